Source: an optimization exercise on an open RTL-to-GDS flow (aim: small area). Production flows keep margins and buffers that such runs may drop.
Where RTL was checked, it was by simulation tests only, not by an equivalence proof against the original.
Runs are listed by start time; runs that overlapped did not see each other's results, and the first one shown may already differ from the original design.
Some runs may be left out. An edit can pass the tests and still lose a function that they never use.
For runs 4, 7 and 8, only the layout was checked, not whether the RTL still works.
No driver is modelled on the clock port, so clock power and skew are understated where the tree is cut down; a real chip needs a root buffer or a tree.
Power and IR drop assume default switching activity.

[flow/design.v]
`timescale 1ns / 1ps
module hello(clk, rst, LED_F12, LCD_E, LCD_RS, LCD_RW, DB, SF_CE0,
                  BTN_NORTH, BTN_SOUTH, BTN_WEST, BTN_EAST
    );
input clk, rst, BTN_NORTH, BTN_SOUTH, BTN_WEST, BTN_EAST;
output reg LED_F12, LCD_RS, LCD_E, LCD_RW, SF_CE0;
output reg [3:0] DB;
localparam [0:(128*8)-1] first_line = "Hello World. This is a verilog module displaying on the LCD.                                                                   ";
localparam [0:(128*8)-1] second_line = "Second line of text. This is a string stored as a bit array.                                                                   ";
reg [31:0] lcd_init_wait_cur;
reg [31:0] cmd_wait_cur;
reg [8:0] display_init_command_cur;
reg [1:0] disp_state;
reg [1:0] disp_state_nxt;
reg [31:0] init_counter;
reg [31:0] cmd_counter;
reg [31:0] wait_after_clear;
reg [7:0] current_command;
reg [8:0] send_data_commands [17*2-1:0] ;
reg [3:0] current_init_step;
reg [2:0] current_cmd_step;
reg clear_display;
reg display_change;
reg btn_north_detected, btn_east_detected, btn_west_detected;
reg btn_east, btn_west, btn_north;
reg [5:0] cur_ptr;
integer loop;
reg cmd_ready;
reg cmd_or_data; reg [7:0] cmd; reg cmd_valid;
reg [1:0] cmd_state;
reg [1:0] cmd_state_nxt;
always @(*)
begin
    case (current_init_step)
        4'd0: lcd_init_wait_cur = 750000 ;
        4'd1: lcd_init_wait_cur = 750000 + 12 ;
        4'd2: lcd_init_wait_cur = 750000 + 12 + 205000 ;
        4'd3: lcd_init_wait_cur = 750000 + 12 + 205000 + 12 ;
        4'd4: lcd_init_wait_cur = 750000 + 12 + 205000 + 12 + 5000;
        4'd5: lcd_init_wait_cur = 750000 + 12 + 205000 + 12 + 5000 + 12 ;
        4'd6: lcd_init_wait_cur = 750000 + 12 + 205000 + 12 + 5000 + 12 + 2000 ;
        4'd7: lcd_init_wait_cur = 750000 + 12 + 205000 + 12 + 5000 + 12 + 2000 + 12 ;
        4'd8: lcd_init_wait_cur = 750000 + 12 + 205000 + 12 + 5000 + 12 + 2000 + 12 + 2000 ;
        default: lcd_init_wait_cur = 0;
    endcase
end
always @(*)
begin
    case (current_cmd_step)
        3'd0: cmd_wait_cur = 1;
        3'd1: cmd_wait_cur = 1 + 15;
        3'd2: cmd_wait_cur = 1 + 15 + 50;
        3'd3: cmd_wait_cur = 1 + 15 + 50 + 15;
        3'd4: cmd_wait_cur = 1 + 15 + 50 + 15 + 4000;
        default: cmd_wait_cur = 0;
    endcase
end
always @(*)
begin
    case (current_command[1:0])
        2'd0: display_init_command_cur = {1'b0, 8'h28};
        2'd1: display_init_command_cur = {1'b0, 8'b110};
        2'd2: display_init_command_cur = {1'b0, 8'h0c};
        default: display_init_command_cur = {1'b0, 8'b1};
    endcase
end
always @(posedge clk)
begin
    if (rst)
    begin
        clear_display <= 0;
        display_change <= 0;
        cur_ptr = 0;
        LED_F12 <= 0;
        btn_east <= 0;
        btn_west <= 0;
        btn_north <= 0;
        btn_east_detected <= 0;
        btn_west_detected <= 0;
        btn_north_detected <= 0;
    end
    else
    begin
    if (btn_north != BTN_NORTH)
    begin
        btn_north_detected <= 1;
        btn_north <= BTN_NORTH;
    end
    else btn_north_detected <= 0;
    if (btn_east != BTN_EAST)
    begin
        btn_east_detected <= 1;
        btn_east <= BTN_EAST;
    end
    else btn_east_detected <= 0;
    if (btn_west != BTN_WEST)
    begin
        btn_west_detected <= 1;
        btn_west <= BTN_WEST;
    end
    else btn_west_detected <= 0;
    if (disp_state == 3)
    begin
        if (btn_east_detected == 1 && btn_east == 1)
        begin
            display_change <= 1;
            cur_ptr = cur_ptr + 6'b1;
        end
        if (btn_west_detected == 1 && btn_west == 1)
        begin
            display_change <= 1;
            if (cur_ptr != 0) cur_ptr = cur_ptr - 6'b1;
        end
        if (btn_north_detected == 1 && btn_north == 1)
        begin
            clear_display <= 1;
        end
    end
    if (display_change == 1)
    begin
        LED_F12 <= ~LED_F12;
        display_change <= 0;
    end
    if (clear_display == 1)
        clear_display <= 0;
    end
end
task write_command_nibble;
    input [3:0] cmd;
    begin
        LCD_RW <= 0;
        DB <= cmd;
        LCD_E <=1;
     end
endtask
task write_pause;
    LCD_E <= 0;
endtask
task write_cmd_or_data(input [31:0] index, input cmd_or_data_, input [7:0] cmd_);
    begin
    if ((cmd_ready != 0) && (cmd_valid == 0))
    begin
        if (cmd_ready == 1)
        begin
            cmd_or_data <= cmd_or_data_;
            cmd <= cmd_;
            cmd_valid <= 1;
        end
    end
    if ((cmd_ready == 0) && (cmd_valid == 1))
    begin
        cmd_valid <= 0;
        current_command <= current_command + 1;
    end
    end
endtask
always @(posedge clk)
begin
    if (rst)
    begin
        cmd_state <= 0;
        cmd_state_nxt <= 0;
        cmd_ready <= 1;
        cmd_counter <= 0;
        current_cmd_step <= 0;
        LCD_E <= 0;
        DB <= 3'h3;
        LCD_RS <= 0;
        LCD_RW <= 0;
    end
    else
    begin
    case (cmd_state)
        0:
        begin
            if (cmd_valid == 1)
            begin
                cmd_state_nxt <= 1;
                cmd_ready <= 0;
            end
            cmd_counter <= 0;
            current_cmd_step <= 0;
        end
        1:
        begin
            LCD_RS <= cmd_or_data;
            if (cmd_counter == cmd_wait_cur )
            begin
                case (current_cmd_step)
                    0: write_command_nibble( cmd [7:4] );
                    1: LCD_E <= 0;
                    2: write_command_nibble( cmd [3:0] );
                    3: LCD_E <= 0;
                    4:
                        begin
                            cmd_state_nxt <= 0;
                            cmd_ready <= 1;
                        end
                endcase
                current_cmd_step <= (current_cmd_step + 3'h1);
            end
            cmd_counter <= cmd_counter + 1;
        end
    endcase
    cmd_state <= cmd_state_nxt;
    end
end
always @(posedge clk)
begin
    if (rst)
    begin
        disp_state <= 0;
        disp_state_nxt <= 0;
        init_counter <= 0;
        current_init_step <= 0;
        current_command <= 0;
        wait_after_clear <= 0;
        cmd_valid <= 0;
        cmd_or_data <= 0;
        cmd <= 0;
        SF_CE0 <= 0;
    end
    else
    begin
    case (disp_state)
        0:
        begin
            SF_CE0 <= 1;
            if (init_counter == lcd_init_wait_cur)
            begin
                if (current_init_step != 9-1)
                    current_init_step <= (current_init_step + 4'h1);
            end
            if (current_init_step == 9-1)
            begin
                disp_state_nxt <= 1;
                current_init_step <= 0;
                init_counter <= 0;
            end
            else
            begin
                init_counter <= init_counter + 1;
            end
            end
        1:
        begin
            if (current_command < 4)
                write_cmd_or_data( current_command, display_init_command_cur[8], display_init_command_cur[7:0]  );
            if ((current_command==4) && (cmd_ready != 0) && wait_after_clear <= 82000 ) wait_after_clear <= wait_after_clear + 1;
            if (wait_after_clear > 82000) begin
                wait_after_clear <=0;
                current_command <= 0;
                disp_state_nxt <= 2;
            end
        end
        2:
        begin
            send_data_commands[0] <= {1'b0, 8'h80};
            for (loop = 1; loop < 17; loop = loop + 1)
            begin
                send_data_commands[loop] <= {1'b1, first_line[(loop+cur_ptr)*8+:8] };
            end
            send_data_commands[17] <= {1'b0, 8'h80 | 8'h40};
            for (loop = 18; loop < 34; loop = loop + 1)
            begin
                send_data_commands[loop] <= {1'b1, second_line[(loop-17+cur_ptr)*8+:8] };
            end
            if (current_command < 34) write_cmd_or_data(current_command, send_data_commands[current_command][8], send_data_commands[current_command][7:0]);
            if ( (current_command==34) && (cmd_ready != 0) && (cmd_valid == 0) )
            begin
                current_command <= 0;
                disp_state_nxt <= 3;
            end
        end
        3:
        begin
            if (clear_display) disp_state_nxt <= 1;
            if (display_change) disp_state_nxt <= 2;
        end
        default:
        begin
        end
    endcase
    disp_state <= disp_state_nxt;
    end
end
endmodule
[flow/run.sh]
#!/bin/bash
# synth_recipe.tcl (not shown) runs the flow's synth.tcl, then flattens the netlist and writes it again
# the make line also repeats each setting of config.mk as NAME=value (left out here)
make -C /OpenROAD-flow-scripts/flow DESIGN_CONFIG=/design/flow/config.mk WORK_HOME=/design/flow/orfs CLKGATE_MAP_FILE= SYNTH_SCRIPT=/design/flow/synth_recipe.tcl finish
[flow/config.mk]
export PLATFORM = sky130hd
export DESIGN_NAME = hello
export DESIGN_NICKNAME = hello
export VERILOG_FILES = /design/flow/design.v
export SDC_FILE = /design/flow/constraint.sdc
export NUM_CORES = 4
export LEC_CHECK = 0
export CAP_MARGIN = 20
export CORE_MARGIN = 2
export CORE_UTILIZATION = 40
export PLACE_DENSITY = 0.6
export SLEW_MARGIN = 20
[flow/constraint.sdc]
create_clock -name core_clock -period 10.0 [get_ports {clk}]
set_input_delay 2.0000 -clock core_clock [delete_from_list [all_inputs] [get_ports {clk}]]
set_output_delay 2.0000 -clock core_clock [all_outputs]
set_load 0.01 [all_outputs]
==> results_dict.tcl, run 1 <==
set metrics [dict create \
    first_iter_violations 6758 \
    final_layout_size_suffix_gt1_frac 0.0804 \
    yosys_top_cell_by_area "sky130_fd_sc_hd__edfxtp_1" \
    leading_post_synthesis_cells_by_instance_count "sky130_fd_sc_hd__nand2_1 (580), sky130_fd_sc_hd__nor2_1 (574), sky130_fd_sc_hd__a21oi_1 (440)" \
    ctsLongestPathBuffers 3 \
    timing.critical_path.mode_cell "sky130_fd_sc_hd__buf_4" \
    std_cell_rows 107 \
    port_buffers 12 \
    netlist_area_sq_um 34300 \
    tritoncts_clock_tree "built" \
    cts_htree_levels 2 \
    setup_viol 0 \
    wl_per_cell_um 29.7 \
    grt_antenna_before_repair 10 \
    cap_violations 0 \
    slew_headroom 0.155 \
    start_kind "register" \
    outcome "finished clean" \
    area_delta_synth_final_pct 8.20 \
    worst_clock_skew_ns 0.0418 \
    routabilityCongestion 1.09 \
    filler_cell_count 8742 \
    cp_max_fo 69 \
    grt_pass1_vias 34100 \
    hold_viol 0 \
    drt_first_pass_iters 8 \
    detailedPlacementHpwl_mm 112 \
    ant_nets 0 \
    ys_ff_latch 389 \
    maximum_number_of_pins_on_one_net_before_global_route_repair 142 \
    grt_remaining_overflow 0 \
    yosys.cell_types.count 93 \
    clock_tree.root_cell "sky130_fd_sc_hd__clkbuf_16" \
    design.die.area_sq_um 88100 \
    drc 0 \
    end_kind "register" \
    tns_ns 0 \
    synthesis.yosys.warnings 2 \
    synth.area.top_cells "sky130_fd_sc_hd__edfxtp_1 (20%), sky130_fd_sc_hd__dfxtp_1 (9.6%), sky130_fd_sc_hd__a21oi_1 (6.4%), sky130_fd_sc_hd__nand2_1 (6.3%), sky130_fd_sc_hd__nor2_1 (6.3%)" \
    finalCriticalPeriod_ns 5.15 \
    syn_inst 4652 \
    clock_insertion_delay_worst_skew_ns 0.63 \
    mean_instance_size_in_the_synthesized_netlist_sq_um 7.38 \
    clkSinkCount 389 \
    path_class "reg2reg" \
    critical-path-max-stage-delay_ns 1.00 \
    fraction_of_synthesis_flops_using_an_asynchronous_set_or_reset_pin 0 \
    dpl.cell_count 5489 \
    yosysTopAreaCellShare 0.196 \
    start_util 0.403 \
    arrival_ns 5.42 \
    slew_violations 0 \
    finalNonFillerCells 5573 \
    synth-edff-count 224 \
    drt-total-wl_mm 165 \
    tritoncts.num_buffers 45 \
    worst_pin_slew_ns 1.26 \
    layout_worst_path_cycle_share 0.515 \
    cell_by_cell_trace_of_the_critical_path "buf_4 > buf_4 > ha_1 > nand2_1 > nor2_1 > nor3_1" \
    nets 4470 \
    postCtsResizedCells 0 \
    fin_util 0.436 \
    critical_path.slowest_cell "sky130_fd_sc_hd__nor2_1" \
    route.vias.total 38800 \
    synth_most_common_cell "sky130_fd_sc_hd__nand2_1" \
    die-height_um 297 \
    synthFlopType "sky130_fd_sc_hd__edfxtp_1" \
    rsz0062_at_grt "no" \
    floorplan.die.width_um 297 \
    synth.yosys.seq_area_share 0.292 \
    num_io_pins 15 \
    hold_path.class "reg2reg" \
    data_required_time_of_the_worst_path_ns 10.27 \
    cts.hold.buffers_added 0 \
    wire_length_of_the_first_global_routing_pass_mm 238 \
    synth_nets 4730 \
    core-area_sq_um 85100 \
    path_clk_slew_ns 0.06 \
    cts_setup_buffers 0 \
    routed_via_density 6.97 \
    grt_util_all_layers 0.356 \
    fmaxAchievable_mhz 194 \
]
==> path summary, 6_finish.rpt <==
| path | slack (ns) | to | start | cells past startpoint |
|---|---|---|---|---|
| max reg2reg | 4.85 | send_data_commands[18][3]$_SDFFCE_PP0P_ | cur_ptr[2]$_SDFFE_PP0P_ | 6 |
| min reg2reg | 0.43 | clear_display$_SDFF_PP0_ | clear_display$_SDFF_PP0_ | 1 |
| max | 4.85 | send_data_commands[18][3]$_SDFFCE_PP0P_ | cur_ptr[2]$_SDFFE_PP0P_ | 6 |
| min | 0.43 | clear_display$_SDFF_PP0_ | clear_display$_SDFF_PP0_ | 1 |
==> final cells by class <==
cell class,count,area (sq um),area share
Antenna cell,3,7.51,0.000202
Clock buffer,61,1240,0.0335
Clock inverter,20,278,0.00748
Inverter,69,259,0.00698
Multi-Input combinational cell,3729,22600,0.610
Sequential cell,389,10000,0.271
Tap cell,1144,1430,0.0386
Timing Repair Buffer,158,1220,0.0330
==> kinds of logic after synthesis <==
logic type                 share of synthesized area
and+or+nand+nor                                0.228
adders and majority gates                     0.0271
xor gates and xnor gates                      0.0424
AOI/OAI and AO/OA                              0.320
muxes                                         0.0308
DFF                                            0.292
other                                       0.000109
buffers and inverters                         0.0595
==> cell usage in the layout, fill, tap and decap left out, types with 92 or more instances in the layout <==
| cell | Yosys | routed |
|---|---|---|
| sky130_fd_sc_hd__nor2_1 | 574 | 568 |
| sky130_fd_sc_hd__o211ai_1 | 92 | 92 |
| sky130_fd_sc_hd__a22oi_1 | 112 | 112 |
| sky130_fd_sc_hd__dfxtp_1 | 165 | 160 |
| sky130_fd_sc_hd__buf_4 | 1 | 145 |
| sky130_fd_sc_hd__a21oi_1 | 440 | 440 |
| sky130_fd_sc_hd__nor3_1 | 136 | 136 |
| sky130_fd_sc_hd__o21ai_0 | 339 | 339 |
| sky130_fd_sc_hd__nand3_1 | 123 | 123 |
| sky130_fd_sc_hd__nand2_1 | 580 | 580 |
| sky130_fd_sc_hd__edfxtp_1 | 224 | 224 |
| sky130_fd_sc_hd__a211oi_1 | 148 | 148 |
==> worst max-delay path: cells and delay by family, from the launching register on <==
family	cells	cell delay (ns)
adders and majority gates	1	0.98
buffers and inverters	2	1.15
DFF	1	0.68
and+or+nand+nor	3	1.98
==> stage by stage <==
step | hold WS, ns | area (sq um) | setup slack, ns
2_1_floorplan | 0.398 | 34300 | 1.09
6_report | 0.432 | 37100 | 4.85
4_1_cts | 0.432 | 37100 | 5.05
3_5_place_dp | 0.422 | 35600 | 5.07
5_1_grt | 0.437 | 37100 | 4.88
3_3_place_gp | 0.420 | 35600 | 5.05
==> layer usage <==
layer,part of all wire,global-route usage,up-vias
li1,-,-,16900
met1,0.38,0.482,18300
met2,0.40,0.499,3030
met3,0.14,0.0979,674
met4,0.075,0.216,10
met5,0.00042,0,-
==> registers in the layout, indices dropped and copies added (netlist names), 2 cells and up <==
name,cells
send_data_commands,224
cmd_counter,32
init_counter,32
wait_after_clear,32
lcd_init_wait_cur,15
cmd,8
current_command,8
cur_ptr,6
DB,4
current_init_step,4
current_cmd_step,3
disp_state,2
disp_state_nxt,2
Power of run 1 is not shown: the default activity estimate is doubtful for this run.
==> run 2: changes to the inputs <==
==> flow/design.v (replaced) <==
`timescale 1ns / 1ps
module hello(clk, rst, LED_F12, LCD_E, LCD_RS, LCD_RW, DB, SF_CE0,
             BTN_NORTH, BTN_SOUTH, BTN_WEST, BTN_EAST);
input clk, rst, BTN_NORTH, BTN_SOUTH, BTN_WEST, BTN_EAST;
output reg LED_F12, LCD_RS, SF_CE0;
output LCD_E, LCD_RW;
output reg [3:0] DB;
function [6:0] text_rom(input [7:0] x);
begin
    text_rom = 7'bx;
    case (x)
    8'd2: text_rom = 7'h48;
    8'd3: text_rom = 7'h65;
    8'd4: text_rom = 7'h6c;
    8'd5: text_rom = 7'h6c;
    8'd6: text_rom = 7'h6f;
    8'd7: text_rom = 7'h20;
    8'd8: text_rom = 7'h57;
    8'd9: text_rom = 7'h6f;
    8'd10: text_rom = 7'h72;
    8'd11: text_rom = 7'h6c;
    8'd12: text_rom = 7'h64;
    8'd13: text_rom = 7'h2e;
    8'd14: text_rom = 7'h20;
    8'd15: text_rom = 7'h54;
    8'd16: text_rom = 7'h68;
    8'd17: text_rom = 7'h69;
    8'd18: text_rom = 7'h73;
    8'd19: text_rom = 7'h20;
    8'd20: text_rom = 7'h69;
    8'd21: text_rom = 7'h73;
    8'd22: text_rom = 7'h20;
    8'd23: text_rom = 7'h61;
    8'd24: text_rom = 7'h20;
    8'd25: text_rom = 7'h76;
    8'd26: text_rom = 7'h65;
    8'd27: text_rom = 7'h72;
    8'd28: text_rom = 7'h69;
    8'd29: text_rom = 7'h6c;
    8'd30: text_rom = 7'h6f;
    8'd31: text_rom = 7'h67;
    8'd32: text_rom = 7'h20;
    8'd33: text_rom = 7'h6d;
    8'd34: text_rom = 7'h6f;
    8'd35: text_rom = 7'h64;
    8'd36: text_rom = 7'h75;
    8'd37: text_rom = 7'h6c;
    8'd38: text_rom = 7'h65;
    8'd39: text_rom = 7'h20;
    8'd40: text_rom = 7'h64;
    8'd41: text_rom = 7'h69;
    8'd42: text_rom = 7'h73;
    8'd43: text_rom = 7'h70;
    8'd44: text_rom = 7'h6c;
    8'd45: text_rom = 7'h61;
    8'd46: text_rom = 7'h79;
    8'd47: text_rom = 7'h69;
    8'd48: text_rom = 7'h6e;
    8'd49: text_rom = 7'h67;
    8'd50: text_rom = 7'h20;
    8'd51: text_rom = 7'h6f;
    8'd52: text_rom = 7'h6e;
    8'd53: text_rom = 7'h20;
    8'd54: text_rom = 7'h74;
    8'd55: text_rom = 7'h68;
    8'd56: text_rom = 7'h65;
    8'd57: text_rom = 7'h20;
    8'd58: text_rom = 7'h4c;
    8'd59: text_rom = 7'h43;
    8'd60: text_rom = 7'h44;
    8'd61: text_rom = 7'h2e;
    8'd62: text_rom = 7'h20;
    8'd63: text_rom = 7'h20;
    8'd64: text_rom = 7'h20;
    8'd65: text_rom = 7'h20;
    8'd66: text_rom = 7'h20;
    8'd67: text_rom = 7'h20;
    8'd68: text_rom = 7'h20;
    8'd69: text_rom = 7'h20;
    8'd70: text_rom = 7'h20;
    8'd71: text_rom = 7'h20;
    8'd72: text_rom = 7'h20;
    8'd73: text_rom = 7'h20;
    8'd74: text_rom = 7'h20;
    8'd75: text_rom = 7'h20;
    8'd76: text_rom = 7'h20;
    8'd77: text_rom = 7'h20;
    8'd78: text_rom = 7'h20;
    8'd79: text_rom = 7'h20;
    8'd80: text_rom = 7'h20;
    8'd147: text_rom = 7'h53;
    8'd148: text_rom = 7'h65;
    8'd149: text_rom = 7'h63;
    8'd150: text_rom = 7'h6f;
    8'd151: text_rom = 7'h6e;
    8'd152: text_rom = 7'h64;
    8'd153: text_rom = 7'h20;
    8'd154: text_rom = 7'h6c;
    8'd155: text_rom = 7'h69;
    8'd156: text_rom = 7'h6e;
    8'd157: text_rom = 7'h65;
    8'd158: text_rom = 7'h20;
    8'd159: text_rom = 7'h6f;
    8'd160: text_rom = 7'h66;
    8'd161: text_rom = 7'h20;
    8'd162: text_rom = 7'h74;
    8'd163: text_rom = 7'h65;
    8'd164: text_rom = 7'h78;
    8'd165: text_rom = 7'h74;
    8'd166: text_rom = 7'h2e;
    8'd167: text_rom = 7'h20;
    8'd168: text_rom = 7'h54;
    8'd169: text_rom = 7'h68;
    8'd170: text_rom = 7'h69;
    8'd171: text_rom = 7'h73;
    8'd172: text_rom = 7'h20;
    8'd173: text_rom = 7'h69;
    8'd174: text_rom = 7'h73;
    8'd175: text_rom = 7'h20;
    8'd176: text_rom = 7'h61;
    8'd177: text_rom = 7'h20;
    8'd178: text_rom = 7'h73;
    8'd179: text_rom = 7'h74;
    8'd180: text_rom = 7'h72;
    8'd181: text_rom = 7'h69;
    8'd182: text_rom = 7'h6e;
    8'd183: text_rom = 7'h67;
    8'd184: text_rom = 7'h20;
    8'd185: text_rom = 7'h73;
    8'd186: text_rom = 7'h74;
    8'd187: text_rom = 7'h6f;
    8'd188: text_rom = 7'h72;
    8'd189: text_rom = 7'h65;
    8'd190: text_rom = 7'h64;
    8'd191: text_rom = 7'h20;
    8'd192: text_rom = 7'h61;
    8'd193: text_rom = 7'h73;
    8'd194: text_rom = 7'h20;
    8'd195: text_rom = 7'h61;
    8'd196: text_rom = 7'h20;
    8'd197: text_rom = 7'h62;
    8'd198: text_rom = 7'h69;
    8'd199: text_rom = 7'h74;
    8'd200: text_rom = 7'h20;
    8'd201: text_rom = 7'h61;
    8'd202: text_rom = 7'h72;
    8'd203: text_rom = 7'h72;
    8'd204: text_rom = 7'h61;
    8'd205: text_rom = 7'h79;
    8'd206: text_rom = 7'h2e;
    8'd207: text_rom = 7'h20;
    8'd208: text_rom = 7'h20;
    8'd209: text_rom = 7'h20;
    8'd210: text_rom = 7'h20;
    8'd211: text_rom = 7'h20;
    8'd212: text_rom = 7'h20;
    8'd213: text_rom = 7'h20;
    8'd214: text_rom = 7'h20;
    8'd215: text_rom = 7'h20;
    8'd216: text_rom = 7'h20;
    8'd217: text_rom = 7'h20;
    8'd218: text_rom = 7'h20;
    8'd219: text_rom = 7'h20;
    8'd220: text_rom = 7'h20;
    8'd221: text_rom = 7'h20;
    8'd222: text_rom = 7'h20;
    8'd223: text_rom = 7'h20;
    8'd224: text_rom = 7'h20;
    8'd225: text_rom = 7'h20;
    endcase
end
endfunction
localparam K_RS  = 2;
localparam K_HI  = 1 + 2;
localparam K_E0  = 1 + 15 + 2;
localparam K_LO  = 1 + 15 + 50 + 2;
localparam K_E1  = K_LO + 15;
localparam K_END = K_E1 + 4000 + 1;
localparam W_END = K_END + 82000 + 1;
localparam I_END = 750000 + 4*12 + 205000 + 5000 + 2000 + 2;
reg [19:0] T;
reg B, V, P;
reg [1:0] ds, dn;
reg [5:0] cc;
reg [5:0] cur_ptr;
reg be, bw, bn, pe, pw, pn;
reg dchg, clr;
wire [12:0] K = T[12:0];
wire kend = B && (K == K_END);
wire R = !B || kend;
wire W = (ds == 1) && (cc == 4);
assign LCD_RW = 1'b0;
assign LCD_E = B && ((K >= K_HI+1 && K <= K_E0) || (K >= K_LO+1 && K <= K_E1));
wire [6:0] a = cc + cur_ptr;
wire [6:0] ch = text_rom({cc >= 19, a});
reg [8:0] sel;
always @(*) begin
    sel = {1'b0, 8'h80};
    if (ds == 1 || ds == 2) begin
        if (cc == 1 && !P) sel = {1'b0, 8'h28};
        if (ds == 1) begin
            if (cc == 2) sel = {1'b0, 8'b110};
            if (cc == 3) sel = {1'b0, 8'h0c};
            if (cc == 4) sel = {1'b0, 8'b1};
        end else begin
            if (cc >= 2 && cc <= 17) sel = {1'b1, 1'b0, ch};
            if (cc == 18) sel = {1'b0, 8'h80 | 8'h40};
            if (cc >= 19) sel = {1'b1, 1'b0, ch};
        end
    end
end
always @(posedge clk) begin
    if (rst) begin
        T <= 0;
        B <= 0;
    end else if (ds == 0) begin
        T <= (T == I_END) ? 20'd0 : T + 20'd1;
    end else if (B) begin
        if (kend) begin
            B <= 0;
            T <= W ? T + 20'd1 : 20'd0;
        end else
            T <= T + 20'd1;
    end else if (V) begin
        B <= 1;
        T <= T + 20'd1;
    end else if (W) begin
        T <= (T == W_END) ? 20'd0 : T + 20'd1;
    end
end
always @(posedge clk) begin
    if (rst) begin
        LCD_RS <= 0;
        DB <= 4'h3;
    end else if (B) begin
        if (K == K_RS) LCD_RS <= sel[8];
        if (K == K_HI) DB <= sel[7:4];
        if (K == K_LO) DB <= sel[3:0];
    end
end
always @(posedge clk) SF_CE0 <= !rst;
always @(posedge clk) begin
    if (rst) begin
        ds <= 0;
        dn <= 0;
        cc <= 0;
        V <= 0;
        P <= 0;
    end else begin
        ds <= dn;
        case (ds)
        0:
            if (T == I_END) begin
                ds <= 1;
                dn <= 1;
            end
        1: begin
            if (cc < 4) begin
                if (R && !V) V <= 1;
                if (!R && V) begin V <= 0; cc <= cc + 1; end
            end
            if (cc >= 2) P <= 0;
            if (W && !B && T == W_END) begin
                cc <= 0;
                dn <= 2;
            end
        end
        2: begin
            if (cc < 34) begin
                if (R && !V) V <= 1;
                if (!R && V) begin V <= 0; cc <= cc + 1; end
            end
            if (cc == 34 && R && !V) begin
                cc <= 0;
                dn <= 3;
            end
        end
        3: begin
            P <= 1;
            if (clr) dn <= 1;
            if (dchg) dn <= 2;
        end
        endcase
    end
end
always @(posedge clk) begin
    be <= BTN_EAST;
    bw <= BTN_WEST;
    bn <= BTN_NORTH;
    pe <= BTN_EAST & ~be;
    pw <= BTN_WEST & ~bw;
    pn <= BTN_NORTH & ~bn;
end
always @(posedge clk) begin
    if (rst) begin
        dchg <= 0;
        clr <= 0;
        LED_F12 <= 0;
        cur_ptr <= 0;
    end else begin
        dchg <= !dchg && ds == 3 && (pe || pw);
        clr <= !clr && ds == 3 && pn;
        if (dchg) LED_F12 <= !LED_F12;
        if (ds == 3) begin
            if (pe && !pw)
                cur_ptr <= cur_ptr + 6'd1;
            else if (pw && !pe) begin
                if (cur_ptr != 0) cur_ptr <= cur_ptr - 6'd1;
            end else if (pe && pw && cur_ptr == 6'd63)
                cur_ptr <= 0;
        end
    end
end
endmodule
==> run 2 against run 1 <==
Still clean on timing, DRC and antenna. Core utilization up 0.21 points. Synthesized area fell by 86%. Sequential cell count is 335 lower. Final cell count down 86%. Routed wire length down 92%.
==> results_dict.tcl, run 2 <==
set metrics [dict create \
    outcome "finished clean" \
    hold_viol 0 \
    rsz0062_at_grt "no" \
    registers.top_by_ff_count "T" \
    area_used_by_multi_input_combinational_logic_sq_um 3520 \
    floorplan.die.width_um 114 \
    min_path_cells 1 \
    combinationalPowerShare 0.039 \
    routed_via_density 6.18 \
    cts.hold.buffers_added 0 \
    yosysTopAreaCellShare 0.222 \
    yosys_top_cell_by_area "sky130_fd_sc_hd__dfxtp_1" \
    clkSinkCount 54 \
    register_area_sq_um 1080 \
    data_required_time_of_the_worst_path_ns 8.00 \
    layout_common_cells "sky130_fd_sc_hd__nor2_1 (79), sky130_fd_sc_hd__nand2_1 (75), sky130_fd_sc_hd__dfxtp_1 (54)" \
    synth_most_common_cell "sky130_fd_sc_hd__nor2_1" \
    cellLeakagePower_nw 1.92 \
    final_layout_size_suffix_gt1_frac 0.0711 \
    synthFlopType "sky130_fd_sc_hd__dfxtp_1" \
    cp_max_fo 6 \
    synth-edff-count 0 \
    end_kind "primary output" \
    placed_cell_area_sq_um 5050 \
    vdd.ir_drop.worst_uv 109 \
    top_flop_regs "T: 20 flops, cc: 6 flops, cur_ptr: 6 flops" \
    die-height_um 114 \
    powerDensity_nw_per_um2 88.4 \
    area_delta_synth_final_pct 7.41 \
    drc 0 \
    design.die.area_sq_um 13100 \
    grt_antenna_before_repair 0 \
    largest_register_ffs 20 \
    fraction_of_power_consumed_by_the_clock_network 0.486 \
    finalCriticalPeriod_ns 4.45 \
    worstReg2RegStart "cc[2]$_SDFFE_PP0P_" \
    start_util 0.408 \
    crit-reg2reg-capture "DB[1]$_SDFFE_PP1P_" \
    power.switching_fraction 0.204 \
    routabilityCongestion 0.966 \
    drt_first_pass_iters 5 \
    worst_clock_skew_ns 0.00778 \
    filler_cell_count 1232 \
    min_delay_worst_endpoint "pe$_DFF_P_" \
    port_buffers 12 \
    min_from "be$_DFF_P_" \
    fmaxAchievable_mhz 225 \
    layout_worst_path_cycle_share 0.445 \
    proportion_of_power_drawn_by_flip_flops_and_latches 0.476 \
    layout.cells.most_common "sky130_fd_sc_hd__nor2_1" \
    ctsLongestPathBuffers 2 \
    post-route-cell-area_sq_um 5240 \
    cts_setup_buffers 0 \
    syn_inst 644 \
    grt_util_all_layers 0.214 \
    tritoncts.num_buffers 5 \
    slew_headroom 0.379 \
    postCtsResizedCells 0 \
    wire_length_of_the_first_global_routing_pass_mm 22.7 \
    ys_ff_latch 54 \
    setup_viol 0 \
    drt-total-wl_mm 14.0 \
    ant_nets 0 \
    arrival_ns 2.45 \
    tns_ns 0 \
    num_io_pins 15 \
    netlist_area_sq_um 4880 \
    synth_nets 685 \
    mean_instance_size_in_the_synthesized_netlist_sq_um 7.58 \
    std_cell_rows 40 \
    route.vias.total 4823 \
    tritoncts_clock_tree "built" \
    slew_violations 0 \
    yosys.cell_types.count 85 \
    fraction_of_synthesis_flops_using_an_asynchronous_set_or_reset_pin 0 \
    synth.area.top_cells "sky130_fd_sc_hd__dfxtp_1 (22%), sky130_fd_sc_hd__ha_1 (8.7%), sky130_fd_sc_hd__nor2_1 (6.1%), sky130_fd_sc_hd__nand2_1 (5.8%), sky130_fd_sc_hd__a21oi_1 (3.1%)" \
    first_iter_violations 457 \
    wl_per_cell_um 17.9 \
    leading_post_synthesis_cells_by_instance_count "sky130_fd_sc_hd__nor2_1 (79), sky130_fd_sc_hd__nand2_1 (75), sky130_fd_sc_hd__dfxtp_1 (54)" \
    synthesis.yosys.warnings 1 \
    power.internal_mw 0.369 \
    maximum_number_of_pins_on_one_net_before_global_route_repair 30 \
    hold_path.class "reg2reg" \
    diodes 0 \
    clock_insertion_delay_worst_skew_ns 0.30 \
    nets 673 \
    synth.yosys.seq_area_share 0.222 \
    cap_violations 0 \
    path_class "reg2out" \
    grt_pass1_vias 4605 \
    grt_remaining_overflow 0 \
    start_kind "register" \
    core-area_sq_um 12000 \
    reg2reg_setup_slack_ns 6.25 \
    detailedPlacementHpwl_mm 10.2 \
    reg2regPathDepth 9 \
    worst_pin_slew_ns 0.931 \
    clock_tree.root_cell "sky130_fd_sc_hd__clkbuf_16" \
    cts_htree_levels 2 \
    switching_power_mw 0.0946 \
    path_clk_slew_ns 0.07 \
]
run 2: power by group through the flow:
stage	clock (mW)	combinational, mW	sequential (mW)
after global routing	0.238	0.0202	0.221
after detailed placement	0	0.0178	0.225
after CTS	0.231	0.0179	0.220
final	0.225	0.0178	0.220
after floorplan	0	0.0128	0.224
after global placement	0	0.0176	0.225
run 2: logic make-up after synthesis:
logic type,count (synthesis),share of synthesized area
compound gates,177,0.270
xor+xnor,29,0.0551
fa+ha+maj,35,0.0913
buf+inv,61,0.0579
flops,54,0.222
mux,4,0.00846
other cells,1,0.000768
simple gates,283,0.295
run 2: cell type report:
type,instances,share of cell area
clock buffer,5,0.0239
clock inverter,3,0.0131
sequential,54,0.206
tap,147,0.0351
inverter,23,0.0165
timing repair buffer,19,0.0329
multi-input combinational,529,0.672
run 2: how the worst max path moves through the flow:
stage,start,slack [ns],cells past startpoint,endpoint
finish,T[8]$_SDFFE_PP0P_,5.55,4,LCD_E
global route,T[8]$_SDFFE_PP0P_,5.47,4,LCD_E
CTS,T[8]$_SDFFE_PP0P_,5.53,4,LCD_E
detailed placement,T[8]$_SDFFE_PP0P_,5.86,4,LCD_E
global placement,T[8]$_SDFFE_PP0P_,5.87,4,LCD_E
floorplan,T[8]$_SDFFE_PP0P_,6.46,3,LCD_E
run 2: per-layer routing:
layer	part of all wire	vias up	routed length (um)	GRT usage
met5	0	-	0	0
met4	0.035	0	485	0.101
met3	0.057	44	802	0.0291
met2	0.46	182	6470	0.355
met1	0.44	2249	6200	0.274
li1	-	2348	-	-
run 2: through the flow:
step	power, mW	util	instances	hold WS [ns]	setup slack [ns]
after global placement	0.243	0.422	772	0.372	5.87
after detailed placement	0.243	0.422	772	0.375	5.86
after global routing	0.479	0.438	780	0.390	5.47
after floorplan	0.237	-	644	0.367	6.46
final	0.463	0.438	780	0.383	5.55
after CTS	0.469	0.438	780	0.385	5.53
run 2: critical path: stages (launching register included):
cell	delay [ns]
sky130_fd_sc_hd__dfxtp_1	0.37
sky130_fd_sc_hd__or4_1	0.61
sky130_fd_sc_hd__or3_4	0.38
sky130_fd_sc_hd__and4b_1	0.26
sky130_fd_sc_hd__clkdlybuf4s50_1	0.54
==> run 3: changes to the inputs <==
==> flow/flow/run.sh (new file) <==
#!/bin/bash
# Standard synthesis, then an area-oriented re-mapping of the combinational
# logic (flip-flops kept as they are, same names and cells), then the
# standard layout steps from the floorplan on.
set -euo pipefail
HERE=$(pwd)
RES=$HERE/orfs/results/$FLOW_PLATFORM/hello/base
LIB=$FLOW_HOME/platforms/$FLOW_PLATFORM/lib/sky130_fd_sc_hd__tt_025C_1v80.lib

bash standard.sh synth > standard_synth.log 2>&1

cp $RES/1_2_yosys.v $HERE/1_2_yosys_standard.v
DU=$(sed -n '/DONT_USE_CELLS += /,/^$/p' $FLOW_HOME/platforms/$FLOW_PLATFORM/config.mk \
     | grep -o "sky130_fd_sc_hd__[a-z0-9_]*" | sed 's/^/-dont_use /' | tr '\n' ' ')
yosys -p "
read_liberty -ignore_miss_func $LIB
read_verilog -overwrite $HERE/flow/ff_stubs.v
read_verilog $HERE/1_2_yosys_standard.v
hierarchy -top $FLOW_TOP
flatten
opt_clean -purge
read_liberty -lib -overwrite $LIB
abc -liberty $LIB $DU -script $HERE/flow/abc_area.scr
opt_clean -purge
setundef -zero
hilomap -singleton -hicell sky130_fd_sc_hd__conb_1 HI -locell sky130_fd_sc_hd__conb_1 LO
splitnets
opt_clean -purge
stat -liberty $LIB
check -assert
write_verilog -noattr -noexpr -nohex -nodec $HERE/1_2_yosys_area.v
" > reopt.log 2>&1

cp $HERE/1_2_yosys_area.v $RES/1_2_yosys.v
rm -f $RES/1_synth.odb
bash standard.sh finish > standard_finish.log 2>&1
==> flow/flow/abc_area.scr (new file) <==
strash
&get -n
&deepsyn -T 60 -S 1
&dch -f
&nf -R 1000
&put
==> flow/flow/ff_stubs.v (new file) <==
// Flip-flop cells kept as they are while the combinational logic is re-mapped.
(* blackbox *) module sky130_fd_sc_hd__dfxtp_1(input CLK, input D, output Q); endmodule
==> flow/standard.sh (new file) <==
#!/bin/bash
# synth_recipe.tcl (not shown) runs the flow's synth.tcl, then flattens the netlist and writes it again
# the make line also repeats each setting of config.mk as NAME=value (left out here)
make -C /OpenROAD-flow-scripts/flow DESIGN_CONFIG=/design/flow/config.mk WORK_HOME=/design/flow/orfs CLKGATE_MAP_FILE= SYNTH_SCRIPT=/design/flow/synth_recipe.tcl "${@:-finish}"
removed: flow/run.sh
==> run 3 against run 2 <==
Still clean on timing, DRC and antenna. Global-route usage is 0.90 points higher. Sequential share of layout area is 8.1 points higher. Synthesized area is 31% lower. Clock-buffer cell count unchanged. Largest cell class unchanged. Largest power group is now sequential cells. Highest routed layer unchanged.
==> results_dict.tcl, run 3 <==
set metrics [dict create \
    slew_headroom 0.432 \
    grt_remaining_overflow 0 \
    synth_nets 474 \
    min_path_cells 1 \
    synthesis.yosys.warnings 1 \
    worst_pin_slew_ns 0.849 \
    wire_length_of_the_first_global_routing_pass_mm 15.9 \
    area_delta_synth_final_pct 11.2 \
    grtUsageMet3 0.0298 \
    slew_violations 0 \
    timing.critical_path.mode_cell "sky130_fd_sc_hd__a21oi_1" \
    maximum_number_of_pins_on_one_net_before_global_route_repair 21 \
    data_required_time_of_the_worst_path_ns 10.18 \
    tritoncts.num_buffers 5 \
    grt_pass1_vias 3184 \
    ctsLongestPathBuffers 2 \
    routabilityCongestion 0.979 \
    top_flop_regs "T: 20 flops, cc: 6 flops, cur_ptr: 6 flops" \
    clock_tree.root_cell "sky130_fd_sc_hd__clkbuf_8" \
    timing.critical_path.depth 18 \
    clkSinkCount 54 \
    cts.hold.buffers_added 0 \
    detailedPlacementHpwl_mm 7.63 \
    tritoncts_clock_tree "built" \
    ant_nets 0 \
    busiest_grt_layer "met2" \
    cts_htree_levels 2 \
    reg2reg_setup_slack_ns 4.88 \
    cap_violations 0 \
    end_kind "register" \
    num_io_pins 15 \
    registers.top_by_ff_count "T" \
    grt.met2_usage 0.329 \
    floorplan.die.width_um 96 \
    crit_family "compound AO/OA/AOI/OAI gates" \
    start_kind "register" \
    critical_path.slowest_cell "sky130_fd_sc_hd__o41ai_1" \
    syn_inst 468 \
    drt-total-wl_mm 10.2 \
    postLayoutSetupSlackWorst_ns 4.88 \
    dp_worst_setup_slack_ns 4.99 \
    reg2regPathDepth 18 \
    route.vias.total 3709 \
    die-height_um 96 \
    layout.cells.most_common "sky130_fd_sc_hd__nor2_1" \
    cp_max_fo 9 \
    start_util 0.412 \
    outcome "finished clean" \
    routed_via_density 6.20 \
    tns_ns 0 \
    netlist_area_sq_um 3390 \
    powerDensity_nw_per_um2 95.4 \
    mean_instance_size_in_the_synthesized_netlist_sq_um 7.23 \
    setup_viol 0 \
    worst-path-buf-inv 0 \
    path_class "reg2reg" \
    design.die.area_sq_um 9220 \
    drt_first_pass_iters 5 \
    finalCriticalPeriod_ns 5.12 \
    vdd.ir_drop.worst_uv 63.2 \
    layout_worst_path_cycle_share 0.512 \
    path_clk_slew_ns 0.10 \
    grt_antenna_before_repair 0 \
    port_buffers 12 \
    wl_per_cell_um 17.0 \
    postCtsResizedCells 0 \
    clock_insertion_delay_worst_skew_ns 0.31 \
    fmaxAchievable_mhz 195 \
    first_iter_violations 286 \
    core-area_sq_um 8220 \
    std_cell_rows 33 \
    critical-path-max-stage-delay_ns 0.64 \
    layout_common_cells "sky130_fd_sc_hd__nor2_1 (68), sky130_fd_sc_hd__dfxtp_1 (54), sky130_fd_sc_hd__nand2_1 (52)" \
    hold_viol 0 \
    final_layout_size_suffix_gt1_frac 0.0264 \
    drc 0 \
    cellLeakagePower_nw 1.31 \
    hold_path.class "reg2reg" \
    worst_clock_skew_ns 0.00562 \
    largest_register_ffs 20 \
    nets 499 \
    arrival_ns 5.30 \
    diodes 0 \
    cts_setup_buffers 0 \
    grtUsageMet1 0.317 \
    cell_by_cell_trace_of_the_critical_path "xnor2_1 > a21oi_1 > nor2_1 > maj3_1 > xor2_1 > nor2_1 > o41ai_1 > a21oi_1 > nand3b_1 > a21oi_1 > a21oi_1 > nor2_1 > a21oi_1 > nor2_1 > a2111oi_0 > nor4_1 > a211oi_1 > nor3_1" \
    rsz0062_at_grt "no" \
    grt_util_all_layers 0.223 \
]
-- run 3: cell count changes in the layout (fill, tap and decap cells not counted), sizes merged, moves of 11 or more --
cell,before,now
nor2,80,68
nand3,22,7
clkinv,1,12
xor2,19,8
a21oi,33,49
o21ai,24,36
ha,34,0
nand2,75,52
nand4,13,2
inv,23,1
o211ai,14,2
-- run 3: layer usage --
metal | wire length (um) | up-vias
met5 | 0 | -
met3 | 795 | 47
met4 | 425 | 0
li1 | - | 1784
met2 | 4290 | 199
met1 | 4640 | 1679
-- run 3: layout make-up --
type	count	area [sq um]
clock inverters	2	13.8
inverters	11	41.3
well taps	105	131
fillers	828	4450
repair buffers	18	165
multi-input cells	403	2260
flip-flops and latches	54	1080
clock buffers	5	68.8
-- run 3: power by group --
group | internal, mW | switching (mW) | total, mW
logic | 0.00687 | 0.00863 | 0.0155
registers | 0.218 | 0.00373 | 0.222
clock network | 0.0486 | 0.0731 | 0.122
-- run 3: per-stage QoR --
stage | util | cell area [sq um] | std cells | hold slack (ns) | total power, mW
after detailed placement | 0.448 | 3680 | 591 | 0.372 | 0.242
after floorplan | - | 3390 | 468 | 0.367 | 0.236
after global routing | 0.458 | 3760 | 598 | 0.395 | 0.373
after CTS | 0.458 | 3760 | 598 | 0.386 | 0.365
final | 0.458 | 3760 | 598 | 0.385 | 0.359
after global placement | 0.448 | 3680 | 591 | 0.372 | 0.242
-- run 3: worst register-to-register path, stage by stage (launching register included) --
cell,delay (ns)
sky130_fd_sc_hd__dfxtp_1,0.43
sky130_fd_sc_hd__xnor2_1,0.44
sky130_fd_sc_hd__a21oi_1,0.10
sky130_fd_sc_hd__nor2_1,0.24
sky130_fd_sc_hd__maj3_1,0.37
sky130_fd_sc_hd__xor2_1,0.54
sky130_fd_sc_hd__nor2_1,0.27
sky130_fd_sc_hd__o41ai_1,0.64
sky130_fd_sc_hd__a21oi_1,0.28
sky130_fd_sc_hd__nand3b_1,0.25
sky130_fd_sc_hd__a21oi_1,0.10
sky130_fd_sc_hd__a21oi_1,0.24
sky130_fd_sc_hd__nor2_1,0.11
sky130_fd_sc_hd__a21oi_1,0.12
sky130_fd_sc_hd__nor2_1,0.05
sky130_fd_sc_hd__a2111oi_0,0.38
sky130_fd_sc_hd__nor4_1,0.11
sky130_fd_sc_hd__a211oi_1,0.23
sky130_fd_sc_hd__nor3_1,0.08
-- run 3: path summary, 6_finish.rpt --
check | startpoint | to
worst min-delay path | be$_DFF_P_ | pe$_DFF_P_
worst max-delay path | cc[1]$_SDFFE_PP0P_ | DB[2]$_SDFFE_PP0P_
worst min register to register | be$_DFF_P_ | pe$_DFF_P_
worst max register to register | cc[1]$_SDFFE_PP0P_ | DB[2]$_SDFFE_PP0P_
==> run 4: changes to the inputs <==
--- a/flow/design.v
+++ b/flow/design.v
@@ -176,19 +176,29 @@
 localparam K_LO  = 1 + 15 + 50 + 2;
 localparam K_E1  = K_LO + 15;
 localparam K_END = K_E1 + 4000 + 1;
-localparam W_END = K_END + 82000 + 1;
-localparam I_END = 750000 + 4*12 + 205000 + 5000 + 2000 + 2;
+localparam [19:0] W_END = (4 << 13) + K_END + 82000 + 1;
+localparam [19:0] I_END = 750000 + 4*12 + 205000 + 5000 + 2000 + 2;
 reg [19:0] T;
 reg B, V, P;
 reg [1:0] ds, dn;
-reg [5:0] cc;
 reg [5:0] cur_ptr;
 reg be, bw, bn, pe, pw, pn;
 reg dchg, clr;
 wire [12:0] K = T[12:0];
+wire [5:0] cc = T[18:13];
+wire in_init = ds == 0;
+wire in_clr = ds == 1;
+wire in_dsp = ds == 2;
 wire kend = B && (K == K_END);
 wire R = !B || kend;
-wire W = (ds == 1) && (cc == 4);
+wire ccge4 = |cc[5:2];
+wire W = in_clr && ccge4;                   
+wire wend = W && !B && ((T & W_END) == W_END);
+wire dend = in_dsp && cc == 34 && R && !V;
+wire iend = in_init && ((T & I_END) == I_END);
+wire sending = (in_clr && !ccge4) || (in_dsp && cc < 34);
+wire cc_inc = sending && !R && V;
+wire t_inc = in_init || B || V || W;
 assign LCD_RW = 1'b0;
 assign LCD_E = B && ((K >= K_HI+1 && K <= K_E0) || (K >= K_LO+1 && K <= K_E1));
 wire [6:0] a = cc + cur_ptr;
@@ -196,9 +206,9 @@
 reg [8:0] sel;
 always @(*) begin
     sel = {1'b0, 8'h80};
-    if (ds == 1 || ds == 2) begin
+    if (in_clr || in_dsp) begin
         if (cc == 1 && !P) sel = {1'b0, 8'h28};
-        if (ds == 1) begin
+        if (in_clr) begin
             if (cc == 2) sel = {1'b0, 8'b110};
             if (cc == 3) sel = {1'b0, 8'h0c};
             if (cc == 4) sel = {1'b0, 8'b1};
@@ -210,23 +220,18 @@
     end
 end
 always @(posedge clk) begin
-    if (rst) begin
+    if (rst || iend || wend || dend)
         T <= 0;
+    else if (kend && !W)
+        T <= {T[19:13], 13'd0};
+    else
+        T <= T + {cc_inc, 12'd0, t_inc};
+end
+always @(posedge clk) begin
+    if (rst || kend)
         B <= 0;
-    end else if (ds == 0) begin
-        T <= (T == I_END) ? 20'd0 : T + 20'd1;
-    end else if (B) begin
-        if (kend) begin
-            B <= 0;
-            T <= W ? T + 20'd1 : 20'd0;
-        end else
-            T <= T + 20'd1;
-    end else if (V) begin
+    else if (V)
         B <= 1;
-        T <= T + 20'd1;
-    end else if (W) begin
-        T <= (T == W_END) ? 20'd0 : T + 20'd1;
-    end
 end
 always @(posedge clk) begin
     if (rst) begin
@@ -243,44 +248,24 @@
     if (rst) begin
         ds <= 0;
         dn <= 0;
-        cc <= 0;
         V <= 0;
         P <= 0;
     end else begin
         ds <= dn;
-        case (ds)
-        0:
-            if (T == I_END) begin
-                ds <= 1;
-                dn <= 1;
-            end
-        1: begin
-            if (cc < 4) begin
-                if (R && !V) V <= 1;
-                if (!R && V) begin V <= 0; cc <= cc + 1; end
-            end
-            if (cc >= 2) P <= 0;
-            if (W && !B && T == W_END) begin
-                cc <= 0;
-                dn <= 2;
-            end
-        end
-        2: begin
-            if (cc < 34) begin
-                if (R && !V) V <= 1;
-                if (!R && V) begin V <= 0; cc <= cc + 1; end
-            end
-            if (cc == 34 && R && !V) begin
-                cc <= 0;
-                dn <= 3;
-            end
+        if (sending && R && !V) V <= 1;
+        if (sending && !R && V) V <= 0;
+        if (iend) begin
+            ds <= 1;
+            dn <= 1;
         end
-        3: begin
+        if (in_clr && cc >= 2) P <= 0;
+        if (wend) dn <= 2;
+        if (dend) dn <= 3;
+        if (ds == 3) begin
             P <= 1;
             if (clr) dn <= 1;
             if (dchg) dn <= 2;
         end
-        endcase
     end
 end
 always @(posedge clk) begin
--- a/flow/flow/run.sh
+++ b/flow/flow/run.sh
@@ -8,6 +8,10 @@
 LIB=$FLOW_HOME/platforms/$FLOW_PLATFORM/lib/sky130_fd_sc_hd__tt_025C_1v80.lib
 
 bash standard.sh synth > standard_synth.log 2>&1
+# only plain D flip-flops are expected (kept as they are below)
+if grep -o "sky130_fd_sc_hd__[a-z0-9_]*" $RES/1_2_yosys.v | sort -u | grep -E "__(df|edf|sdf|sedf|dl)" | grep -qv "__dfxtp_1$"; then
+  echo "unexpected sequential cell" >&2; exit 1
+fi
 
 cp $RES/1_2_yosys.v $HERE/1_2_yosys_standard.v
 DU=$(sed -n '/DONT_USE_CELLS += /,/^$/p' $FLOW_HOME/platforms/$FLOW_PLATFORM/config.mk \
@@ -33,4 +37,7 @@
 
 cp $HERE/1_2_yosys_area.v $RES/1_2_yosys.v
 rm -f $RES/1_synth.odb
+# smallest buffer on each port; no dummy loads in the clock tree
+export BUFFER_PORTS_ARGS="-buffer_cell sky130_fd_sc_hd__buf_1"
+export CTS_ARGS="-sink_clustering_enable -repair_clock_nets -dont_use_dummy_load"
 bash standard.sh finish > standard_finish.log 2>&1
--- a/flow/config.mk
+++ b/flow/config.mk
@@ -8,5 +8,6 @@
 export CAP_MARGIN = 20
 export CORE_MARGIN = 2
 export CORE_UTILIZATION = 40
+export GPL_TIMING_DRIVEN = 0
 export PLACE_DENSITY = 0.6
 export SLEW_MARGIN = 20
==> run 4 against run 3 <==
Still clean on timing, DRC and antenna. Non-clock buffer count shrank 5. Worst hold slack barely moved. Sequential cell count decreased by 6. Largest cell class unchanged.
==> results_dict.tcl, run 4 <==
set metrics [dict create \
    outcome "finished clean" \
    grt_antenna_before_repair 0 \
    postCtsResizedCells 0 \
    grt_remaining_overflow 0 \
    worstReg2RegStart "T[14]$_SDFFE_PP0N_" \
    route.vias.total 3465 \
    powerDensity_nw_per_um2 92.7 \
    clock_insertion_delay_worst_skew_ns 0.30 \
    data_required_time_of_the_worst_path_ns 10.14 \
    dpl.cell_count 559 \
    num_io_pins 15 \
    cellLeakagePower_nw 1.22 \
    clock_tree.root_cell "sky130_fd_sc_hd__clkbuf_8" \
    min_delay_worst_endpoint "pe$_DFF_P_" \
    worst_pin_slew_ns 1.01 \
    ctsLongestPathBuffers 2 \
    filler_cell_count 815 \
    met1_length_mm 4.44 \
    cp_max_fo 14 \
    cap_violations 0 \
    placed_cell_area_sq_um 3320 \
    core-area_sq_um 7690 \
    drt_first_pass_iters 5 \
    detailedPlacementHpwl_mm 7.25 \
    syn_inst 445 \
    setup_viol 0 \
    hold_viol 0 \
    end_kind "register" \
    top_flop_regs "T: 20 flops, cur_ptr: 6 flops, DB: 4 flops" \
    tritoncts.num_buffers 5 \
    ant_nets 0 \
    registers.top_by_ff_count "T" \
    vdd.ir_drop.worst_uv 50.5 \
    rsz0062_at_grt "no" \
    reg2reg_setup_slack_ns 3.98 \
    port_buffers 12 \
    tns_ns 0 \
    hold_path.class "reg2reg" \
    met3RoutedLength_um 672 \
    cts_setup_buffers 0 \
    reg2regPathDepth 19 \
    top_metal_layer_carrying_routed_signals "met4" \
    arrival_ns 6.15 \
    path_class "reg2reg" \
    maximum_number_of_pins_on_one_net_before_global_route_repair 19 \
    nets 471 \
    start_kind "register" \
    grt_util_all_layers 0.229 \
    diodes 0 \
    synth_nets 451 \
    largest_register_ffs 20 \
    crit-reg2reg-capture "DB[3]$_SDFFE_PP0P_" \
    drc 0 \
    tritoncts_clock_tree "built" \
    cts_htree_levels 2 \
    design_power_total_mw 0.315 \
    floorplan.die.width_um 92.7 \
    mean_instance_size_in_the_synthesized_netlist_sq_um 7.07 \
    start_util 0.409 \
    finalNonFillerCells 565 \
    final_layout_size_suffix_gt1_frac 0.0151 \
    netlist_area_sq_um 3150 \
    std_cell_rows 32 \
    cts.hold.buffers_added 0 \
    slew_headroom 0.325 \
    min_from "be$_DFF_P_" \
    path_clk_slew_ns 0.09 \
    met2WireLength_mm 4.06 \
    layout_worst_path_cycle_share 0.602 \
    slew_violations 0 \
    finalCriticalPeriod_ns 6.02 \
    fmaxAchievable_mhz 166 \
    routabilityCongestion 0.980 \
    routed_via_density 6.13 \
    worst_clock_skew_ns 0.0173 \
    grt_pass1_vias 3234 \
    die-height_um 92.7 \
    design.die.area_sq_um 8590 \
    clkSinkCount 48 \
    min_path_cells 1 \
    post-route-cell-area_sq_um 3400 \
    drt-total-wl_mm 9.54 \
    wl_per_cell_um 16.9 \
    first_iter_violations 384 \
    area_delta_synth_final_pct 8.15 \
    layout_common_cells "sky130_fd_sc_hd__nor2_1 (65), sky130_fd_sc_hd__nand2_1 (65), sky130_fd_sc_hd__dfxtp_1 (48)" \
    wire_length_of_the_first_global_routing_pass_mm 15.8 \
    synthesis.yosys.warnings 1 \
]
run 4: changes by cell type in the layout (fill, tap and decap cells not counted), sizes merged, moves of 7 or more:
cell           delta
a21oi            -17
and3              -7
buf               +7
clkdlybuf4s50    -12
clkinv            -7
nand2            +13
nand3            +12
run 4: worst max path at each step:
stage,start,endpoint,slack [ns],cells after the start
after floorplan,T[14]$_SDFFE_PP0N_,DB[3]$_SDFFE_PP0P_,5.18,19
after global placement,T[14]$_SDFFE_PP0N_,DB[3]$_SDFFE_PP0P_,3.55,19
after detailed placement,T[14]$_SDFFE_PP0N_,DB[3]$_SDFFE_PP0P_,3.70,19
after CTS,T[14]$_SDFFE_PP0N_,DB[3]$_SDFFE_PP0P_,3.68,19
after global routing,T[14]$_SDFFE_PP0N_,DB[3]$_SDFFE_PP0P_,3.61,19
final,T[14]$_SDFFE_PP0N_,DB[3]$_SDFFE_PP0P_,3.98,19
run 4: per-stage QoR:
stage           util  setup slack, ns  hold WS, ns
3_5_place_dp   0.432             3.70        0.373
6_report       0.443             3.98        0.385
3_3_place_gp   0.432             3.55        0.373
2_1_floorplan      -             5.18        0.367
4_1_cts        0.441             3.68        0.387
5_1_grt        0.443             3.61        0.397
run 4: power by group:
group / internal, mW / leakage, nW / switching (mW)
clock: 0.0453 / 0.0359 / 0.0612
sequential: 0.194 / 0.390 / 0.00326
combinational: 0.00477 / 0.792 / 0.00739
run 4: routing by layer:
metal,track usage,vias to the layer above
met5,0,-
met4,0.107,0
met3,0.0366,35
met2,0.345,168
met1,0.320,1573
li1,-,1689
run 4: critical path, stage by stage, from the launching register on:
cell and delay (ns):
sky130_fd_sc_hd__dfxtp_1 0.64, sky130_fd_sc_hd__xor2_1 0.42, sky130_fd_sc_hd__nand2_1 0.21, sky130_fd_sc_hd__o21a_1 0.20
sky130_fd_sc_hd__maj3_1 0.42, sky130_fd_sc_hd__maj3_1 0.44, sky130_fd_sc_hd__xnor2_2 0.56, sky130_fd_sc_hd__nand2_1 0.31
sky130_fd_sc_hd__or3_1 0.45, sky130_fd_sc_hd__nor2_1 0.26, sky130_fd_sc_hd__a311o_1 0.22, sky130_fd_sc_hd__nand2_1 0.08
sky130_fd_sc_hd__o211ai_1 0.23, sky130_fd_sc_hd__o21ai_0 0.19, sky130_fd_sc_hd__xnor2_1 0.18, sky130_fd_sc_hd__a21oi_1 0.11
sky130_fd_sc_hd__a2111oi_0 0.57, sky130_fd_sc_hd__nor4bb_1 0.12, sky130_fd_sc_hd__o21ai_0 0.12, sky130_fd_sc_hd__a31oi_1 0.11
run 4: final cells by class:
| type | count | area [sq um] | area share |
|---|---|---|---|
| Clock buffer | 5 | 68.8 | 0.0202 |
| Inverter | 5 | 18.8 | 0.00551 |
| Multi-Input combinational cell | 392 | 2170 | 0.639 |
| Timing Repair Buffer | 13 | 52.6 | 0.0154 |
| Sequential cell | 48 | 961 | 0.282 |
| Tap cell | 102 | 128 | 0.0375 |
==> run 5: changes to the inputs <==
--- a/flow/design.v
+++ b/flow/design.v
@@ -179,10 +179,10 @@
 localparam [19:0] W_END = (4 << 13) + K_END + 82000 + 1;
 localparam [19:0] I_END = 750000 + 4*12 + 205000 + 5000 + 2000 + 2;
 reg [19:0] T;
-reg B, V, P;
+reg B, V;
 reg [1:0] ds, dn;
 reg [5:0] cur_ptr;
-reg be, bw, bn, pe, pw, pn;
+reg be, bw, bn, pew, pn;
 reg dchg, clr;
 wire [12:0] K = T[12:0];
 wire [5:0] cc = T[18:13];
@@ -207,7 +207,7 @@
 always @(*) begin
     sel = {1'b0, 8'h80};
     if (in_clr || in_dsp) begin
-        if (cc == 1 && !P) sel = {1'b0, 8'h28};
+        if (cc == 1 && DB[2:0] != 0) sel = {1'b0, 8'h28};
         if (in_clr) begin
             if (cc == 2) sel = {1'b0, 8'b110};
             if (cc == 3) sel = {1'b0, 8'h0c};
@@ -249,7 +249,6 @@
         ds <= 0;
         dn <= 0;
         V <= 0;
-        P <= 0;
     end else begin
         ds <= dn;
         if (sending && R && !V) V <= 1;
@@ -258,22 +257,21 @@
             ds <= 1;
             dn <= 1;
         end
-        if (in_clr && cc >= 2) P <= 0;
         if (wend) dn <= 2;
         if (dend) dn <= 3;
         if (ds == 3) begin
-            P <= 1;
             if (clr) dn <= 1;
             if (dchg) dn <= 2;
         end
     end
 end
+wire ne = BTN_EAST & ~be;
+wire nw = BTN_WEST & ~bw;
 always @(posedge clk) begin
     be <= BTN_EAST;
     bw <= BTN_WEST;
     bn <= BTN_NORTH;
-    pe <= BTN_EAST & ~be;
-    pw <= BTN_WEST & ~bw;
+    pew <= ne | nw;
     pn <= BTN_NORTH & ~bn;
 end
 always @(posedge clk) begin
@@ -283,15 +281,15 @@
         LED_F12 <= 0;
         cur_ptr <= 0;
     end else begin
-        dchg <= !dchg && ds == 3 && (pe || pw);
+        dchg <= !dchg && ds == 3 && pew;
         clr <= !clr && ds == 3 && pn;
         if (dchg) LED_F12 <= !LED_F12;
-        if (ds == 3) begin
-            if (pe && !pw)
+        if (dn == 3) begin
+            if (ne && !nw)
                 cur_ptr <= cur_ptr + 6'd1;
-            else if (pw && !pe) begin
+            else if (nw && !ne) begin
                 if (cur_ptr != 0) cur_ptr <= cur_ptr - 6'd1;
-            end else if (pe && pw && cur_ptr == 6'd63)
+            end else if (ne && nw && cur_ptr == 6'd63)
                 cur_ptr <= 0;
         end
     end
--- a/flow/flow/run.sh
+++ b/flow/flow/run.sh
@@ -16,7 +16,12 @@
 cp $RES/1_2_yosys.v $HERE/1_2_yosys_standard.v
 DU=$(sed -n '/DONT_USE_CELLS += /,/^$/p' $FLOW_HOME/platforms/$FLOW_PLATFORM/config.mk \
      | grep -o "sky130_fd_sc_hd__[a-z0-9_]*" | sed 's/^/-dont_use /' | tr '\n' ' ')
-yosys -p "
+# ABC's deepsyn is a randomized search: run it with 4 seeds at once and keep
+# the smallest result
+remap() {
+  local S=$1
+  printf 'strash\n&get -n\n&deepsyn -T %s -S %s\n&dch -f\n&nf -R 1000 -p\n&put\n' "$DEEPSYN_T" "$S" > $HERE/abc_area_$S.scr
+  yosys -p "
 read_liberty -ignore_miss_func $LIB
 read_verilog -overwrite $HERE/flow/ff_stubs.v
 read_verilog $HERE/1_2_yosys_standard.v
@@ -24,16 +29,31 @@
 flatten
 opt_clean -purge
 read_liberty -lib -overwrite $LIB
-abc -liberty $LIB $DU -script $HERE/flow/abc_area.scr
+abc -liberty $LIB $DU -script $HERE/abc_area_$S.scr
 opt_clean -purge
 setundef -zero
 hilomap -singleton -hicell sky130_fd_sc_hd__conb_1 HI -locell sky130_fd_sc_hd__conb_1 LO
 splitnets
 opt_clean -purge
-stat -liberty $LIB
+tee -o $HERE/remap_$S.stat stat -liberty $LIB
 check -assert
-write_verilog -noattr -noexpr -nohex -nodec $HERE/1_2_yosys_area.v
-" > reopt.log 2>&1
+write_verilog -noattr -noexpr -nohex -nodec $HERE/1_2_yosys_area_$S.v
+" > remap_$S.log 2>&1
+}
+DEEPSYN_T=${DEEPSYN_T:-240}
+for S in 1 2 3 4; do remap $S & done
+wait
+best=""; bestA=""
+for S in 1 2 3 4; do
+  [ -s $HERE/1_2_yosys_area_$S.v ] || continue
+  grep -q "Found and reported 0 problems" remap_$S.log || continue
+  A=$(grep "Chip area" $HERE/remap_$S.stat | awk '{print $NF}')
+  echo "seed $S: $A" >> remap_summary.log
+  if [ -z "$best" ] || awk "BEGIN {exit !($A < $bestA)}"; then best=$S; bestA=$A; fi
+done
+[ -n "$best" ] || { echo "re-mapping failed" >&2; exit 1; }
+echo "best: seed $best ($bestA)" >> remap_summary.log
+cp $HERE/1_2_yosys_area_$best.v $HERE/1_2_yosys_area.v
 
 cp $HERE/1_2_yosys_area.v $RES/1_2_yosys.v
 rm -f $RES/1_synth.odb
removed: flow/flow/abc_area.scr
==> run 5 against run 4 <==
Still clean on timing, DRC and antenna. Total power is 6.1% lower. Register-to-register slack lost 0.37 ns. Synthesized cell count down 6.5%.
==> results_dict.tcl, run 5 <==
set metrics [dict create \
    outcome "finished clean" \
    tritoncts_clock_tree "built" \
    clock_tree.root_cell "sky130_fd_sc_hd__clkbuf_8" \
    powerDensity_nw_per_um2 91.8 \
    clock_insertion_delay_worst_skew_ns 0.29 \
    worstSetupStartpoint "T[14]$_SDFFE_PP0N_" \
    maximum_number_of_pins_on_one_net_before_global_route_repair 17 \
    cellLeakagePower_nw 1.11 \
    routed_via_density 6.09 \
    reg2reg_setup_slack_ns 3.61 \
    synth_nets 422 \
    route.vias.total 3242 \
    registers.top_by_ff_count "T" \
    wire_length_of_the_first_global_routing_pass_mm 14.8 \
    critical_path.slowest_cell "sky130_fd_sc_hd__xor2_1" \
    top_flop_regs "T: 20 flops, cur_ptr: 6 flops, DB: 4 flops" \
    largest_register_ffs 20 \
    drc 0 \
    setup_viol 0 \
    area_used_by_multi_input_combinational_logic_sq_um 2050 \
    diodes 0 \
    layout_common_cells "sky130_fd_sc_hd__nor2_1 (65), sky130_fd_sc_hd__dfxtp_1 (46), sky130_fd_sc_hd__nand2_1 (46)" \
    finalCriticalPeriod_ns 6.39 \
    arrival_ns 6.55 \
    postCtsResizedCells 0 \
    worst-path-buf-inv 0 \
    cp_max_fo 13 \
    cts_htree_levels 2 \
    mean_instance_size_in_the_synthesized_netlist_sq_um 7.15 \
    critical-path-max-stage-delay_ns 0.74 \
    first_iter_violations 295 \
    filler_cell_count 783 \
    grt_util_all_layers 0.222 \
    fmaxAchievable_mhz 157 \
    drt-total-wl_mm 9.05 \
    grt_antenna_before_repair 0 \
    num_io_pins 15 \
    worst_clock_skew_ns 0.0249 \
    post-route-cell-area_sq_um 3230 \
    die-height_um 90.2 \
    routabilityCongestion 0.953 \
    slew_headroom 0.330 \
    wl_per_cell_um 17.0 \
    hold_path.class "reg2reg" \
    netlist_area_sq_um 2980 \
    worstReg2RegStart "T[14]$_SDFFE_PP0N_" \
    data_required_time_of_the_worst_path_ns 10.17 \
    final_layout_size_suffix_gt1_frac 0.0162 \
    tns_ns 0 \
    std_cell_rows 31 \
    slew_violations 0 \
    vdd.ir_drop.worst_uv 68.3 \
    floorplan.die.width_um 90.2 \
    grt_pass1_vias 2998 \
    reg2regPathDepth 19 \
    crit_family "compound AO/OA/AOI/OAI gates" \
    core-area_sq_um 7210 \
    tritoncts.num_buffers 5 \
    cts_setup_buffers 0 \
    end_kind "register" \
    path_clk_slew_ns 0.09 \
    cts.hold.buffers_added 0 \
    timing.critical_path.mode_cell "sky130_fd_sc_hd__a21oi_1" \
    placed_cell_area_sq_um 3150 \
    drt_first_pass_iters 5 \
    design.die.area_sq_um 8140 \
    start_util 0.412 \
    area_delta_synth_final_pct 8.49 \
    ant_nets 0 \
    hold_viol 0 \
    register_area_sq_um 921 \
    layout_worst_path_cycle_share 0.639 \
    layout.cells.most_common "sky130_fd_sc_hd__nor2_1" \
    nets 441 \
    cap_violations 0 \
    critical_path.endpoint "DB[2]$_SDFFE_PP0P_" \
    syn_inst 416 \
    path_class "reg2reg" \
    grt_remaining_overflow 0 \
    rsz0062_at_grt "no" \
    crit-reg2reg-capture "DB[2]$_SDFFE_PP0P_" \
    worst_pin_slew_ns 0.997 \
    synthesis.yosys.warnings 1 \
    ctsLongestPathBuffers 2 \
    port_buffers 12 \
    timing.critical_path.depth 19 \
    cell_by_cell_trace_of_the_critical_path "xnor2_1 > a21oi_1 > nor2_1 > maj3_1 > maj3_1 > xor2_1 > nor2_1 > a21oi_1 > a21boi_0 > a21oi_1 > a21oi_1 > a21oi_1 > a21oi_1 > a21oi_1 > o31ai_1 > o311ai_0 > a31oi_1 > o221ai_1 > o211a_1" \
    detailedPlacementHpwl_mm 6.89 \
    start_kind "register" \
    clkSinkCount 46 \
]
[run 5: how the worst min path moves through the flow]
| stage | from | to | slack (ns) | cells after the start |
|---|---|---|---|---|
| after floorplan | bn$_DFF_P_ | pn$_DFF_P_ | 0.37 | 1 |
| after global placement | bn$_DFF_P_ | pn$_DFF_P_ | 0.37 | 1 |
| after detailed placement | bn$_DFF_P_ | pn$_DFF_P_ | 0.38 | 1 |
| after CTS | bn$_DFF_P_ | pn$_DFF_P_ | 0.39 | 1 |
| after global routing | bn$_DFF_P_ | pn$_DFF_P_ | 0.43 | 1 |
| final | bn$_DFF_P_ | pn$_DFF_P_ | 0.39 | 1 |
[run 5: stage by stage]
stage                     cells  power [mW]  hold slack, ns  setup slack, ns   util
after CTS                   532       0.301           0.395             3.80  0.446
after floorplan             416       0.198           0.367             5.29      -
after detailed placement    527       0.202           0.382             3.83  0.437
final                       532       0.296           0.391             3.61  0.447
after global placement      527       0.202           0.374             3.54  0.436
after global routing        532       0.309           0.429             3.22  0.447
[run 5: final cells by class]
class | instances | share of cell area
multi-input cells | 364 | 0.634
clock buffers | 5 | 0.0213
inverters | 6 | 0.00698
flip-flops and latches | 46 | 0.285
well taps | 99 | 0.0384
repair buffers | 12 | 0.0140
[run 5: worst register-to-register path: cells and delay by family, from the launching register on]
family / cells / cell delay, ns
AO/OA/AOI/OAI: 13 / 3.30
flip-flops: 1 / 0.63
AND/OR/NAND/NOR: 2 / 0.53
XOR/XNOR: 2 / 0.94
adder cells (fa/ha/maj): 2 / 0.89
[run 5: routing by layer]
layer	share of wire	track usage	routed length, um	vias to the layer above
met5	0	0	0	-
met3	0.044	0.0226	398	24
met1	0.43	0.281	3930	1515
met4	0.036	0.117	327	0
met2	0.49	0.372	4400	113
li1	-	-	-	1590
[run 5: power breakdown]
part / internal (mW) / switching, mW / total, mW
Sequential: 0.185 / 0.00230 / 0.188
Combinational: 0.00338 / 0.00647 / 0.00986
Clock: 0.0451 / 0.0536 / 0.0987
Total: 0.234 / 0.0624 / 0.296
==> run 6: changes to the inputs <==
--- a/flow/design.v
+++ b/flow/design.v
@@ -219,13 +219,11 @@
         end
     end
 end
-always @(posedge clk) begin
-    if (rst || iend || wend || dend)
-        T <= 0;
-    else if (kend && !W)
-        T <= {T[19:13], 13'd0};
-    else
-        T <= T + {cc_inc, 12'd0, t_inc};
+wire [13:0] tlo_inc = {1'b0, T[12:0]} + t_inc;
+wire t_clr = rst || iend || wend || dend;
+always @(posedge clk) begin
+    T[12:0] <= (t_clr || (kend && !W)) ? 13'd0 : tlo_inc[12:0];
+    T[19:13] <= t_clr ? 7'd0 : T[19:13] + (tlo_inc[13] | cc_inc);
 end
 always @(posedge clk) begin
     if (rst || kend)
@@ -251,8 +249,7 @@
         V <= 0;
     end else begin
         ds <= dn;
-        if (sending && R && !V) V <= 1;
-        if (sending && !R && V) V <= 0;
+        if (sending) V <= R;    
         if (iend) begin
             ds <= 1;
             dn <= 1;
@@ -267,6 +264,8 @@
 end
 wire ne = BTN_EAST & ~be;
 wire nw = BTN_WEST & ~bw;
+wire ptr_inc = ne && (!nw || &cur_ptr);
+wire ptr_dec = nw && !ne && |cur_ptr;
 always @(posedge clk) begin
     be <= BTN_EAST;
     bw <= BTN_WEST;
@@ -284,14 +283,8 @@
         dchg <= !dchg && ds == 3 && pew;
         clr <= !clr && ds == 3 && pn;
         if (dchg) LED_F12 <= !LED_F12;
-        if (dn == 3) begin
-            if (ne && !nw)
-                cur_ptr <= cur_ptr + 6'd1;
-            else if (nw && !ne) begin
-                if (cur_ptr != 0) cur_ptr <= cur_ptr - 6'd1;
-            end else if (ne && nw && cur_ptr == 6'd63)
-                cur_ptr <= 0;
-        end
+        if (dn == 3)
+            cur_ptr <= cur_ptr + {{5{ptr_dec}}, ptr_inc | ptr_dec};
     end
 end
 endmodule
--- a/flow/flow/run.sh
+++ b/flow/flow/run.sh
@@ -57,7 +57,9 @@
 
 cp $HERE/1_2_yosys_area.v $RES/1_2_yosys.v
 rm -f $RES/1_synth.odb
-# smallest buffer on each port; no dummy loads in the clock tree
+# smallest buffer on each port; no dummy loads in the clock tree, and the
+# clock port drives the tree's leaf buffers directly (post_cts.tcl)
 export BUFFER_PORTS_ARGS="-buffer_cell sky130_fd_sc_hd__buf_1"
 export CTS_ARGS="-sink_clustering_enable -repair_clock_nets -dont_use_dummy_load"
+export POST_CTS_TCL=$HERE/flow/post_cts.tcl
 bash standard.sh finish > standard_finish.log 2>&1
==> flow/flow/post_cts.tcl (new file) <==
proc drop_clock_root { max_leaves } {
  set block [ord::get_db_block]
  set clk_net [$block findNet clk]
  set roots {}
  foreach it [$clk_net getITerms] { if {[$it isInputSignal]} { lappend roots $it } }
  if {[llength $roots] != 1} { puts "drop_clock_root: [llength $roots] cells on the clock port, left as is"; return }
  set root [[lindex $roots 0] getInst]
  if {![string match "*clkbuf*" [[$root getMaster] getName]]} { puts "drop_clock_root: root is not a buffer, left as is"; return }
  set root_out ""
  foreach it [$root getITerms] { if {[$it isOutputSignal]} { set root_out [$it getNet] } }
  set leaves {}
  foreach it [$root_out getITerms] {
    if {![$it isInputSignal]} continue
    if {![string match "*clkbuf*" [[[$it getInst] getMaster] getName]]} { puts "drop_clock_root: root drives a non-buffer, left as is"; return }
    lappend leaves $it
  }
  if {[llength $leaves] < 1 || [llength $leaves] > $max_leaves} { puts "drop_clock_root: [llength $leaves] leaves, left as is"; return }
  foreach it $leaves { $it disconnect; $it connect $clk_net }
  foreach it [$root getITerms] { if {[$it isInputSignal]} { $it disconnect } }
  set name [$root getName]
  odb::dbInst_destroy $root
  odb::dbNet_destroy $root_out
  puts "drop_clock_root: removed $name; [llength $leaves] leaf buffers on the clock port"
}
drop_clock_root 4
estimate_parasitics -placement
report_clock_skew
==> run 6 against run 5 <==
Still clean on timing, DRC and antenna. Routed wire length up 0.19%. Register-to-register slack better by 0.91 ns. Final cell count down 1.1%. Sequential cell count unchanged. Die area down 0.84%. Critical path depth unchanged. Sequential power about the same. Total power down 5.5%. Via count down 0.68%. First-iteration DRC count down 19%. Fmax up 17%. Clock skew down 0.0044 ns. Critical path type unchanged.
==> results_dict.tcl, run 6 <==
set metrics [dict create \
    outcome "finished clean" \
    worst-path-buf-inv 0 \
    top_flop_regs "T: 20 flops, cur_ptr: 6 flops, DB: 4 flops" \
    crit_family "compound AO/OA/AOI/OAI gates" \
    layout_common_cells "sky130_fd_sc_hd__nor2_1 (69), sky130_fd_sc_hd__dfxtp_1 (46), sky130_fd_sc_hd__nand2_1 (37)" \
    grt_remaining_overflow 0 \
    min_from "bn$_DFF_P_" \
    detailedPlacementHpwl_mm 6.84 \
    critical-path-max-stage-delay_ns 0.60 \
    core-area_sq_um 7210 \
    num_io_pins 15 \
    data_required_time_of_the_worst_path_ns 10.02 \
    mean_instance_size_in_the_synthesized_netlist_sq_um 7.19 \
    critical_path.slowest_cell "sky130_fd_sc_hd__nor3_1" \
    path_clk_slew_ns 0.09 \
    worstSetupStartpoint "T[13]$_SDFF_PP0_" \
    layout_worst_path_cycle_share 0.547 \
    hold_viol 0 \
    routed_via_density 6.12 \
    first_iter_violations 238 \
    final_layout_size_suffix_gt1_frac 0.0164 \
    timing.critical_path.depth 19 \
    rsz0062_at_grt "no" \
    wl_per_cell_um 17.2 \
    fmaxAchievable_mhz 183 \
    layout.cells.most_common "sky130_fd_sc_hd__nor2_1" \
    drt_first_pass_iters 5 \
    min_path_cells 1 \
    area_delta_synth_final_pct 8.36 \
    netlist_area_sq_um 2950 \
    synthesis.yosys.warnings 1 \
    end_kind "register" \
    maximum_number_of_pins_on_one_net_before_global_route_repair 17 \
    slew_violations 0 \
    routabilityCongestion 0.990 \
    clock_insertion_delay_worst_skew_ns 0.15 \
    std_cell_rows 31 \
    diodes 0 \
    largest_register_ffs 20 \
    worst_clock_skew_ns 0.0205 \
    drt-total-wl_mm 9.07 \
    path_class "reg2reg" \
    wire_length_of_the_first_global_routing_pass_mm 14.8 \
    arrival_ns 5.49 \
    ant_nets 0 \
    port_buffers 12 \
    hold_path.class "reg2reg" \
    grt_antenna_before_repair 0 \
    synth_nets 416 \
    die-height_um 89.9 \
    start_util 0.409 \
    floorplan.die.width_um 89.9 \
    setup_viol 0 \
    worst_pin_slew_ns 0.934 \
    finalCriticalPeriod_ns 5.47 \
    slew_headroom 0.373 \
    tns_ns 0 \
    fin_util 0.443 \
    powerDensity_nw_per_um2 87.6 \
    registers.top_by_ff_count "T" \
    cell_by_cell_trace_of_the_critical_path "a22oi_1 > nor2_1 > maj3_1 > maj3_1 > xnor2_1 > nor3_1 > nor2_1 > nand2_1 > nor2_1 > o41ai_1 > nor2_1 > a32oi_1 > nor2b_1 > o22ai_1 > o21ai_0 > xnor2_1 > o22ai_1 > a21oi_1 > o21ai_0" \
    grt_util_all_layers 0.222 \
    route.vias.total 3220 \
    start_kind "register" \
    drc 0 \
    design.die.area_sq_um 8080 \
    timing.critical_path.mode_cell "sky130_fd_sc_hd__nor2_1" \
    cp_max_fo 15 \
    worstReg2RegStart "T[13]$_SDFF_PP0_" \
    placed_cell_area_sq_um 3130 \
    grt_pass1_vias 2958 \
    vdd.ir_drop.worst_uv 97.9 \
    cellLeakagePower_nw 1.10 \
    nets 435 \
    cap_violations 0 \
    post-route-cell-area_sq_um 3200 \
    clkSinkCount 46 \
    syn_inst 410 \
    reg2regPathDepth 19 \
]
[run 6: metrics by stage]
stage | power (mW) | worst slack, ns | instances | hold WS, ns
finish | 0.280 | 4.53 | 526 | 0.392
floorplan | 0.198 | 5.85 | 410 | 0.367
global route | 0.291 | 4.31 | 526 | 0.421
global placement | 0.201 | 4.41 | 521 | 0.378
detailed placement | 0.202 | 4.76 | 521 | 0.378
[run 6: where the power goes]
group / internal, mW / total (mW) / switching, mW
combinational: 0.00354 / 0.00977 / 0.00624
sequential: 0.185 / 0.188 / 0.00252
clock: 0.0366 / 0.0824 / 0.0458
total: 0.225 / 0.280 / 0.0546
[run 6: final timing paths]
check / to / slack, ns
worst min register to register: pn$_DFF_P_ / 0.39
worst max-delay path: DB[0]$_SDFFE_PP1P_ / 4.53
worst min-delay path: pn$_DFF_P_ / 0.39
worst max register to register: DB[0]$_SDFFE_PP1P_ / 4.53
[run 6: layout make-up]
class	count	area, sq um
Tap cell	99	124
Multi-Input combinational cell	361	2030
Timing Repair Buffer	13	52.6
Fill cell	806	4020
Clock buffer	4	55.1
Inverter	3	11.3
Sequential cell	46	921
[run 6: layer usage]
metal  wire length (um)  global-route usage  vias up
met5                  0                   0        -
met4                377               0.114        0
met3                465              0.0226       32
met2               4410               0.388      125
met1               3820               0.272     1500
li1                   -                   -     1563
==> run 7: changes to the inputs <==
--- a/flow/design.v
+++ b/flow/design.v
@@ -2,8 +2,8 @@
 module hello(clk, rst, LED_F12, LCD_E, LCD_RS, LCD_RW, DB, SF_CE0,
              BTN_NORTH, BTN_SOUTH, BTN_WEST, BTN_EAST);
 input clk, rst, BTN_NORTH, BTN_SOUTH, BTN_WEST, BTN_EAST;
-output reg LED_F12, LCD_RS, SF_CE0;
-output LCD_E, LCD_RW;
+output reg LED_F12, LCD_RS;
+output LCD_E, LCD_RW, SF_CE0;
 output reg [3:0] DB;
 function [6:0] text_rom(input [7:0] x);
 begin
@@ -241,14 +241,15 @@
         if (K == K_LO) DB <= sel[3:0];
     end
 end
-always @(posedge clk) SF_CE0 <= !rst;
+assign SF_CE0 = !(in_init && dn != 0);
 always @(posedge clk) begin
     if (rst) begin
         ds <= 0;
-        dn <= 0;
+        dn <= 1;
         V <= 0;
     end else begin
-        ds <= dn;
+        ds <= in_init ? 0 : dn;
+        if (in_init) dn <= 0;
         if (sending) V <= R;    
         if (iend) begin
             ds <= 1;
--- a/flow/flow/run.sh
+++ b/flow/flow/run.sh
@@ -40,7 +40,7 @@
 write_verilog -noattr -noexpr -nohex -nodec $HERE/1_2_yosys_area_$S.v
 " > remap_$S.log 2>&1
 }
-DEEPSYN_T=${DEEPSYN_T:-240}
+DEEPSYN_T=${DEEPSYN_T:-60}
 for S in 1 2 3 4; do remap $S & done
 wait
 best=""; bestA=""
--- a/flow/config.mk
+++ b/flow/config.mk
@@ -7,7 +7,7 @@
 export LEC_CHECK = 0
 export CAP_MARGIN = 20
 export CORE_MARGIN = 2
-export CORE_UTILIZATION = 40
+export CORE_UTILIZATION = 65
 export GPL_TIMING_DRIVEN = 0
-export PLACE_DENSITY = 0.6
+export PLACE_DENSITY = 0.75
 export SLEW_MARGIN = 20
==> run 7 against run 6 <==
Final cell count is 5.7% lower. Synthesized cell count is 4.4% higher. Non-clock buffer count fell by 1. Via count grew 4.3%. Synthesized area increased by 1.4%. Sequential power fell by 2%. Clock power shrank 2%. Largest cell class unchanged. Largest power group unchanged.
==> results_dict.tcl, run 7 <==
set metrics [dict create \
    grt_remaining_overflow 0 \
    ant_nets 0 \
    top_flop_regs "T: 20 flops, cur_ptr: 6 flops, DB: 4 flops" \
    critical-path-max-stage-delay_ns 0.59 \
    area_delta_synth_final_pct 5.52 \
    timing.critical_path.mode_cell "sky130_fd_sc_hd__o21ai_0" \
    synth_nets 434 \
    proportion_of_power_drawn_by_flip_flops_and_latches 0.669 \
    powerDensity_nw_per_um2 87.1 \
    fraction_of_power_consumed_by_the_clock_network 0.293 \
    largest_register_ffs 20 \
    slew_headroom 0.344 \
    filler_cell_count 369 \
    tns_ns 0 \
    synthesis.yosys.warnings 1 \
    finalHoldWorstSlack_ns 0.397 \
    power.switching_fraction 0.194 \
    final_layout_size_suffix_gt1_frac 0.00901 \
    worst_clock_skew_ns 0.0239 \
    netlist_area_sq_um 2990 \
    wl_per_cell_um 16.3 \
    start_util 0.682 \
    port_buffers 12 \
    diodes 0 \
    vdd.ir_drop.worst_uv 122 \
    die-height_um 71.8 \
    fmaxAchievable_mhz 196 \
    layout_worst_path_cycle_share 0.510 \
    routabilityCongestion 1.07 \
    route.vias.total 3357 \
    cap_violations 0 \
    nets 452 \
    grt_util_all_layers 0.326 \
    outcome "finished clean" \
    maximum_number_of_pins_on_one_net_before_global_route_repair 20 \
    worst_pin_slew_ns 0.983 \
    worst-path-buf-inv 0 \
    layout.cells.most_common "sky130_fd_sc_hd__nor2_1" \
    combinationalPowerShare 0.038 \
    drt_first_pass_iters 5 \
    power.internal_mw 0.222 \
    core-area_sq_um 4380 \
    mean_instance_size_in_the_synthesized_netlist_sq_um 6.99 \
    crit_family "compound AO/OA/AOI/OAI gates" \
    design.die.area_sq_um 5160 \
    floorplan.die.width_um 71.8 \
    std_cell_rows 24 \
    rsz0062_at_grt "no" \
    first_iter_violations 739 \
    syn_inst 428 \
    hold_viol 0 \
    routed_via_density 6.77 \
    cellLeakagePower_nw 1.15 \
    finalCriticalPeriod_ns 5.10 \
    grt_antenna_before_repair 0 \
    critical_path.slowest_cell "sky130_fd_sc_hd__dfxtp_1" \
    layout_common_cells "sky130_fd_sc_hd__nor2_1 (75), sky130_fd_sc_hd__nand2_1 (54), sky130_fd_sc_hd__dfxtp_1 (45)" \
    start_kind "register" \
    wire_length_of_the_first_global_routing_pass_mm 13.6 \
    cp_max_fo 18 \
    slew_violations 0 \
    clock_insertion_delay_worst_skew_ns 0.15 \
    registers.top_by_ff_count "T" \
    cell_by_cell_trace_of_the_critical_path "xnor2_1 > a21oi_1 > nor2_1 > maj3_1 > maj3_1 > or2_0 > and2_0 > nor2_1 > o21ai_0 > a2111oi_0 > o21ai_0 > nand3_1 > o21ai_0 > a21oi_1 > o21ai_0 > a32o_1" \
    end_kind "register" \
    clkSinkCount 45 \
    path_clk_slew_ns 0.08 \
    detailedPlacementHpwl_mm 5.94 \
    path_class "reg2reg" \
    switching_power_mw 0.0534 \
    grt_pass1_vias 2992 \
    num_io_pins 15 \
    drt-total-wl_mm 8.08 \
    hold_path.class "reg2reg" \
    arrival_ns 5.13 \
    setup_viol 0 \
    data_required_time_of_the_worst_path_ns 10.03 \
    drc 0 \
]
==> run 7: worst register-to-register path: cells and delay by family, from the launching register on <==
kind / cells / cell delay [ns]
simple gates: 5 / 1.51
compound gates: 8 / 1.87
fa+ha+maj: 2 / 0.84
xor+xnor: 1 / 0.20
flops: 1 / 0.59
==> run 7: through the flow <==
| step | power (mW) | util | instances | instance area, sq um | worst slack, ns |
|---|---|---|---|---|---|
| after floorplan | 0.194 | - | 428 | 2990 | 5.89 |
| after global placement | 0.198 | 0.707 | 492 | 3100 | 5.11 |
| after detailed placement | 0.198 | 0.707 | 492 | 3100 | 5.10 |
| after global routing | 0.283 | 0.720 | 496 | 3160 | 4.46 |
| final | 0.275 | 0.720 | 496 | 3160 | 4.90 |
==> run 7: path summary, 6_finish.rpt <==
kind,startpoint,endpoint,slack (ns),depth (start not counted)
hold reg to reg,bn$_DFF_P_,pn$_DFF_P_,0.40,1
setup / recovery,T[14]$_SDFF_PP0_,DB[2]$_SDFFE_PP0P_,4.90,16
hold / removal,bn$_DFF_P_,pn$_DFF_P_,0.40,1
setup reg to reg,T[14]$_SDFF_PP0_,DB[2]$_SDFFE_PP0P_,4.90,16
==> run 7: cell type report <==
| type | count | area (sq um) | area share |
|---|---|---|---|
| multi-input combinational | 381 | 2080 | 0.660 |
| sequential | 45 | 901 | 0.285 |
| tap | 52 | 65.1 | 0.0206 |
| clock buffer | 4 | 55.1 | 0.0174 |
| timing repair buffer | 12 | 45.0 | 0.0143 |
| inverter | 2 | 7.51 | 0.00238 |
==> run 7: power groups by stage <==
stage / clock network, mW / registers, mW / logic, mW
global route: 0.0868 / 0.184 / 0.0116
floorplan: 0 / 0.187 / 0.00681
finish: 0.0807 / 0.184 / 0.0104
global placement: 0 / 0.188 / 0.00968
detailed placement: 0 / 0.188 / 0.0101
==> run 7: metal layers <==
layer,global-route usage,up-vias,part of all wire
met4,0.132,0,0.035
met3,0.0422,40,0.082
met2,0.495,207,0.43
met1,0.469,1500,0.45
li1,-,1610,-
met5,0,-,0
==> run 8: changes to the inputs <==
--- a/flow/config.mk
+++ b/flow/config.mk
@@ -7,7 +7,7 @@
 export LEC_CHECK = 0
 export CAP_MARGIN = 20
 export CORE_MARGIN = 2
-export CORE_UTILIZATION = 65
+export CORE_UTILIZATION = 40
 export GPL_TIMING_DRIVEN = 0
-export PLACE_DENSITY = 0.75
+export PLACE_DENSITY = 0.6
 export SLEW_MARGIN = 20
==> run 8 against run 7 <==
Clock power rose by 2%. First-iteration DRC count shrank 67%. Synthesized cell count stayed put. Cell area rose by 1.9%. Fmax down 4.8%. Critical path depth is the same. Die area increased by 59%. Via count is 3.6% lower. Clock skew down 0.010 ns. Final cell count increased by 9.5%. Worst setup slack got worse by 0.25 ns. Routed wire length increased by 7.9%.
==> results_dict.tcl, run 8 <==
set metrics [dict create \
    outcome "finished clean" \
    rsz0062_at_grt "no" \
    netlist_area_sq_um 2990 \
    start_kind "register" \
    placed_cell_area_sq_um 3160 \
    detailedPlacementHpwl_mm 6.60 \
    cellLeakagePower_nw 1.15 \
    nets 452 \
    routabilityCongestion 0.968 \
    diodes 0 \
    start_util 0.412 \
    maximum_number_of_pins_on_one_net_before_global_route_repair 20 \
    core-area_sq_um 7250 \
    design.die.area_sq_um 8190 \
    port_buffers 12 \
    design_power_total_mw 0.276 \
    grt_pass1_vias 3051 \
    floorplan.die.width_um 90.5 \
    cap_violations 0 \
    largest_register_ffs 20 \
    layout.cells.most_common "sky130_fd_sc_hd__nor2_1" \
    syn_inst 428 \
    finalHoldWorstSlack_ns 0.384 \
    top_flop_regs "T: 20 flops, cur_ptr: 6 flops, DB: 4 flops" \
    slew_violations 0 \
    wire_length_of_the_first_global_routing_pass_mm 14.7 \
    std_cell_rows 31 \
    mean_instance_size_in_the_synthesized_netlist_sq_um 6.99 \
    wl_per_cell_um 16.1 \
    worst_clock_skew_ns 0.0138 \
    slew_headroom 0.302 \
    cp_max_fo 18 \
    grt_util_all_layers 0.214 \
    path_class "reg2reg" \
    layout_worst_path_cycle_share 0.535 \
    synthesis.yosys.warnings 1 \
    drt-total-wl_mm 8.72 \
    grt_antenna_before_repair 0 \
    registers.top_by_ff_count "T" \
    hold_path.class "reg2reg" \
    drt_first_pass_iters 4 \
    drc 0 \
    path_clk_slew_ns 0.08 \
    layout_common_cells "sky130_fd_sc_hd__nor2_1 (75), sky130_fd_sc_hd__nand2_1 (54), sky130_fd_sc_hd__dfxtp_1 (45)" \
    worst_pin_slew_ns 1.05 \
    end_kind "register" \
    tns_ns 0 \
    data_required_time_of_the_worst_path_ns 10.03 \
    finalCriticalPeriod_ns 5.35 \
    routed_via_density 5.96 \
    grt_remaining_overflow 0 \
    final_layout_size_suffix_gt1_frac 0.00901 \
    clkSinkCount 45 \
    route.vias.total 3237 \
    post-route-cell-area_sq_um 3220 \
    hold_viol 0 \
    first_iter_violations 241 \
    powerDensity_nw_per_um2 85.9 \
    area_delta_synth_final_pct 7.49 \
    die-height_um 90.5 \
    vdd.ir_drop.worst_uv 82.0 \
    synth_nets 434 \
    ant_nets 0 \
    fmaxAchievable_mhz 187 \
    clock_insertion_delay_worst_skew_ns 0.14 \
    setup_viol 0 \
    num_io_pins 15 \
    arrival_ns 5.38 \
]
## run 8: cell counts in the layout (fill, tap and decap cells not counted)
Identical to the previous run, type by type.
## run 8: through the flow
stage	utilization	cells	setup slack (ns)
after floorplan	-	428	5.89
after global placement	0.436	539	4.70
after detailed placement	0.436	539	4.83
after global routing	0.443	543	4.26
final	0.443	543	4.65
## run 8: routing by layer
layer | GRT usage | part of all wire | routed length, um | vias to the layer above
li1 | - | - | - | 1607
met1 | 0.271 | 0.45 | 3910 | 1450
met2 | 0.352 | 0.45 | 3960 | 148
met3 | 0.0284 | 0.055 | 481 | 32
met4 | 0.112 | 0.042 | 367 | 0
met5 | 0 | 0 | 0 | -
## run 8: area by class of cell
type                       count  area, sq um
fill                         775         4040
timing repair buffer          12         45.0
clock buffer                   4         55.1
tap                           99          124
sequential                    45          901
inverter                       2         7.51
multi-input combinational    381         2080
## run 8: path summary, 6_finish.rpt
| check | from | end | slack [ns] | cells after the start |
|---|---|---|---|---|
| worst max register to register | T[14]$_SDFF_PP0_ | DB[2]$_SDFFE_PP0P_ | 4.65 | 16 |
| worst min register to register | bn$_DFF_P_ | pn$_DFF_P_ | 0.38 | 1 |
| worst min-delay path | bn$_DFF_P_ | pn$_DFF_P_ | 0.38 | 1 |
| worst max-delay path | T[14]$_SDFF_PP0_ | DB[2]$_SDFFE_PP0P_ | 4.65 | 16 |
## run 8: worst max-delay path, stage by stage, from the launching register on
cell	delay, ns
sky130_fd_sc_hd__dfxtp_1	0.61
sky130_fd_sc_hd__xnor2_1	0.21
sky130_fd_sc_hd__a21oi_1	0.26
sky130_fd_sc_hd__nor2_1	0.13
sky130_fd_sc_hd__maj3_1	0.43
sky130_fd_sc_hd__maj3_1	0.40
sky130_fd_sc_hd__or2_0	0.26
sky130_fd_sc_hd__and2_0	0.54
sky130_fd_sc_hd__nor2_1	0.47
sky130_fd_sc_hd__o21ai_0	0.17
sky130_fd_sc_hd__a2111oi_0	0.63
sky130_fd_sc_hd__o21ai_0	0.30
sky130_fd_sc_hd__nand3_1	0.21
sky130_fd_sc_hd__o21ai_0	0.10
sky130_fd_sc_hd__a21oi_1	0.15
sky130_fd_sc_hd__o21ai_0	0.10
sky130_fd_sc_hd__a32o_1	0.25
## run 8: power breakdown
part	switching (mW)	internal (mW)	total, mW
Clock	0.0457	0.0366	0.0823
Combinational	0.00641	0.00368	0.0101
Sequential	0.00238	0.181	0.184
Total	0.0545	0.222	0.276
==> run 9: changes to the inputs <==
==> flow/design.v (replaced) <==
`timescale 1ns / 1ps
module hello(clk, rst, LED_F12, LCD_E, LCD_RS, LCD_RW, DB, SF_CE0,
             BTN_NORTH, BTN_SOUTH, BTN_WEST, BTN_EAST);
input clk, rst, BTN_NORTH, BTN_SOUTH, BTN_WEST, BTN_EAST;
output reg LED_F12, LCD_RS;
output LCD_E, LCD_RW, SF_CE0;
output reg [3:0] DB;
function [6:0] text_rom(input [7:0] x);
begin
    text_rom = 7'bx;
    case (x)
    8'd1: text_rom = 7'h48;
    8'd2: text_rom = 7'h65;
    8'd3: text_rom = 7'h6c;
    8'd4: text_rom = 7'h6c;
    8'd5: text_rom = 7'h6f;
    8'd6: text_rom = 7'h20;
    8'd7: text_rom = 7'h57;
    8'd8: text_rom = 7'h6f;
    8'd9: text_rom = 7'h72;
    8'd10: text_rom = 7'h6c;
    8'd11: text_rom = 7'h64;
    8'd12: text_rom = 7'h2e;
    8'd13: text_rom = 7'h20;
    8'd14: text_rom = 7'h54;
    8'd15: text_rom = 7'h68;
    8'd16: text_rom = 7'h69;
    8'd17: text_rom = 7'h73;
    8'd18: text_rom = 7'h20;
    8'd19: text_rom = 7'h69;
    8'd20: text_rom = 7'h73;
    8'd21: text_rom = 7'h20;
    8'd22: text_rom = 7'h61;
    8'd23: text_rom = 7'h20;
    8'd24: text_rom = 7'h76;
    8'd25: text_rom = 7'h65;
    8'd26: text_rom = 7'h72;
    8'd27: text_rom = 7'h69;
    8'd28: text_rom = 7'h6c;
    8'd29: text_rom = 7'h6f;
    8'd30: text_rom = 7'h67;
    8'd31: text_rom = 7'h20;
    8'd32: text_rom = 7'h6d;
    8'd33: text_rom = 7'h6f;
    8'd34: text_rom = 7'h64;
    8'd35: text_rom = 7'h75;
    8'd36: text_rom = 7'h6c;
    8'd37: text_rom = 7'h65;
    8'd38: text_rom = 7'h20;
    8'd39: text_rom = 7'h64;
    8'd40: text_rom = 7'h69;
    8'd41: text_rom = 7'h73;
    8'd42: text_rom = 7'h70;
    8'd43: text_rom = 7'h6c;
    8'd44: text_rom = 7'h61;
    8'd45: text_rom = 7'h79;
    8'd46: text_rom = 7'h69;
    8'd47: text_rom = 7'h6e;
    8'd48: text_rom = 7'h67;
    8'd49: text_rom = 7'h20;
    8'd50: text_rom = 7'h6f;
    8'd51: text_rom = 7'h6e;
    8'd52: text_rom = 7'h20;
    8'd53: text_rom = 7'h74;
    8'd54: text_rom = 7'h68;
    8'd55: text_rom = 7'h65;
    8'd56: text_rom = 7'h20;
    8'd57: text_rom = 7'h4c;
    8'd58: text_rom = 7'h43;
    8'd59: text_rom = 7'h44;
    8'd60: text_rom = 7'h2e;
    8'd61: text_rom = 7'h20;
    8'd62: text_rom = 7'h20;
    8'd63: text_rom = 7'h20;
    8'd64: text_rom = 7'h20;
    8'd65: text_rom = 7'h20;
    8'd66: text_rom = 7'h20;
    8'd67: text_rom = 7'h20;
    8'd68: text_rom = 7'h20;
    8'd69: text_rom = 7'h20;
    8'd70: text_rom = 7'h20;
    8'd71: text_rom = 7'h20;
    8'd72: text_rom = 7'h20;
    8'd73: text_rom = 7'h20;
    8'd74: text_rom = 7'h20;
    8'd75: text_rom = 7'h20;
    8'd76: text_rom = 7'h20;
    8'd77: text_rom = 7'h20;
    8'd78: text_rom = 7'h20;
    8'd79: text_rom = 7'h20;
    8'd129: text_rom = 7'h53;
    8'd130: text_rom = 7'h65;
    8'd131: text_rom = 7'h63;
    8'd132: text_rom = 7'h6f;
    8'd133: text_rom = 7'h6e;
    8'd134: text_rom = 7'h64;
    8'd135: text_rom = 7'h20;
    8'd136: text_rom = 7'h6c;
    8'd137: text_rom = 7'h69;
    8'd138: text_rom = 7'h6e;
    8'd139: text_rom = 7'h65;
    8'd140: text_rom = 7'h20;
    8'd141: text_rom = 7'h6f;
    8'd142: text_rom = 7'h66;
    8'd143: text_rom = 7'h20;
    8'd144: text_rom = 7'h74;
    8'd145: text_rom = 7'h65;
    8'd146: text_rom = 7'h78;
    8'd147: text_rom = 7'h74;
    8'd148: text_rom = 7'h2e;
    8'd149: text_rom = 7'h20;
    8'd150: text_rom = 7'h54;
    8'd151: text_rom = 7'h68;
    8'd152: text_rom = 7'h69;
    8'd153: text_rom = 7'h73;
    8'd154: text_rom = 7'h20;
    8'd155: text_rom = 7'h69;
    8'd156: text_rom = 7'h73;
    8'd157: text_rom = 7'h20;
    8'd158: text_rom = 7'h61;
    8'd159: text_rom = 7'h20;
    8'd160: text_rom = 7'h73;
    8'd161: text_rom = 7'h74;
    8'd162: text_rom = 7'h72;
    8'd163: text_rom = 7'h69;
    8'd164: text_rom = 7'h6e;
    8'd165: text_rom = 7'h67;
    8'd166: text_rom = 7'h20;
    8'd167: text_rom = 7'h73;
    8'd168: text_rom = 7'h74;
    8'd169: text_rom = 7'h6f;
    8'd170: text_rom = 7'h72;
    8'd171: text_rom = 7'h65;
    8'd172: text_rom = 7'h64;
    8'd173: text_rom = 7'h20;
    8'd174: text_rom = 7'h61;
    8'd175: text_rom = 7'h73;
    8'd176: text_rom = 7'h20;
    8'd177: text_rom = 7'h61;
    8'd178: text_rom = 7'h20;
    8'd179: text_rom = 7'h62;
    8'd180: text_rom = 7'h69;
    8'd181: text_rom = 7'h74;
    8'd182: text_rom = 7'h20;
    8'd183: text_rom = 7'h61;
    8'd184: text_rom = 7'h72;
    8'd185: text_rom = 7'h72;
    8'd186: text_rom = 7'h61;
    8'd187: text_rom = 7'h79;
    8'd188: text_rom = 7'h2e;
    8'd189: text_rom = 7'h20;
    8'd190: text_rom = 7'h20;
    8'd191: text_rom = 7'h20;
    8'd192: text_rom = 7'h20;
    8'd193: text_rom = 7'h20;
    8'd194: text_rom = 7'h20;
    8'd195: text_rom = 7'h20;
    8'd196: text_rom = 7'h20;
    8'd197: text_rom = 7'h20;
    8'd198: text_rom = 7'h20;
    8'd199: text_rom = 7'h20;
    8'd200: text_rom = 7'h20;
    8'd201: text_rom = 7'h20;
    8'd202: text_rom = 7'h20;
    8'd203: text_rom = 7'h20;
    8'd204: text_rom = 7'h20;
    8'd205: text_rom = 7'h20;
    8'd206: text_rom = 7'h20;
    8'd207: text_rom = 7'h20;
    endcase
end
endfunction
localparam K_RS  = 2;
localparam K_HI  = 1 + 2;
localparam K_E0  = 1 + 15 + 2;
localparam K_LO  = 1 + 15 + 50 + 2;
localparam K_E1  = K_LO + 15;
localparam K_END = K_E1 + 4000 + 1;
localparam [19:0] W_END = (4 << 13) + K_END + 82000 + 1;
localparam [19:0] I_END = 750000 + 4*12 + 205000 + 5000 + 2000 + 2;
reg [19:0] T;
reg B, V;
reg [1:0] ds, dn;
reg [6:0] ptr;
reg be, bw, bn, pew, pn;
reg dchg, clr;
wire [12:0] K = T[12:0];
wire [5:0] cc = T[18:13];
wire in_init = ds == 0;
wire in_clr = ds == 1;
wire in_dsp = ds == 2;
wire kend = B && (K == K_END);
wire R = !B || kend;
wire ccge4 = |cc[5:2];
wire W = in_clr && ccge4;                   
wire wend = W && !B && ((T & W_END) == W_END);
wire dend = in_dsp && cc == 34 && R && !V;
wire iend = in_init && ((T & I_END) == I_END);
wire sending = (in_clr && !ccge4) || (in_dsp && cc < 34);
wire cc_inc = sending && !R && V;
wire t_inc = in_init || B || V || W;
assign LCD_RW = 1'b0;
assign LCD_E = B && ((K >= K_HI+1 && K <= K_E0) || (K >= K_LO+1 && K <= K_E1));
wire [6:0] ch = text_rom({cc >= 19, ptr});
reg [8:0] sel;
always @(*) begin
    sel = {1'b0, 8'h80};
    if (in_clr || in_dsp) begin
        if (cc == 1 && DB[2:0] != 0) sel = {1'b0, 8'h28};
        if (in_clr) begin
            if (cc == 2) sel = {1'b0, 8'b110};
            if (cc == 3) sel = {1'b0, 8'h0c};
            if (cc == 4) sel = {1'b0, 8'b1};
        end else begin
            if (cc >= 2 && cc <= 17) sel = {1'b1, 1'b0, ch};
            if (cc == 18) sel = {1'b0, 8'h80 | 8'h40};
            if (cc >= 19) sel = {1'b1, 1'b0, ch};
        end
    end
end
wire [13:0] tlo_inc = {1'b0, T[12:0]} + t_inc;
wire t_clr = rst || iend || wend || dend;
always @(posedge clk) begin
    T[12:0] <= (t_clr || (kend && !W)) ? 13'd0 : tlo_inc[12:0];
    T[19:13] <= t_clr ? 7'd0 : T[19:13] + (tlo_inc[13] | cc_inc);
end
always @(posedge clk) begin
    if (rst || kend)
        B <= 0;
    else if (V)
        B <= 1;
end
always @(posedge clk) begin
    if (rst) begin
        LCD_RS <= 0;
        DB <= 4'h3;
    end else if (B) begin
        if (K == K_RS) LCD_RS <= sel[8];
        if (K == K_HI) DB <= sel[7:4];
        if (K == K_LO) DB <= sel[3:0];
    end
end
assign SF_CE0 = !(in_init && dn != 0);
always @(posedge clk) begin
    if (rst) begin
        ds <= 0;
        dn <= 1;
        V <= 0;
    end else begin
        ds <= in_init ? 0 : dn;
        if (in_init) dn <= 0;
        if (sending) V <= R;    
        if (iend) begin
            ds <= 1;
            dn <= 1;
        end
        if (wend) dn <= 2;
        if (dend) dn <= 3;
        if (ds == 3) begin
            if (clr) dn <= 1;
            if (dchg) dn <= 2;
        end
    end
end
wire ne = BTN_EAST & ~be;
wire nw = BTN_WEST & ~bw;
wire ptr_inc = ne && (!nw || &ptr[5:0]);
wire ptr_dec = nw && !ne && |ptr[5:0];
wire ptr_chr = in_dsp && cc_inc && cc != 0 && cc != 17;
wire ptr_back = in_dsp && ((cc_inc && cc == 17) || dend);
wire [6:0] ptr_pm = ptr + {{6{ptr_dec && dn == 3}}, 1'b1};
always @(posedge clk) begin
    be <= BTN_EAST;
    bw <= BTN_WEST;
    bn <= BTN_NORTH;
    pew <= ne | nw;
    pn <= BTN_NORTH & ~bn;
end
always @(posedge clk) begin
    if (rst) begin
        dchg <= 0;
        clr <= 0;
        LED_F12 <= 0;
        ptr <= 0;
    end else begin
        dchg <= !dchg && ds == 3 && pew;
        clr <= !clr && ds == 3 && pn;
        if (dchg) LED_F12 <= !LED_F12;
        if (ptr_back)
            ptr <= ptr - 7'd16;
        else if (dn == 3) begin
            if (ptr_inc || ptr_dec) ptr <= {1'b0, ptr_pm[5:0]};
        end else if (ptr_chr)
            ptr <= ptr_pm;
    end
end
endmodule
--- a/flow/flow/run.sh
+++ b/flow/flow/run.sh
@@ -40,7 +40,7 @@
 write_verilog -noattr -noexpr -nohex -nodec $HERE/1_2_yosys_area_$S.v
 " > remap_$S.log 2>&1
 }
-DEEPSYN_T=${DEEPSYN_T:-60}
+DEEPSYN_T=${DEEPSYN_T:-900}
 for S in 1 2 3 4; do remap $S & done
 wait
 best=""; bestA=""
==> run 9 against run 8 <==
Register-to-register slack improved by 0.21 ns. Clock-buffer cell count unchanged. Clock skew about the same. Final cell count decreased by 11%. Critical path type unchanged. Worst hold slack improved by 0.0029 ns. Clock power increased by 2%. Sequential share of layout area increased by 2.9 points. Sequential cell count increased by 1. Via count decreased by 9.9%. Synthesized cell count decreased by 10%. Core utilization decreased by 0.28 points. Global-route usage decreased by 1.1 points. Highest routed layer unchanged.
==> results_dict.tcl, run 9 <==
set metrics [dict create \
    finalCriticalPeriod_ns 5.14 \
    drt-total-wl_mm 7.64 \
    maximum_number_of_pins_on_one_net_before_global_route_repair 24 \
    reg2reg_setup_slack_ns 4.86 \
    grt_antenna_before_repair 0 \
    start_util 0.411 \
    wl_per_cell_um 15.9 \
    clkSinkCount 46 \
    route.vias.total 2918 \
    met1_length_mm 3.78 \
    routed_via_density 6.07 \
    worst_pin_slew_ns 1.01 \
    cap_violations 0 \
    power.switching_fraction 0.197 \
    outcome "finished clean" \
    worstSetupStartpoint "ptr[0]$_SDFFE_PP0P_" \
    diodes 0 \
    num_io_pins 15 \
    path_clk_slew_ns 0.08 \
    worst_clock_skew_ns 0.0135 \
    filler_cell_count 722 \
    slew_violations 0 \
    nets 409 \
    worst-path-buf-inv 0 \
    drt_first_pass_iters 5 \
    largest_register_ffs 20 \
    met3RoutedLength_um 429 \
    drc 0 \
    powerDensity_nw_per_um2 94.3 \
    switching_power_mw 0.0554 \
    hold_viol 0 \
    reg2regPathDepth 22 \
    timing.critical_path.mode_cell "sky130_fd_sc_hd__nand2_1" \
    fraction_of_power_consumed_by_the_clock_network 0.299 \
    cellLeakagePower_nw 1.00 \
    mean_instance_size_in_the_synthesized_netlist_sq_um 7.21 \
    met2WireLength_mm 3.31 \
    cell_by_cell_trace_of_the_critical_path "nand2_1 > nand2b_1 > nor2_1 > o31ai_1 > a31o_1 > nor3_1 > a21oi_1 > a21oi_1 > o21ai_0 > nand2_1 > o221ai_1 > nand2_1 > nand2_1 > a221o_1 > o21a_1 > nor3_1 > a311oi_1 > o211ai_1 > o21ai_0 > a21oi_1 > or4_1 > o21ai_0" \
    power.internal_mw 0.225 \
    arrival_ns 5.22 \
    vdd.ir_drop.worst_uv 71.8 \
    critical_path.slowest_cell "sky130_fd_sc_hd__dfxtp_1" \
    ant_nets 0 \
    fmaxAchievable_mhz 194 \
    cp_max_fo 22 \
    data_required_time_of_the_worst_path_ns 10.08 \
    core-area_sq_um 6760 \
    std_cell_rows 30 \
    worstReg2RegStart "ptr[0]$_SDFFE_PP0P_" \
    top_flop_regs "T: 20 flops, ptr: 7 flops, DB: 4 flops" \
    end_kind "register" \
    wire_length_of_the_first_global_routing_pass_mm 12.5 \
    setup_viol 0 \
    crit_family "compound AO/OA/AOI/OAI gates" \
    registers.top_by_ff_count "T" \
    layout_common_cells "sky130_fd_sc_hd__nor2_1 (62), sky130_fd_sc_hd__nand2_1 (49), sky130_fd_sc_hd__dfxtp_1 (46)" \
    layout.cells.most_common "sky130_fd_sc_hd__nor2_1" \
    grt_util_all_layers 0.202 \
    start_kind "register" \
    area_delta_synth_final_pct 7.21 \
    critical-path-max-stage-delay_ns 0.86 \
    combinationalPowerShare 0.032 \
    hold_path.class "reg2reg" \
    final_layout_size_suffix_gt1_frac 0.00998 \
    layout_worst_path_cycle_share 0.514 \
    design.die.area_sq_um 7620 \
    port_buffers 12 \
    timing.critical_path.depth 22 \
    grt_remaining_overflow 0 \
    detailedPlacementHpwl_mm 5.65 \
    syn_inst 385 \
    netlist_area_sq_um 2780 \
    synthesis.yosys.warnings 1 \
    synth_nets 391 \
    floorplan.die.width_um 87.3 \
    fin_util 0.441 \
    crit-reg2reg-capture "DB[1]$_SDFFE_PP1P_" \
    tns_ns 0 \
    first_iter_violations 215 \
    slew_headroom 0.323 \
    clock_insertion_delay_worst_skew_ns 0.14 \
    path_class "reg2reg" \
    rsz0062_at_grt "no" \
    grt_pass1_vias 2583 \
    proportion_of_power_drawn_by_flip_flops_and_latches 0.670 \
    critical_path.endpoint "DB[1]$_SDFFE_PP1P_" \
    routabilityCongestion 0.989 \
    top_metal_layer_carrying_routed_signals "met4" \
    die-height_um 87.3 \
]
## run 9: cell types whose count changed in the layout (fill, tap and decap cells not counted), moves of 6 or more
cell / change
sky130_fd_sc_hd__a31oi_1: -6
sky130_fd_sc_hd__clkinv_1: +6
sky130_fd_sc_hd__nand3_1: +10
sky130_fd_sc_hd__nor2_1: -13
sky130_fd_sc_hd__nor3_1: -6
sky130_fd_sc_hd__o21ai_0: -16
## run 9: power groups by stage
stage | Combinational (mW) | Clock, mW | Sequential [mW]
after floorplan | 0.00579 | 0 | 0.191
after global routing | 0.0100 | 0.0913 | 0.188
after detailed placement | 0.00906 | 0 | 0.192
final | 0.00894 | 0.0838 | 0.188
after global placement | 0.00884 | 0 | 0.192
## run 9: how the worst min path moves through the flow
stage	start	to	cells past startpoint
finish	bn$_DFF_P_	pn$_DFF_P_	1
global placement	bn$_DFF_P_	pn$_DFF_P_	1
floorplan	bn$_DFF_P_	pn$_DFF_P_	1
detailed placement	bn$_DFF_P_	pn$_DFF_P_	1
global route	bn$_DFF_P_	pn$_DFF_P_	1
## run 9: through the flow
stage | instances | hold slack, ns | area, sq um | worst slack (ns) | total power [mW]
6_report | 481 | 0.387 | 2980 | 4.86 | 0.281
5_1_grt | 481 | 0.391 | 2980 | 4.40 | 0.290
3_5_place_dp | 477 | 0.377 | 2920 | 5.05 | 0.201
3_3_place_gp | 477 | 0.372 | 2920 | 4.81 | 0.201
2_1_floorplan | 385 | 0.367 | 2780 | 5.94 | 0.197
## run 9: layout make-up
class,count,area (sq um),share of cell area
inverters,8,30.0,0.0101
multi-input cells,331,1830,0.613
flip-flops and latches,46,921,0.309
clock buffers,4,55.1,0.0185
repair buffers,12,45.0,0.0151
well taps,80,100,0.0336
## run 9: layer usage
metal	global-route usage	up-vias
met5	0	-
met4	0.0517	0
met3	0.0322	16
met2	0.306	110
met1	0.299	1338
li1	-	1454
==> run 10: changes to the inputs <==
--- a/flow/flow/run.sh
+++ b/flow/flow/run.sh
@@ -40,7 +40,7 @@
 write_verilog -noattr -noexpr -nohex -nodec $HERE/1_2_yosys_area_$S.v
 " > remap_$S.log 2>&1
 }
-DEEPSYN_T=${DEEPSYN_T:-900}
+DEEPSYN_T=${DEEPSYN_T:-1800}
 for S in 1 2 3 4; do remap $S & done
 wait
 best=""; bestA=""
==> run 10 against run 9 <==
Sequential cell count unchanged. Synthesized cell count down 0.78%. Still clean on timing, DRC and antenna. Critical path depth fell by 7. Clock skew rose by 0.0099 ns. Sequential share of layout area rose by 0.078 points. Critical path type unchanged. Fmax increased by 19%. Combinational power grew 12%. Clock-buffer cell count unchanged. Total power increased by 0.37%.
==> results_dict.tcl, run 10 <==
set metrics [dict create \
    outcome "finished clean" \
    vdd.ir_drop.worst_uv 92.8 \
    start_util 0.410 \
    postLayoutSetupSlackWorst_ns 5.67 \
    ant_nets 0 \
    grtUsageMet1 0.283 \
    finalNonFillerCells 478 \
    drt_first_pass_iters 5 \
    powerDensity_nw_per_um2 94.9 \
    layout_common_cells "sky130_fd_sc_hd__nor2_1 (64), sky130_fd_sc_hd__dfxtp_1 (46), sky130_fd_sc_hd__a21oi_1 (37)" \
    top_flop_regs "T: 20 flops, ptr: 7 flops, DB: 4 flops" \
    layout.cells.most_common "sky130_fd_sc_hd__nor2_1" \
    largest_register_ffs 20 \
    grt_util_all_layers 0.203 \
    worstReg2RegStart "ptr[2]$_SDFFE_PP0P_" \
    area_used_by_multi_input_combinational_logic_sq_um 1830 \
    dp_worst_setup_slack_ns 5.80 \
    slew_violations 0 \
    rsz0062_at_grt "no" \
    core-area_sq_um 6760 \
    busiest_grt_layer "met2" \
    nets 406 \
    fmaxAchievable_mhz 231 \
    data_required_time_of_the_worst_path_ns 10.09 \
    end_kind "register" \
    tns_ns 0 \
    registers.top_by_ff_count "T" \
    reg2regPathDepth 15 \
    grt_pass1_vias 2668 \
    area_delta_synth_final_pct 7.23 \
    clkSinkCount 46 \
    wl_per_cell_um 15.7 \
    cellLeakagePower_nw 1.00 \
    num_io_pins 15 \
    detailedPlacementHpwl_mm 5.52 \
    crit-reg2reg-capture "DB[1]$_SDFFE_PP1P_" \
    cp_max_fo 23 \
    path_clk_slew_ns 0.08 \
    syn_inst 382 \
    drt-total-wl_mm 7.50 \
    start_kind "register" \
    cap_violations 0 \
    wire_length_of_the_first_global_routing_pass_mm 12.7 \
    floorplan.die.width_um 87.2 \
    worst_pin_slew_ns 0.991 \
    grt_antenna_before_repair 0 \
    register_area_sq_um 921 \
    path_class "reg2reg" \
    hold_path.class "reg2reg" \
    hold_viol 0 \
    grt.met2_usage 0.334 \
    clock_insertion_delay_worst_skew_ns 0.15 \
    mean_instance_size_in_the_synthesized_netlist_sq_um 7.25 \
    worstSetupStartpoint "ptr[2]$_SDFFE_PP0P_" \
    first_iter_violations 228 \
    route.vias.total 2896 \
    routabilityCongestion 0.949 \
    netlist_area_sq_um 2770 \
    maximum_number_of_pins_on_one_net_before_global_route_repair 26 \
    worst_clock_skew_ns 0.0234 \
    std_cell_rows 30 \
    slew_headroom 0.336 \
    fin_util 0.439 \
    design.die.area_sq_um 7600 \
    synth_nets 388 \
    synthesis.yosys.warnings 1 \
    arrival_ns 4.42 \
    grtUsageMet3 0.0246 \
    final_layout_size_suffix_gt1_frac 0.0101 \
    reg2reg_setup_slack_ns 5.67 \
    filler_cell_count 725 \
    finalCriticalPeriod_ns 4.33 \
    layout_worst_path_cycle_share 0.433 \
    die-height_um 87.2 \
    diodes 0 \
    setup_viol 0 \
    dpl.cell_count 474 \
    routed_via_density 6.06 \
    drc 0 \
    grt_remaining_overflow 0 \
    port_buffers 12 \
    critical_path.endpoint "DB[1]$_SDFFE_PP1P_" \
]
==> run 10: cell count changes in the layout (fill, tap and decap cells not counted), sizes merged, moves of 3 or more <==
cell,previous run,this run
nand2b,5,13
o31ai,5,2
a21oi,31,37
nand3,23,14
and2,9,3
nand2,49,31
nor2b,7,17
nor3,22,33
o32ai,1,4
a22oi,4,0
xor2,7,3
==> run 10: where the power goes <==
part           total (mW)  leakage (nW)  switching (mW)  internal [mW]
registers           0.189         0.373         0.00330          0.185
logic              0.0100         0.599         0.00611        0.00390
clock network      0.0831        0.0288          0.0465         0.0366
==> run 10: per-stage QoR <==
stage	cell area, sq um	hold slack, ns	power (mW)
global placement	2910	0.371	0.203
floorplan	2770	0.367	0.199
finish	2970	0.373	0.282
global route	2970	0.393	0.294
detailed placement	2910	0.377	0.203
==> run 10: critical path: stages, from the launching register on <==
cell and delay, ns:
sky130_fd_sc_hd__dfxtp_1 0.82, sky130_fd_sc_hd__nand2_1 0.29, sky130_fd_sc_hd__nand2_1 0.28, sky130_fd_sc_hd__nand2_1 0.08, sky130_fd_sc_hd__o21ai_0 0.23, sky130_fd_sc_hd__a21boi_0 0.67, sky130_fd_sc_hd__o311a_1 0.32, sky130_fd_sc_hd__a31o_1 0.19
sky130_fd_sc_hd__o21bai_1 0.19, sky130_fd_sc_hd__nand3_1 0.13, sky130_fd_sc_hd__a31oi_1 0.26, sky130_fd_sc_hd__nor3_1 0.10, sky130_fd_sc_hd__nor4_1 0.19, sky130_fd_sc_hd__nor3_1 0.09, sky130_fd_sc_hd__a311oi_1 0.28, sky130_fd_sc_hd__o22a_1 0.16
==> run 10: cell type report <==
class                           instances  area share
Tap cell                               80      0.0337
Multi-Input combinational cell        330       0.615
Inverter                                6     0.00759
Timing Repair Buffer                   12      0.0152
Clock buffer                            4      0.0185
Sequential cell                        46       0.310
==> run 10: metal layers <==
metal	vias up	routed length, um
li1	1443	-
met1	1342	3510
met2	93	3460
met3	18	407
met4	0	130
met5	-	0
==> run 10: worst min path at each step <==
stage,endpoint,from,cells past startpoint
global placement,pn$_DFF_P_,bn$_DFF_P_,1
finish,pn$_DFF_P_,bn$_DFF_P_,1
detailed placement,pn$_DFF_P_,bn$_DFF_P_,1
floorplan,pn$_DFF_P_,bn$_DFF_P_,1
global route,pn$_DFF_P_,bn$_DFF_P_,1
==> run 11: changes to the inputs <==
--- a/flow/flow/run.sh
+++ b/flow/flow/run.sh
@@ -40,7 +40,7 @@
 write_verilog -noattr -noexpr -nohex -nodec $HERE/1_2_yosys_area_$S.v
 " > remap_$S.log 2>&1
 }
-DEEPSYN_T=${DEEPSYN_T:-1800}
+DEEPSYN_T=${DEEPSYN_T:-900}
 for S in 1 2 3 4; do remap $S & done
 wait
 best=""; bestA=""
@@ -58,7 +58,8 @@
 cp $HERE/1_2_yosys_area.v $RES/1_2_yosys.v
 rm -f $RES/1_synth.odb
 # smallest buffer on each port; no dummy loads in the clock tree, and the
-# clock port drives the tree's leaf buffers directly (post_cts.tcl)
+# clock port drives the tree's leaf buffers directly, each as small as the
+# clock-pin slew allows (post_cts.tcl)
 export BUFFER_PORTS_ARGS="-buffer_cell sky130_fd_sc_hd__buf_1"
 export CTS_ARGS="-sink_clustering_enable -repair_clock_nets -dont_use_dummy_load"
 export POST_CTS_TCL=$HERE/flow/post_cts.tcl
--- a/flow/flow/post_cts.tcl
+++ b/flow/flow/post_cts.tcl
@@ -25,3 +25,36 @@
 drop_clock_root 4
 estimate_parasitics -placement
 report_clock_skew
+
+proc leaf_max_slew {iname} {
+  set ms 0
+  foreach op [get_pins -of_objects [get_cells $iname] -filter "direction == output"] {
+    foreach p [get_pins -of_objects [get_nets -of_objects $op] -filter "direction == input"] {
+      set s [get_property $p slew_max]
+      if {$s > $ms} { set ms $s }
+    }
+  }
+  return $ms
+}
+proc shrink_clock_leaves { small limit_ns } {
+  set db [ord::get_db]
+  set clk_net [[ord::get_db_block] findNet clk]
+  foreach it [$clk_net getITerms] {
+    if {![$it isInputSignal]} continue
+    set inst [$it getInst]
+    set orig [[$inst getMaster] getName]
+    if {![string match "*clkbuf*" $orig]} continue
+    $inst swapMaster [$db findMaster $small]
+    estimate_parasitics -placement
+    set s [leaf_max_slew [$inst getName]]
+    if {$s > $limit_ns} {
+      $inst swapMaster [$db findMaster $orig]
+      puts "shrink_clock_leaves: [$inst getName] kept $orig (slew $s ns with $small)"
+    } else {
+      puts "shrink_clock_leaves: [$inst getName] -> $small (slew $s ns)"
+    }
+  }
+  estimate_parasitics -placement
+}
+shrink_clock_leaves sky130_fd_sc_hd__clkbuf_4 0.105
+report_clock_skew
--- a/flow/config.mk
+++ b/flow/config.mk
@@ -7,7 +7,7 @@
 export LEC_CHECK = 0
 export CAP_MARGIN = 20
 export CORE_MARGIN = 2
-export CORE_UTILIZATION = 40
+export CORE_UTILIZATION = 65
 export GPL_TIMING_DRIVEN = 0
-export PLACE_DENSITY = 0.6
+export PLACE_DENSITY = 0.75
 export SLEW_MARGIN = 20
==> run 11 against run 10 <==
Worst setup slack got worse by 0.91 ns. Non-clock buffer count stayed put. Die area shrank 37%. Highest routed layer unchanged. Critical path type unchanged. Clock power fell by 2.5%. Synthesized cell count up 0.79%. First-iteration DRC count increased by 120%. Sequential share of layout area rose by 0.38 points. Via count increased by 8.1%.
==> results_dict.tcl, run 11 <==
set metrics [dict create \
    outcome "finished clean" \
    start_kind "register" \
    slew_violations 0 \
    largest_register_ffs 20 \
    start_util 0.684 \
    area_used_by_multi_input_combinational_logic_sq_um 1830 \
    routed_via_density 6.94 \
    end_kind "register" \
    std_cell_rows 23 \
    setup_viol 0 \
    floorplan.die.width_um 69.4 \
    grt_util_all_layers 0.317 \
    diodes 0 \
    tns_ns 0 \
    final_layout_size_suffix_gt1_frac 0.00998 \
    design.die.area_sq_um 4810 \
    fmaxAchievable_mhz 191 \
    netlist_area_sq_um 2780 \
    clkSinkCount 46 \
    reg2regPathDepth 22 \
    num_io_pins 15 \
    hold_path.class "reg2reg" \
    layout.cells.most_common "sky130_fd_sc_hd__nor2_1" \
    synthesis.yosys.warnings 1 \
    layout_worst_path_cycle_share 0.524 \
    routabilityCongestion 0.999 \
    data_required_time_of_the_worst_path_ns 10.07 \
    crit-reg2reg-capture "DB[1]$_SDFFE_PP1P_" \
    path_clk_slew_ns 0.09 \
    synth_nets 391 \
    grt_antenna_before_repair 0 \
    cellLeakagePower_nw 1.00 \
    grt_pass1_vias 2817 \
    register_area_sq_um 921 \
    rsz0062_at_grt "no" \
    die-height_um 69.4 \
    top_flop_regs "T: 20 flops, ptr: 7 flops, DB: 4 flops" \
    nets 409 \
    placed_cell_area_sq_um 2880 \
    maximum_number_of_pins_on_one_net_before_global_route_repair 24 \
    min_delay_worst_endpoint "pn$_DFF_P_" \
    clock_insertion_delay_worst_skew_ns 0.17 \
    core-area_sq_um 4060 \
    detailedPlacementHpwl_mm 5.54 \
    ant_nets 0 \
    first_iter_violations 499 \
    wire_length_of_the_first_global_routing_pass_mm 12.9 \
    worstReg2RegStart "ptr[0]$_SDFFE_PP0P_" \
    syn_inst 385 \
    post-route-cell-area_sq_um 2930 \
    grt_remaining_overflow 0 \
    vdd.ir_drop.worst_uv 104 \
    worst_pin_slew_ns 1.02 \
    mean_instance_size_in_the_synthesized_netlist_sq_um 7.21 \
    min_from "bn$_DFF_P_" \
    reg2reg_setup_slack_ns 4.76 \
    cap_violations 0 \
    layout_common_cells "sky130_fd_sc_hd__nor2_1 (62), sky130_fd_sc_hd__nand2_1 (49), sky130_fd_sc_hd__dfxtp_1 (46)" \
    powerDensity_nw_per_um2 94.8 \
    area_delta_synth_final_pct 5.63 \
    path_class "reg2reg" \
    arrival_ns 5.31 \
    hold_viol 0 \
    fin_util 0.723 \
    drc 0 \
    filler_cell_count 312 \
    dp_worst_setup_slack_ns 4.96 \
    port_buffers 12 \
    worst_clock_skew_ns 0.0323 \
    registers.top_by_ff_count "T" \
    route.vias.total 3130 \
    drt-total-wl_mm 7.74 \
    finalHoldWorstSlack_ns 0.396 \
    wl_per_cell_um 17.2 \
    postLayoutSetupSlackWorst_ns 4.76 \
    slew_headroom 0.320 \
    min_path_cells 1 \
    cp_max_fo 22 \
    finalCriticalPeriod_ns 5.24 \
    drt_first_pass_iters 5 \
]
-- run 11: worst max-delay path by stage --
stage,start,endpoint,slack [ns],cells past startpoint
2_1_floorplan,ptr[0]$_SDFFE_PP0P_,DB[1]$_SDFFE_PP1P_,5.94,22
3_3_place_gp,ptr[0]$_SDFFE_PP0P_,DB[1]$_SDFFE_PP1P_,4.86,22
3_5_place_dp,ptr[0]$_SDFFE_PP0P_,DB[1]$_SDFFE_PP1P_,4.96,22
5_1_grt,ptr[0]$_SDFFE_PP0P_,DB[1]$_SDFFE_PP1P_,4.29,22
6_report,ptr[0]$_SDFFE_PP0P_,DB[1]$_SDFFE_PP1P_,4.76,22
-- run 11: power breakdown --
part           internal [mW]  leakage [nW]  total (mW)  switching, mW
Combinational        0.00335         0.602     0.00929        0.00594
Clock                 0.0323        0.0262      0.0810         0.0487
Sequential             0.185         0.373       0.188        0.00250
-- run 11: per-layer routing --
layer	global-route usage	vias up	wire length, um	share of wire
met5	0	-	0	0
met4	0.122	0	298	0.039
met3	0.0465	37	758	0.098
met2	0.528	231	3570	0.46
met1	0.416	1408	3110	0.40
li1	-	1454	-	-
-- run 11: stage by stage --
step                      power, mW  instances
after floorplan               0.197        385
after global placement        0.201        447
after detailed placement      0.201        447
after global routing          0.286        451
final                         0.278        451
-- run 11: final cells by class --
type / count / area share
Inverter: 8 / 0.0102
Sequential cell: 46 / 0.314
Multi-Input combinational cell: 331 / 0.622
Tap cell: 50 / 0.0213
Clock buffer: 4 / 0.0166
Timing Repair Buffer: 12 / 0.0154
-- run 11: worst max-delay path, cell delays in order, from the launching register on --
cell and delay, ns:
sky130_fd_sc_hd__dfxtp_1 0.87, sky130_fd_sc_hd__nand2_1 0.23, sky130_fd_sc_hd__nand2b_1 0.34, sky130_fd_sc_hd__nor2_1 0.11
sky130_fd_sc_hd__o31ai_1 0.35, sky130_fd_sc_hd__a31o_1 0.19, sky130_fd_sc_hd__nor3_1 0.07, sky130_fd_sc_hd__a21oi_1 0.20
sky130_fd_sc_hd__a21oi_1 0.09, sky130_fd_sc_hd__o21ai_0 0.12, sky130_fd_sc_hd__nand2_1 0.14, sky130_fd_sc_hd__o221ai_1 0.34
sky130_fd_sc_hd__nand2_1 0.13, sky130_fd_sc_hd__nand2_1 0.09, sky130_fd_sc_hd__a221o_1 0.16, sky130_fd_sc_hd__o21a_1 0.19
sky130_fd_sc_hd__nor3_1 0.07, sky130_fd_sc_hd__a311oi_1 0.40, sky130_fd_sc_hd__o211ai_1 0.13, sky130_fd_sc_hd__o21ai_0 0.14
sky130_fd_sc_hd__a21oi_1 0.11, sky130_fd_sc_hd__or4_1 0.53, sky130_fd_sc_hd__o21ai_0 0.15
==> run 12: changes to the inputs <==
--- a/flow/flow/run.sh
+++ b/flow/flow/run.sh
@@ -40,7 +40,7 @@
 write_verilog -noattr -noexpr -nohex -nodec $HERE/1_2_yosys_area_$S.v
 " > remap_$S.log 2>&1
 }
-DEEPSYN_T=${DEEPSYN_T:-900}
+DEEPSYN_T=${DEEPSYN_T:-1800}
 for S in 1 2 3 4; do remap $S & done
 wait
 best=""; bestA=""
==> run 12 against run 11 <==
Sequential cell count did not move. Worst hold slack barely moved. Critical endpoint is now DB[0]$_SDFFE_PP1P_. Final cell count rose by 0.22%. Die area fell by 0.37%. Register-to-register slack improved by 0.49 ns. Largest cell class unchanged. Combinational power rose by 11%. Highest routed layer unchanged. Core utilization fell by 0.28 points. Total power fell by 0.50%. Sequential power barely moved.
==> results_dict.tcl, run 12 <==
set metrics [dict create \
    outcome "finished clean" \
    cp_max_fo 19 \
    vdd.ir_drop.worst_uv 117 \
    fmaxAchievable_mhz 210 \
    design.die.area_sq_um 4790 \
    tns_ns 0 \
    core-area_sq_um 4060 \
    worst_clock_skew_ns 0.0134 \
    drt_first_pass_iters 5 \
    hold_path.class "reg2reg" \
    routed_via_density 6.87 \
    synth_nets 392 \
    setup_viol 0 \
    arrival_ns 4.79 \
    grt_pass1_vias 2703 \
    ant_nets 0 \
    grt_antenna_before_repair 0 \
    detailedPlacementHpwl_mm 5.63 \
    path_clk_slew_ns 0.09 \
    floorplan.die.width_um 69.2 \
    first_iter_violations 462 \
    start_util 0.681 \
    data_required_time_of_the_worst_path_ns 10.04 \
    layout.cells.most_common "sky130_fd_sc_hd__nor2_1" \
    powerDensity_nw_per_um2 94.7 \
    synthesis.yosys.warnings 1 \
    num_io_pins 15 \
    path_class "reg2reg" \
    drc 0 \
    nets 410 \
    worst_pin_slew_ns 0.856 \
    top_flop_regs "T: 20 flops, ptr: 7 flops, DB: 4 flops" \
    mean_instance_size_in_the_synthesized_netlist_sq_um 7.16 \
    slew_headroom 0.422 \
    start_kind "register" \
    drt-total-wl_mm 7.79 \
    port_buffers 12 \
    finalCriticalPeriod_ns 4.75 \
    std_cell_rows 23 \
    end_kind "register" \
    route.vias.total 3104 \
    dp_worst_setup_slack_ns 5.39 \
    layout_worst_path_cycle_share 0.475 \
    hold_viol 0 \
    grt_remaining_overflow 0 \
    syn_inst 386 \
    final_layout_size_suffix_gt1_frac 0.00995 \
    layout_common_cells "sky130_fd_sc_hd__nor2_1 (60), sky130_fd_sc_hd__dfxtp_1 (46), sky130_fd_sc_hd__o21ai_0 (35), sky130_fd_sc_hd__nand2_1 (35), sky130_fd_sc_hd__a21oi_1 (34)" \
    area_delta_synth_final_pct 5.66 \
    wire_length_of_the_first_global_routing_pass_mm 12.8 \
    postLayoutSetupSlackWorst_ns 5.25 \
    clock_insertion_delay_worst_skew_ns 0.15 \
    maximum_number_of_pins_on_one_net_before_global_route_repair 24 \
    diodes 0 \
    largest_register_ffs 20 \
    die-height_um 69.2 \
    registers.top_by_ff_count "T" \
    wl_per_cell_um 17.2 \
    netlist_area_sq_um 2770 \
    cap_violations 0 \
    rsz0062_at_grt "no" \
    grt_util_all_layers 0.322 \
    routabilityCongestion 0.994 \
    clkSinkCount 46 \
    slew_violations 0 \
    cellLeakagePower_nw 1.01 \
]
run 12: changes by cell type in the layout (fill, tap and decap cells not counted), moves of 3 or more:
| cell | change |
|---|---|
| sky130_fd_sc_hd__and3_1 | +4 |
| sky130_fd_sc_hd__nor3_1 | +9 |
| sky130_fd_sc_hd__o21ai_0 | +19 |
| sky130_fd_sc_hd__xnor2_1 | -6 |
| sky130_fd_sc_hd__nand3_1 | -9 |
| sky130_fd_sc_hd__a21oi_1 | +3 |
| sky130_fd_sc_hd__nand2b_1 | +3 |
| sky130_fd_sc_hd__nor4_1 | -5 |
| sky130_fd_sc_hd__nor2b_1 | +3 |
| sky130_fd_sc_hd__a311oi_1 | -3 |
| sky130_fd_sc_hd__nand2_1 | -14 |
run 12: layout make-up:
type	count	area, sq um
well taps	50	62.6
flip-flops and latches	46	921
inverters	9	33.8
clock buffers	4	48.8
multi-input cells	331	1810
fillers	317	1140
repair buffers	12	45.0
run 12: layer usage:
layer	up-vias	track usage	wire length, um
li1	1466	-	-
met1	1419	0.458	3280
met2	198	0.488	3410
met3	21	0.0669	924
met4	0	0.105	177
met5	-	0	0
run 12: final timing paths:
check | from | endpoint | slack (ns) | depth (start not counted)
worst max register to register | ptr[3]$_SDFFE_PP0P_ | DB[0]$_SDFFE_PP1P_ | 5.25 | 17
worst max-delay path | ptr[3]$_SDFFE_PP0P_ | DB[0]$_SDFFE_PP1P_ | 5.25 | 17
worst min register to register | bn$_DFF_P_ | pn$_DFF_P_ | 0.40 | 1
worst min-delay path | bn$_DFF_P_ | pn$_DFF_P_ | 0.40 | 1
run 12: worst max-delay path, cell delays in order (launching register included):
cell	delay (ns)
sky130_fd_sc_hd__dfxtp_1	0.73
sky130_fd_sc_hd__clkinv_1	0.48
sky130_fd_sc_hd__nor2_1	0.27
sky130_fd_sc_hd__o21ai_0	0.12
sky130_fd_sc_hd__o21ai_0	0.39
sky130_fd_sc_hd__clkinv_1	0.22
sky130_fd_sc_hd__o41ai_1	0.21
sky130_fd_sc_hd__nor2_1	0.15
sky130_fd_sc_hd__a31oi_1	0.28
sky130_fd_sc_hd__nor2_1	0.08
sky130_fd_sc_hd__nor4b_1	0.51
sky130_fd_sc_hd__or3_1	0.26
sky130_fd_sc_hd__o21ai_0	0.11
sky130_fd_sc_hd__and3_1	0.20
sky130_fd_sc_hd__o21ai_0	0.14
sky130_fd_sc_hd__o21ai_0	0.12
sky130_fd_sc_hd__a221oi_1	0.33
sky130_fd_sc_hd__nor2_1	0.07
run 12: per-stage QoR:
stage | total power [mW] | instance area, sq um | std cells | util | hold slack, ns
floorplan | 0.198 | 2770 | 386 | - | 0.367
global placement | 0.202 | 2870 | 448 | 0.708 | 0.375
detailed placement | 0.202 | 2870 | 448 | 0.708 | 0.380
global route | 0.284 | 2920 | 452 | 0.720 | 0.410
finish | 0.277 | 2920 | 452 | 0.720 | 0.396
run 12: power by group:
part | switching (mW) | leakage, nW | internal, mW
clock network | 0.0460 | 0.0262 | 0.0323
logic | 0.00667 | 0.614 | 0.00360
registers | 0.00284 | 0.373 | 0.185
total | 0.0555 | 1.01 | 0.221

-- what the ideal ports hide --
How much do the figures lean on ideal ports? The routed layouts below were timed once more, with nothing changed but the port constraints. Step 1 sets driving cells, clkbuf_16 on the clock port and buf_2 on the other inputs (assumed; they add their load-dependent delay and slew). Step 2 adds t to the input delays and takes it off the output delays; t is the mean of the earliest and latest rising clock arrival at the registers after step 1. Input paths then give back, and output paths get back, about the clock's delay inside the block. a / b / c = ideal ports / drivers / drivers and shift; a / b = the first two.
run | t, ns | setup WS [ns] | pins driven straight from the clock port
run 1 | 0.678 | 4.850 / 4.850 / 4.850 | 1
run 2 | 0.326 | 5.549 / 5.516 / 5.842 | 1
run 3 | 0.344 | 4.884 / 4.884 / 4.884 | 1
run 4 | 0.322 | 3.982 / 3.982 / 3.982 | 1
run 5 | 0.309 | 3.612 / 3.612 / 3.612 | 1
run 6 | 0.194 | 4.527 / 4.527 / 4.527 | 4
run 7 | 0.186 | 4.903 / 4.903 / 4.903 | 4
run 8 | 0.186 | 4.649 / 4.649 / 4.649 | 4
run 9 | 0.191 | 4.856 / 4.856 / 4.856 | 4
run 10 | 0.189 | 5.672 / 5.672 / 5.672 | 4
run 11 | 0.202 | 4.760 / 4.760 / 4.760 | 4
run 12 | 0.199 | 5.248 / 5.248 / 5.248 | 4
After both steps setup and hold are still met in every run listed.
